This design comes from an exercise in tuning for small area on the open sky130 flow, not from production work. Function was checked by simulation only, so behaviour that the tests miss may differ from the original. The runs stand in the order in which they began. Some may have run side by side, so a run need not build on the results above it, and the first need not be the original design. The series may have gaps, and a smaller design here may also do less where the tests do not look. No activity file was given, so power comes from the tool's default toggle rates.

===== flow/run.sh =====
#!/bin/bash
# synth_recipe.tcl (not shown) runs the flow's synth.tcl, then flattens the netlist and writes it again
# the make line also repeats each setting of config.mk as NAME=value (left out here)
make -C /OpenROAD-flow-scripts/flow DESIGN_CONFIG=/design/flow/config.mk WORK_HOME=/design/flow/orfs CLKGATE_MAP_FILE= SYNTH_SCRIPT=/design/flow/synth_recipe.tcl finish

===== flow/config.mk =====
export PLATFORM = sky130hd
export DESIGN_NAME = VendingMachine
export DESIGN_NICKNAME = VendingMachine
export VERILOG_FILES = /design/flow/design.v
export SDC_FILE = /design/flow/constraint.sdc
export NUM_CORES = 4
export LEC_CHECK = 0
export CAP_MARGIN = 20
export CORE_MARGIN = 2
export CORE_UTILIZATION = 40
export PLACE_DENSITY = 0.6
export SLEW_MARGIN = 20

===== flow/constraint.sdc =====
create_clock -name core_clock -period 10.0 [get_ports {clock}]
set_input_delay 2.0000 -clock core_clock [delete_from_list [all_inputs] [get_ports {clock}]]
set_output_delay 2.0000 -clock core_clock [all_outputs]
set_load 0.01 [all_outputs]

===== flow/design.v =====
module IoSync(
  input   clock,
  input   io_buy,
  input   io_coin2,
  input   io_coin5,
  input   io_p1,
  input   io_p2,
  output  io_s_buy,
  output  io_s_coin2,
  output  io_s_coin5,
  output  io_s_p1,
  output  io_s_p2
);
  reg  io_s_buy_REG;  
  reg  io_s_buy_REG_1;  
  reg  io_s_coin2_REG;  
  reg  io_s_coin2_REG_1;  
  reg  io_s_coin5_REG;  
  reg  io_s_coin5_REG_1;  
  reg  io_s_p1_REG;  
  reg  io_s_p1_REG_1;  
  reg  io_s_p2_REG;  
  reg  io_s_p2_REG_1;  
  assign io_s_buy = io_s_buy_REG_1;  
  assign io_s_coin2 = io_s_coin2_REG_1;  
  assign io_s_coin5 = io_s_coin5_REG_1;  
  assign io_s_p1 = io_s_p1_REG_1;  
  assign io_s_p2 = io_s_p2_REG_1;  
  always @(posedge clock) begin
    io_s_buy_REG <= io_buy;  
    io_s_buy_REG_1 <= io_s_buy_REG;  
    io_s_coin2_REG <= io_coin2;  
    io_s_coin2_REG_1 <= io_s_coin2_REG;  
    io_s_coin5_REG <= io_coin5;  
    io_s_coin5_REG_1 <= io_s_coin5_REG;  
    io_s_p1_REG <= io_p1;  
    io_s_p1_REG_1 <= io_s_p1_REG;  
    io_s_p2_REG <= io_p2;  
    io_s_p2_REG_1 <= io_s_p2_REG;  
  end
endmodule
module FSM(
  input   clock,
  input   reset,
  input   io_buyCheck,
  input   io_buy,
  input   io_coin2,
  input   io_coin5,
  output  io_add2,
  output  io_add5,
  output  io_subPrice,
  output  io_releaseCan,
  output  io_alarm
);
  reg [2:0] state;  
  wire  _T = 3'h0 == state;  
  wire [2:0] _GEN_0 = io_buy ? 3'h3 : 3'h0;  
  wire  _T_1 = 3'h2 == state;  
  wire  _T_2 = 3'h1 == state;  
  wire [2:0] _GEN_3 = io_buyCheck ? 3'h6 : 3'h4;  
  wire  _T_4 = 3'h4 == state;  
  wire [2:0] _GEN_4 = io_buy ? 3'h4 : 3'h7;  
  wire  _T_5 = 3'h6 == state;  
  wire  _T_6 = 3'h5 == state;  
  wire [2:0] _GEN_5 = io_buy ? 3'h5 : 3'h7;  
  wire [2:0] _GEN_6 = ~(io_buy | io_coin2 | io_coin5) ? 3'h0 : 3'h7;  
  wire [2:0] _GEN_7 = 3'h7 == state ? _GEN_6 : state;  
  wire [2:0] _GEN_8 = 3'h5 == state ? _GEN_5 : _GEN_7;  
  wire [2:0] _GEN_9 = 3'h6 == state ? 3'h5 : _GEN_8;  
  wire [2:0] _GEN_10 = 3'h4 == state ? _GEN_4 : _GEN_9;  
  wire [2:0] _GEN_11 = 3'h3 == state ? _GEN_3 : _GEN_10;  
  wire  _GEN_17 = _T_5 ? 1'h0 : _T_6;  
  wire  _GEN_19 = _T_4 ? 1'h0 : _T_5;  
  wire  _GEN_20 = _T_4 ? 1'h0 : _GEN_17;  
  wire  _GEN_22 = _T_2 ? 1'h0 : _T_4;  
  wire  _GEN_23 = _T_2 ? 1'h0 : _GEN_19;  
  wire  _GEN_24 = _T_2 ? 1'h0 : _GEN_20;  
  wire  _GEN_26 = _T_1 ? 1'h0 : _T_2;  
  wire  _GEN_27 = _T_1 ? 1'h0 : _GEN_22;  
  wire  _GEN_28 = _T_1 ? 1'h0 : _GEN_23;  
  wire  _GEN_29 = _T_1 ? 1'h0 : _GEN_24;  
  assign io_add2 = _T ? 1'h0 : _T_1;  
  assign io_add5 = _T ? 1'h0 : _GEN_26;  
  assign io_subPrice = _T ? 1'h0 : _GEN_28;  
  assign io_releaseCan = _T ? 1'h0 : _GEN_29;  
  assign io_alarm = _T ? 1'h0 : _GEN_27;  
  always @(posedge clock) begin
    if (reset) begin  
      state <= 3'h0;  
    end else if (3'h0 == state) begin  
      if (io_coin2) begin  
        state <= 3'h2;  
      end else if (io_coin5) begin  
        state <= 3'h1;  
      end else begin
        state <= _GEN_0;
      end
    end else if (3'h2 == state) begin  
      state <= 3'h7;  
    end else if (3'h1 == state) begin  
      state <= 3'h7;  
    end else begin
      state <= _GEN_11;
    end
  end
endmodule
module Datapath(
  input        clock,
  input        reset,
  input  [7:0] io_price,
  input        io_add2,
  input        io_add5,
  input        io_subPrice,
  output       io_buyCheck,
  output [7:0] io_sum
);
  reg [7:0] sumReg;  
  wire [7:0] _sumReg_T_1 = sumReg + 8'h2;  
  wire [7:0] _sumReg_T_3 = sumReg + 8'h5;  
  wire [7:0] _sumReg_T_5 = sumReg - io_price;  
  assign io_buyCheck = sumReg >= io_price;  
  assign io_sum = sumReg;  
  always @(posedge clock) begin
    if (reset) begin  
      sumReg <= 8'h0;  
    end else if (io_subPrice) begin  
      sumReg <= _sumReg_T_5;  
    end else if (io_add5) begin  
      sumReg <= _sumReg_T_3;  
    end else if (io_add2) begin  
      sumReg <= _sumReg_T_1;  
    end
  end
endmodule
module SevenSegDec(
  input  [4:0] io_in,
  output [6:0] io_out
);
  wire [6:0] _GEN_0 = 5'h1f == io_in ? 7'h5c : 7'h0;  
  wire [6:0] _GEN_1 = 5'h1e == io_in ? 7'h1c : _GEN_0;  
  wire [6:0] _GEN_2 = 5'h1d == io_in ? 7'h3e : _GEN_1;  
  wire [6:0] _GEN_3 = 5'h1c == io_in ? 7'h78 : _GEN_2;  
  wire [6:0] _GEN_4 = 5'h1b == io_in ? 7'h33 : _GEN_3;  
  wire [6:0] _GEN_5 = 5'h1a == io_in ? 7'h67 : _GEN_4;  
  wire [6:0] _GEN_6 = 5'h19 == io_in ? 7'h73 : _GEN_5;  
  wire [6:0] _GEN_7 = 5'h18 == io_in ? 7'h37 : _GEN_6;  
  wire [6:0] _GEN_8 = 5'h17 == io_in ? 7'h15 : _GEN_7;  
  wire [6:0] _GEN_9 = 5'h16 == io_in ? 7'h38 : _GEN_8;  
  wire [6:0] _GEN_10 = 5'h15 == io_in ? 7'h75 : _GEN_9;  
  wire [6:0] _GEN_11 = 5'h14 == io_in ? 7'h1e : _GEN_10;  
  wire [6:0] _GEN_12 = 5'h13 == io_in ? 7'h3d : _GEN_11;  
  wire [6:0] _GEN_13 = 5'h12 == io_in ? 7'hf : _GEN_12;  
  wire [6:0] _GEN_14 = 5'h11 == io_in ? 7'h39 : _GEN_13;  
  wire [6:0] _GEN_15 = 5'h10 == io_in ? 7'h76 : _GEN_14;  
  wire [6:0] _GEN_16 = 5'hf == io_in ? 7'h71 : _GEN_15;  
  wire [6:0] _GEN_17 = 5'he == io_in ? 7'h79 : _GEN_16;  
  wire [6:0] _GEN_18 = 5'hd == io_in ? 7'h5e : _GEN_17;  
  wire [6:0] _GEN_19 = 5'hc == io_in ? 7'h58 : _GEN_18;  
  wire [6:0] _GEN_20 = 5'hb == io_in ? 7'h7c : _GEN_19;  
  wire [6:0] _GEN_21 = 5'ha == io_in ? 7'h77 : _GEN_20;  
  wire [6:0] _GEN_22 = 5'h9 == io_in ? 7'h6f : _GEN_21;  
  wire [6:0] _GEN_23 = 5'h8 == io_in ? 7'h7f : _GEN_22;  
  wire [6:0] _GEN_24 = 5'h7 == io_in ? 7'h7 : _GEN_23;  
  wire [6:0] _GEN_25 = 5'h6 == io_in ? 7'h7d : _GEN_24;  
  wire [6:0] _GEN_26 = 5'h5 == io_in ? 7'h6d : _GEN_25;  
  wire [6:0] _GEN_27 = 5'h4 == io_in ? 7'h66 : _GEN_26;  
  wire [6:0] _GEN_28 = 5'h3 == io_in ? 7'h4f : _GEN_27;  
  wire [6:0] _GEN_29 = 5'h2 == io_in ? 7'h5b : _GEN_28;  
  wire [6:0] _GEN_30 = 5'h1 == io_in ? 7'h6 : _GEN_29;  
  assign io_out = 5'h0 == io_in ? 7'h3f : _GEN_30;  
endmodule
module DisplayMultiplexer5bit(
  input         clock,
  input         reset,
  input         io_rawEnable,
  input  [27:0] io_raw,
  input  [9:0]  io_sum,
  input  [9:0]  io_price,
  output [6:0]  io_seg,
  output [3:0]  io_an
);
  wire [4:0] decoder_io_in;  
  wire [6:0] decoder_io_out;  
  reg [31:0] tcReg;  
  reg [1:0] anReg;  
  wire [31:0] _tcReg_T_1 = tcReg + 32'h1;  
  wire [1:0] _anReg_T_1 = anReg + 2'h1;  
  wire  _T_1 = 2'h0 == anReg;  
  wire  _T_2 = 2'h1 == anReg;  
  wire  _T_3 = 2'h2 == anReg;  
  wire  _T_4 = 2'h3 == anReg;  
  wire [6:0] _GEN_3 = 2'h3 == anReg ? io_raw[6:0] : decoder_io_out;  
  wire [3:0] _GEN_4 = 2'h2 == anReg ? 4'h2 : 4'h1;  
  wire [6:0] _GEN_5 = 2'h2 == anReg ? io_raw[13:7] : _GEN_3;  
  wire [3:0] _GEN_6 = 2'h1 == anReg ? 4'h4 : _GEN_4;  
  wire [6:0] _GEN_7 = 2'h1 == anReg ? io_raw[20:14] : _GEN_5;  
  wire [3:0] _GEN_8 = 2'h0 == anReg ? 4'h8 : _GEN_6;  
  wire [6:0] _GEN_9 = 2'h0 == anReg ? io_raw[27:21] : _GEN_7;  
  wire [4:0] _GEN_11 = _T_4 ? io_price[4:0] : 5'h0;  
  wire [4:0] _GEN_13 = _T_3 ? io_price[9:5] : _GEN_11;  
  wire [4:0] _GEN_15 = _T_2 ? io_sum[4:0] : _GEN_13;  
  wire [4:0] _GEN_17 = _T_1 ? io_sum[9:5] : _GEN_15;  
  wire [3:0] select = io_rawEnable ? _GEN_8 : _GEN_8;  
  wire [6:0] sevSeg = io_rawEnable ? _GEN_9 : decoder_io_out;  
  SevenSegDec decoder (  
    .io_in(decoder_io_in),
    .io_out(decoder_io_out)
  );
  assign io_seg = ~sevSeg;  
  assign io_an = ~select;  
  assign decoder_io_in = io_rawEnable ? 5'h0 : _GEN_17;  
  always @(posedge clock) begin
    if (reset) begin  
      tcReg <= 32'h0;  
    end else if (tcReg < 32'h64) begin  
      tcReg <= _tcReg_T_1;  
    end else begin
      tcReg <= 32'h0;  
    end
    if (reset) begin  
      anReg <= 2'h0;  
    end else if (!(tcReg < 32'h64)) begin  
      anReg <= _anReg_T_1;  
    end
  end
endmodule
module DecimalSeperator(
  input  [7:0] io_in,
  output [7:0] io_out
);
  wire [7:0] _left_T = io_in / 10'ha;  
  wire [12:0] left = {_left_T, 5'h0};  
  wire [9:0] _GEN_1 = {{2'd0}, io_in};  
  wire [9:0] _GEN_2 = _GEN_1 % 10'ha;  
  wire [7:0] right = _GEN_2[7:0];  
  wire [12:0] _GEN_0 = {{5'd0}, right};  
  wire [12:0] _io_out_T = left | _GEN_0;  
  assign io_out = _io_out_T[7:0];  
endmodule
module RNG(
  input        clock,
  input        reset,
  output [3:0] io_random
);
  reg [3:0] cnt;  
  wire [3:0] _cnt_T_1 = cnt + 4'h1;  
  assign io_random = cnt;  
  always @(posedge clock) begin
    if (reset) begin  
      cnt <= 4'h0;  
    end else if (cnt == 4'hf) begin  
      cnt <= 4'h0;  
    end else begin
      cnt <= _cnt_T_1;  
    end
  end
endmodule
module Win(
  input         clock,
  input         reset,
  input         io_enable,
  output [3:0]  io_visualPoints,
  output [13:0] io_visualBuffer
);
  reg [3:0] cnt;  
  reg [31:0] clk;  
  wire [31:0] _clk_T_1 = clk + 32'h1;  
  wire [3:0] _cnt_T_1 = cnt + 4'h1;  
  wire  _T_2 = 4'h0 == cnt;  
  wire  _T_3 = 4'h1 == cnt;  
  wire  _T_4 = 4'h2 == cnt;  
  wire  _T_5 = 4'h3 == cnt;  
  wire  _T_6 = 4'h4 == cnt;  
  wire  _T_7 = 4'h5 == cnt;  
  wire  _T_8 = 4'h6 == cnt;  
  wire  _T_9 = 4'h7 == cnt;  
  wire  _T_10 = 4'h8 == cnt;  
  wire  _T_11 = 4'h9 == cnt;  
  wire  _T_12 = 4'ha == cnt;  
  wire  _T_13 = 4'hb == cnt;  
  wire  _T_14 = 4'hc == cnt;  
  wire  _T_15 = 4'hd == cnt;  
  wire  _T_16 = 4'he == cnt;  
  wire [2:0] _GEN_5 = 4'he == cnt ? 3'h7 : 3'h0;  
  wire [2:0] _GEN_6 = 4'hd == cnt ? 3'h0 : _GEN_5;  
  wire [2:0] _GEN_7 = 4'hc == cnt ? 3'h7 : _GEN_6;  
  wire [2:0] _GEN_8 = 4'hb == cnt ? 3'h0 : _GEN_7;  
  wire [2:0] _GEN_9 = 4'ha == cnt ? 3'h7 : _GEN_8;  
  wire [2:0] _GEN_10 = 4'h9 == cnt ? 3'h0 : _GEN_9;  
  wire [2:0] _GEN_11 = 4'h8 == cnt ? 3'h7 : _GEN_10;  
  wire [2:0] _GEN_12 = 4'h7 == cnt ? 3'h7 : _GEN_11;  
  wire [2:0] _GEN_13 = 4'h6 == cnt ? 3'h6 : _GEN_12;  
  wire [2:0] _GEN_14 = 4'h5 == cnt ? 3'h5 : _GEN_13;  
  wire [2:0] _GEN_15 = 4'h4 == cnt ? 3'h4 : _GEN_14;  
  wire [2:0] _GEN_16 = 4'h3 == cnt ? 3'h3 : _GEN_15;  
  wire [2:0] _GEN_17 = 4'h2 == cnt ? 3'h2 : _GEN_16;  
  wire [2:0] _GEN_18 = 4'h1 == cnt ? 3'h1 : _GEN_17;  
  wire [2:0] _GEN_19 = 4'h0 == cnt ? 3'h0 : _GEN_18;  
  wire [7:0] _GEN_20 = _T_16 ? 8'h81 : 8'h0;  
  wire [13:0] _GEN_21 = _T_15 ? 14'h2040 : {{6'd0}, _GEN_20};  
  wire [13:0] _GEN_22 = _T_14 ? 14'h408 : _GEN_21;  
  wire [13:0] _GEN_23 = _T_13 ? 14'h81 : _GEN_22;  
  wire [13:0] _GEN_24 = _T_12 ? 14'h2040 : _GEN_23;  
  wire [13:0] _GEN_25 = _T_11 ? 14'h408 : _GEN_24;  
  wire [13:0] _GEN_26 = _T_10 ? 14'h0 : _GEN_25;  
  wire [13:0] _GEN_27 = _T_9 ? 14'h2040 : _GEN_26;  
  wire [13:0] _GEN_28 = _T_8 ? 14'h2040 : _GEN_27;  
  wire [13:0] _GEN_29 = _T_7 ? 14'h81 : _GEN_28;  
  wire [13:0] _GEN_30 = _T_6 ? 14'h81 : _GEN_29;  
  wire [13:0] _GEN_31 = _T_5 ? 14'h2040 : _GEN_30;  
  wire [13:0] _GEN_32 = _T_4 ? 14'h2040 : _GEN_31;  
  wire [13:0] _GEN_33 = _T_3 ? 14'h408 : _GEN_32;  
  assign io_visualPoints = {{1'd0}, _GEN_19};
  assign io_visualBuffer = _T_2 ? 14'h408 : _GEN_33;  
  always @(posedge clock) begin
    if (reset) begin  
      cnt <= 4'h0;  
    end else if (io_enable) begin  
      if (cnt == 4'hf) begin  
        cnt <= 4'h0;  
      end else if (clk == 32'h341) begin  
        cnt <= _cnt_T_1;  
      end
    end
    if (reset) begin  
      clk <= 32'h0;  
    end else if (io_enable) begin  
      if (clk == 32'h341) begin  
        clk <= 32'h0;  
      end else begin
        clk <= _clk_T_1;  
      end
    end
  end
endmodule
module SpeedupTable(
  input  [3:0] io_idx,
  output [4:0] io_out
);
  wire [3:0] _GEN_0 = 4'hf == io_idx ? 4'hc : 4'h0;  
  wire [3:0] _GEN_1 = 4'he == io_idx ? 4'ha : _GEN_0;  
  wire [3:0] _GEN_2 = 4'hd == io_idx ? 4'h8 : _GEN_1;  
  wire [3:0] _GEN_3 = 4'hc == io_idx ? 4'h7 : _GEN_2;  
  wire [3:0] _GEN_4 = 4'hb == io_idx ? 4'h6 : _GEN_3;  
  wire [3:0] _GEN_5 = 4'ha == io_idx ? 4'h5 : _GEN_4;  
  wire [3:0] _GEN_6 = 4'h9 == io_idx ? 4'h4 : _GEN_5;  
  wire [3:0] _GEN_7 = 4'h8 == io_idx ? 4'h3 : _GEN_6;  
  wire [3:0] _GEN_8 = 4'h7 == io_idx ? 4'h2 : _GEN_7;  
  wire [3:0] _GEN_9 = 4'h6 == io_idx ? 4'h2 : _GEN_8;  
  wire [3:0] _GEN_10 = 4'h5 == io_idx ? 4'h2 : _GEN_9;  
  wire [3:0] _GEN_11 = 4'h4 == io_idx ? 4'h1 : _GEN_10;  
  wire [3:0] _GEN_12 = 4'h3 == io_idx ? 4'h1 : _GEN_11;  
  wire [3:0] _GEN_13 = 4'h2 == io_idx ? 4'h1 : _GEN_12;  
  wire [3:0] _GEN_14 = 4'h1 == io_idx ? 4'h1 : _GEN_13;  
  wire [3:0] _GEN_15 = 4'h0 == io_idx ? 4'h0 : _GEN_14;  
  assign io_out = {{1'd0}, _GEN_15};
endmodule
module Pong(
  input         clock,
  input         reset,
  input         io_p1,
  input         io_p2,
  input         io_restart,
  output [6:0]  io_p1points,
  output [6:0]  io_p2points,
  output        io_renderMode,
  output [27:0] io_renderOut
);
  wire  RNG_clock;  
  wire  RNG_reset;  
  wire [3:0] RNG_io_random;  
  wire  win_clock;  
  wire  win_reset;  
  wire  win_io_enable;  
  wire [3:0] win_io_visualPoints;  
  wire [13:0] win_io_visualBuffer;  
  wire [3:0] speedupTable_io_idx;  
  wire [4:0] speedupTable_io_out;  
  reg [3:0] p1pointsPersist;  
  reg [3:0] p2pointsPersist;  
  reg [3:0] p1pointsTable;  
  reg [3:0] p2pointsTable;  
  wire [6:0] _GEN_0 = 4'h8 == p1pointsTable ? 7'h7f : 7'h0;  
  wire [6:0] _GEN_1 = 4'h7 == p1pointsTable ? 7'h7f : _GEN_0;  
  wire [6:0] _GEN_2 = 4'h6 == p1pointsTable ? 7'h7e : _GEN_1;  
  wire [6:0] _GEN_3 = 4'h5 == p1pointsTable ? 7'h7c : _GEN_2;  
  wire [6:0] _GEN_4 = 4'h4 == p1pointsTable ? 7'h78 : _GEN_3;  
  wire [6:0] _GEN_5 = 4'h3 == p1pointsTable ? 7'h70 : _GEN_4;  
  wire [6:0] _GEN_6 = 4'h2 == p1pointsTable ? 7'h60 : _GEN_5;  
  wire [6:0] _GEN_7 = 4'h1 == p1pointsTable ? 7'h40 : _GEN_6;  
  wire [6:0] _GEN_9 = 4'h8 == p2pointsTable ? 7'h7f : 7'h0;  
  wire [6:0] _GEN_10 = 4'h7 == p2pointsTable ? 7'h7f : _GEN_9;  
  wire [6:0] _GEN_11 = 4'h6 == p2pointsTable ? 7'h7e : _GEN_10;  
  wire [6:0] _GEN_12 = 4'h5 == p2pointsTable ? 7'h7c : _GEN_11;  
  wire [6:0] _GEN_13 = 4'h4 == p2pointsTable ? 7'h78 : _GEN_12;  
  wire [6:0] _GEN_14 = 4'h3 == p2pointsTable ? 7'h70 : _GEN_13;  
  wire [6:0] _GEN_15 = 4'h2 == p2pointsTable ? 7'h60 : _GEN_14;  
  wire [6:0] _GEN_16 = 4'h1 == p2pointsTable ? 7'h40 : _GEN_15;  
  reg  blk;  
  reg [31:0] blkCnt;  
  wire [31:0] _blkCnt_T_1 = blkCnt + 32'h1;  
  wire  _GEN_19 = blkCnt == 32'h1388 ? 1'h0 : blk;  
  wire  _GEN_20 = blkCnt == 32'h9c4 | _GEN_19;  
  reg [27:0] buffer;  
  reg [31:0] bufCnt;  
  wire [31:0] _bufCnt_T_1 = bufCnt + 32'h1;  
  reg [3:0] hitCnt;  
  reg [31:0] bulletCnt;  
  wire [31:0] _bulletCnt_T_1 = bulletCnt + 32'h1;  
  wire [23:0] _T_21 = 19'h68 * speedupTable_io_out;  
  wire [23:0] _T_23 = 24'h9c4 - _T_21;  
  wire [31:0] _GEN_168 = {{8'd0}, _T_23};  
  reg  bulletY;  
  reg [2:0] bullet;  
  reg  p1pos;  
  reg  p2pos;  
  reg  p1Trigger_REG;  
  wire  p1Trigger = io_p1 & ~p1Trigger_REG;  
  reg  p2Trigger_REG;  
  wire  p2Trigger = io_p2 & ~p2Trigger_REG;  
  reg [3:0] state;  
  wire  _GEN_24 = io_p2 ? 1'h0 : bulletY;  
  wire [3:0] _GEN_25 = io_p2 ? 4'h4 : state;  
  wire  _GEN_27 = io_p1 | _GEN_24;  
  wire [3:0] _GEN_28 = io_p1 ? 4'h3 : _GEN_25;  
  wire [3:0] _hitCnt_T_1 = hitCnt + 4'h1;  
  wire [3:0] _GEN_29 = hitCnt < 4'hf ? _hitCnt_T_1 : hitCnt;  
  wire  rnd = RNG_io_random < 4'h8;  
  wire [2:0] _bullet_T_1 = bullet + 3'h1;  
  wire [2:0] _GEN_30 = rnd == bulletY ? _bullet_T_1 : bullet;  
  wire [3:0] _GEN_34 = p1pos == bulletY ? 4'h3 : 4'h6;  
  wire  rnd_1 = RNG_io_random > 4'h7;  
  wire [2:0] _bullet_T_3 = bullet - 3'h1;  
  wire [2:0] _GEN_36 = rnd_1 == bulletY ? _bullet_T_3 : bullet;  
  wire [3:0] _GEN_37 = p2pos == bulletY ? _GEN_29 : hitCnt;  
  wire [2:0] _GEN_38 = p2pos == bulletY ? _GEN_36 : bullet;  
  wire  _GEN_39 = p2pos == bulletY ? rnd_1 : bulletY;  
  wire [3:0] _GEN_40 = p2pos == bulletY ? 4'h4 : 4'h5;  
  wire [3:0] _p1pointsPersist_T_1 = p1pointsPersist + 4'h1;  
  wire [3:0] _p1pointsTable_T_1 = p1pointsTable + 4'h1;  
  wire [3:0] _GEN_41 = p1pointsPersist == 4'h6 ? 4'h9 : 4'h8;  
  wire [3:0] _p2pointsPersist_T_1 = p2pointsPersist + 4'h1;  
  wire [3:0] _p2pointsTable_T_1 = p2pointsTable + 4'h1;  
  wire [3:0] _GEN_42 = p2pointsPersist == 4'h6 ? 4'ha : 4'h7;  
  wire [3:0] _GEN_43 = p1Trigger ? 4'h3 : state;  
  wire [3:0] _GEN_44 = p2Trigger ? 4'h4 : state;  
  wire  _T_42 = bulletCnt == 32'h0;  
  wire [2:0] _GEN_45 = bulletCnt == 32'h0 ? _bullet_T_1 : bullet;  
  wire [2:0] _GEN_46 = bullet < 3'h7 ? _GEN_45 : bullet;  
  wire [3:0] _GEN_47 = bullet < 3'h7 ? state : 4'h2;  
  wire [2:0] _GEN_48 = _T_42 ? _bullet_T_3 : bullet;  
  wire [2:0] _GEN_49 = bullet > 3'h0 ? _GEN_48 : bullet;  
  wire [3:0] _GEN_50 = bullet > 3'h0 ? state : 4'h1;  
  wire [3:0] _GEN_51 = p1Trigger ? 4'h0 : state;  
  wire [27:0] _buffer_T = {win_io_visualBuffer, 14'h0};  
  wire [3:0] _GEN_52 = p2Trigger ? 4'h0 : state;  
  wire [3:0] _GEN_53 = 4'ha == state ? _GEN_52 : state;  
  wire [3:0] _GEN_55 = 4'ha == state ? win_io_visualPoints : p2pointsTable;  
  wire [27:0] _GEN_56 = 4'ha == state ? {{14'd0}, win_io_visualBuffer} : buffer;  
  wire [3:0] _GEN_57 = 4'h9 == state ? _GEN_51 : _GEN_53;  
  wire  _GEN_58 = 4'h9 == state | 4'ha == state;  
  wire [3:0] _GEN_59 = 4'h9 == state ? win_io_visualPoints : p1pointsTable;  
  wire [27:0] _GEN_60 = 4'h9 == state ? _buffer_T : _GEN_56;  
  wire [3:0] _GEN_61 = 4'h9 == state ? p2pointsTable : _GEN_55;  
  wire [2:0] _GEN_62 = 4'h4 == state ? _GEN_49 : bullet;  
  wire [3:0] _GEN_63 = 4'h4 == state ? _GEN_50 : _GEN_57;  
  wire  _GEN_64 = 4'h4 == state ? 1'h0 : _GEN_58;  
  wire [3:0] _GEN_65 = 4'h4 == state ? p1pointsTable : _GEN_59;  
  wire [27:0] _GEN_66 = 4'h4 == state ? buffer : _GEN_60;  
  wire [3:0] _GEN_67 = 4'h4 == state ? p2pointsTable : _GEN_61;  
  wire [2:0] _GEN_68 = 4'h3 == state ? _GEN_46 : _GEN_62;  
  wire [3:0] _GEN_69 = 4'h3 == state ? _GEN_47 : _GEN_63;  
  wire  _GEN_70 = 4'h3 == state ? 1'h0 : _GEN_64;  
  wire [3:0] _GEN_71 = 4'h3 == state ? p1pointsTable : _GEN_65;  
  wire [27:0] _GEN_72 = 4'h3 == state ? buffer : _GEN_66;  
  wire [3:0] _GEN_73 = 4'h3 == state ? p2pointsTable : _GEN_67;  
  wire [3:0] _GEN_74 = 4'h8 == state ? _GEN_44 : _GEN_69;  
  wire [2:0] _GEN_75 = 4'h8 == state ? bullet : _GEN_68;  
  wire  _GEN_76 = 4'h8 == state ? 1'h0 : _GEN_70;  
  wire [3:0] _GEN_77 = 4'h8 == state ? p1pointsTable : _GEN_71;  
  wire [27:0] _GEN_78 = 4'h8 == state ? buffer : _GEN_72;  
  wire [3:0] _GEN_79 = 4'h8 == state ? p2pointsTable : _GEN_73;  
  wire [3:0] _GEN_80 = 4'h7 == state ? _GEN_43 : _GEN_74;  
  wire [2:0] _GEN_81 = 4'h7 == state ? bullet : _GEN_75;  
  wire  _GEN_82 = 4'h7 == state ? 1'h0 : _GEN_76;  
  wire [3:0] _GEN_83 = 4'h7 == state ? p1pointsTable : _GEN_77;  
  wire [27:0] _GEN_84 = 4'h7 == state ? buffer : _GEN_78;  
  wire [3:0] _GEN_85 = 4'h7 == state ? p2pointsTable : _GEN_79;  
  wire [3:0] _GEN_86 = 4'h6 == state ? 4'h0 : hitCnt;  
  wire [3:0] _GEN_87 = 4'h6 == state ? _p2pointsPersist_T_1 : p2pointsPersist;  
  wire [3:0] _GEN_88 = 4'h6 == state ? _p2pointsTable_T_1 : _GEN_85;  
  wire [3:0] _GEN_89 = 4'h6 == state ? _GEN_42 : _GEN_80;  
  wire [2:0] _GEN_90 = 4'h6 == state ? bullet : _GEN_81;  
  wire  _GEN_91 = 4'h6 == state ? 1'h0 : _GEN_82;  
  wire [3:0] _GEN_92 = 4'h6 == state ? p1pointsTable : _GEN_83;  
  wire [27:0] _GEN_93 = 4'h6 == state ? buffer : _GEN_84;  
  wire [3:0] _GEN_94 = 4'h5 == state ? 4'h0 : _GEN_86;  
  wire [3:0] _GEN_95 = 4'h5 == state ? _p1pointsPersist_T_1 : p1pointsPersist;  
  wire [3:0] _GEN_96 = 4'h5 == state ? _p1pointsTable_T_1 : _GEN_92;  
  wire [3:0] _GEN_97 = 4'h5 == state ? _GEN_41 : _GEN_89;  
  wire [3:0] _GEN_98 = 4'h5 == state ? p2pointsPersist : _GEN_87;  
  wire [3:0] _GEN_99 = 4'h5 == state ? p2pointsTable : _GEN_88;  
  wire [2:0] _GEN_100 = 4'h5 == state ? bullet : _GEN_90;  
  wire  _GEN_101 = 4'h5 == state ? 1'h0 : _GEN_91;  
  wire [27:0] _GEN_102 = 4'h5 == state ? buffer : _GEN_93;  
  wire [3:0] _GEN_106 = 4'h2 == state ? _GEN_40 : _GEN_97;  
  wire  _GEN_111 = 4'h2 == state ? 1'h0 : _GEN_101;  
  wire [27:0] _GEN_112 = 4'h2 == state ? buffer : _GEN_102;  
  wire [3:0] _GEN_116 = 4'h1 == state ? _GEN_34 : _GEN_106;  
  wire  _GEN_121 = 4'h1 == state ? 1'h0 : _GEN_111;  
  wire [27:0] _GEN_122 = 4'h1 == state ? buffer : _GEN_112;  
  wire [27:0] _GEN_123 = 4'h0 == state ? 28'h0 : _GEN_122;  
  wire  _GEN_125 = 4'h0 == state ? 1'h0 : p1pos;  
  wire  _GEN_126 = 4'h0 == state | p2pos;  
  wire [3:0] _GEN_135 = 4'h0 == state ? _GEN_28 : _GEN_116;  
  wire  _p1pos_T = ~p1pos;  
  wire  _p2pos_T = ~p2pos;  
  wire [16:0] _T_49 = 17'h64 / 3'h4;  
  wire [31:0] _GEN_169 = {{15'd0}, _T_49};  
  wire  _T_52 = 3'h0 == bullet;  
  wire  _T_53 = 3'h1 == bullet;  
  wire  _T_54 = 3'h2 == bullet;  
  wire  _T_55 = 3'h3 == bullet;  
  wire  _T_56 = 3'h4 == bullet;  
  wire  _T_57 = 3'h5 == bullet;  
  wire  _T_58 = 3'h6 == bullet;  
  wire  _T_59 = 3'h7 == bullet;  
  wire [27:0] _GEN_139 = 3'h7 == bullet ? 28'h8 : _GEN_123;  
  wire [27:0] _GEN_140 = 3'h6 == bullet ? 28'h8 : _GEN_139;  
  wire [34:0] _GEN_141 = 3'h5 == bullet ? 35'h400 : {{7'd0}, _GEN_140};  
  wire [34:0] _GEN_142 = 3'h4 == bullet ? 35'h400 : _GEN_141;  
  wire [41:0] _GEN_143 = 3'h3 == bullet ? 42'h20000 : {{7'd0}, _GEN_142};  
  wire [41:0] _GEN_144 = 3'h2 == bullet ? 42'h20000 : _GEN_143;  
  wire [48:0] _GEN_145 = 3'h1 == bullet ? 49'h1000000 : {{7'd0}, _GEN_144};  
  wire [48:0] _GEN_146 = 3'h0 == bullet ? 49'h1000000 : _GEN_145;  
  wire [48:0] _GEN_147 = ~bulletY ? _GEN_146 : {{21'd0}, _GEN_123};  
  wire [48:0] _GEN_148 = _T_59 ? 49'h1 : _GEN_147;  
  wire [48:0] _GEN_149 = _T_58 ? 49'h1 : _GEN_148;  
  wire [48:0] _GEN_150 = _T_57 ? 49'h80 : _GEN_149;  
  wire [48:0] _GEN_151 = _T_56 ? 49'h80 : _GEN_150;  
  wire [48:0] _GEN_152 = _T_55 ? 49'h4000 : _GEN_151;  
  wire [48:0] _GEN_153 = _T_54 ? 49'h4000 : _GEN_152;  
  wire [48:0] _GEN_154 = _T_53 ? 49'h200000 : _GEN_153;  
  wire [48:0] _GEN_155 = _T_52 ? 49'h200000 : _GEN_154;  
  wire [48:0] _GEN_156 = bulletY ? _GEN_155 : _GEN_147;  
  wire [48:0] _GEN_157 = bufCnt == _GEN_169 ? _GEN_156 : {{21'd0}, _GEN_123};  
  wire [18:0] _T_70 = _T_49 * 2'h2;  
  wire [31:0] _GEN_170 = {{13'd0}, _T_70};  
  wire [27:0] _buffer_T_26 = buffer | 28'h2000000;  
  wire [27:0] _buffer_T_29 = buffer | 28'h4000000;  
  wire [48:0] _GEN_158 = p1pos ? {{21'd0}, _buffer_T_29} : _GEN_157;  
  wire [48:0] _GEN_159 = _p1pos_T ? {{21'd0}, _buffer_T_26} : _GEN_158;  
  wire [48:0] _GEN_160 = bufCnt == _GEN_170 ? _GEN_159 : _GEN_157;  
  wire [18:0] _T_75 = _T_49 * 2'h3;  
  wire [31:0] _GEN_171 = {{13'd0}, _T_75};  
  wire [27:0] _buffer_T_31 = buffer | 28'h4;  
  wire [27:0] _buffer_T_33 = buffer | 28'h2;  
  wire [48:0] _GEN_161 = p2pos ? {{21'd0}, _buffer_T_33} : _GEN_160;  
  wire [48:0] _GEN_162 = _p2pos_T ? {{21'd0}, _buffer_T_31} : _GEN_161;  
  wire [48:0] _GEN_163 = bufCnt == _GEN_171 ? _GEN_162 : _GEN_160;  
  wire [48:0] _GEN_167 = state != 4'h0 ? _GEN_163 : {{21'd0}, _GEN_123};  
  wire [48:0] _GEN_172 = reset ? 49'h0 : _GEN_167;  
  RNG RNG (  
    .clock(RNG_clock),
    .reset(RNG_reset),
    .io_random(RNG_io_random)
  );
  Win win (  
    .clock(win_clock),
    .reset(win_reset),
    .io_enable(win_io_enable),
    .io_visualPoints(win_io_visualPoints),
    .io_visualBuffer(win_io_visualBuffer)
  );
  SpeedupTable speedupTable (  
    .io_idx(speedupTable_io_idx),
    .io_out(speedupTable_io_out)
  );
  assign io_p1points = 4'h0 == p1pointsTable ? 7'h0 : _GEN_7;  
  assign io_p2points = 4'h0 == p2pointsTable ? 7'h0 : _GEN_16;  
  assign io_renderMode = 4'h0 == state ? blk : 1'h1;  
  assign io_renderOut = buffer;  
  assign RNG_clock = clock;
  assign RNG_reset = reset;
  assign win_clock = clock;
  assign win_reset = reset;
  assign win_io_enable = 4'h0 == state ? 1'h0 : _GEN_121;  
  assign speedupTable_io_idx = hitCnt;  
  always @(posedge clock) begin
    if (reset) begin  
      p1pointsPersist <= 4'h0;  
    end else if (4'h0 == state) begin  
      p1pointsPersist <= 4'h0;  
    end else if (!(4'h1 == state)) begin  
      if (!(4'h2 == state)) begin  
        p1pointsPersist <= _GEN_95;
      end
    end
    if (reset) begin  
      p2pointsPersist <= 4'h0;  
    end else if (4'h0 == state) begin  
      p2pointsPersist <= 4'h0;  
    end else if (!(4'h1 == state)) begin  
      if (!(4'h2 == state)) begin  
        p2pointsPersist <= _GEN_98;
      end
    end
    if (reset) begin  
      p1pointsTable <= 4'h0;  
    end else if (4'h0 == state) begin  
      p1pointsTable <= 4'h0;  
    end else if (!(4'h1 == state)) begin  
      if (!(4'h2 == state)) begin  
        p1pointsTable <= _GEN_96;
      end
    end
    if (reset) begin  
      p2pointsTable <= 4'h0;  
    end else if (4'h0 == state) begin  
      p2pointsTable <= 4'h0;  
    end else if (!(4'h1 == state)) begin  
      if (!(4'h2 == state)) begin  
        p2pointsTable <= _GEN_99;
      end
    end
    if (reset) begin  
      blk <= 1'h0;  
    end else begin
      blk <= _GEN_20;
    end
    if (reset) begin  
      blkCnt <= 32'h0;  
    end else if (blkCnt == 32'h1388) begin  
      blkCnt <= 32'h0;  
    end else begin
      blkCnt <= _blkCnt_T_1;  
    end
    buffer <= _GEN_172[27:0];  
    if (reset) begin  
      bufCnt <= 32'h0;  
    end else if (bufCnt == 32'h64) begin  
      bufCnt <= 32'h0;  
    end else begin
      bufCnt <= _bufCnt_T_1;  
    end
    if (reset) begin  
      hitCnt <= 4'h0;  
    end else if (4'h0 == state) begin  
      hitCnt <= 4'h0;  
    end else if (4'h1 == state) begin  
      if (p1pos == bulletY) begin  
        hitCnt <= _GEN_29;
      end
    end else if (4'h2 == state) begin  
      hitCnt <= _GEN_37;
    end else begin
      hitCnt <= _GEN_94;
    end
    if (reset) begin  
      bulletCnt <= 32'h0;  
    end else if (bulletCnt >= _GEN_168) begin  
      bulletCnt <= 32'h0;  
    end else begin
      bulletCnt <= _bulletCnt_T_1;  
    end
    if (reset) begin  
      bulletY <= 1'h0;  
    end else if (4'h0 == state) begin  
      bulletY <= _GEN_27;
    end else if (4'h1 == state) begin  
      if (p1pos == bulletY) begin  
        bulletY <= rnd;  
      end
    end else if (4'h2 == state) begin  
      bulletY <= _GEN_39;
    end
    if (reset) begin  
      bullet <= 3'h0;  
    end else if (4'h0 == state) begin  
      if (io_p1) begin  
        bullet <= 3'h0;  
      end else if (io_p2) begin  
        bullet <= 3'h7;  
      end
    end else if (4'h1 == state) begin  
      if (p1pos == bulletY) begin  
        bullet <= _GEN_30;
      end
    end else if (4'h2 == state) begin  
      bullet <= _GEN_38;
    end else begin
      bullet <= _GEN_100;
    end
    if (reset) begin  
      p1pos <= 1'h0;  
    end else if (state != 4'h0) begin  
      if (p1Trigger) begin  
        p1pos <= ~p1pos;  
      end else begin
        p1pos <= _GEN_125;
      end
    end else begin
      p1pos <= _GEN_125;
    end
    if (reset) begin  
      p2pos <= 1'h0;  
    end else if (state != 4'h0) begin  
      if (p2Trigger) begin  
        p2pos <= ~p2pos;  
      end else begin
        p2pos <= _GEN_126;
      end
    end else begin
      p2pos <= _GEN_126;
    end
    p1Trigger_REG <= io_p1;  
    p2Trigger_REG <= io_p2;  
    if (reset) begin  
      state <= 4'h0;  
    end else if (state != 4'h0) begin  
      if (io_restart) begin  
        state <= 4'h0;  
      end else begin
        state <= _GEN_135;
      end
    end else begin
      state <= _GEN_135;
    end
  end
endmodule
module VendingMachine(
  input        clock,
  input        reset,
  input        io_pongMode,
  input  [4:0] io_price,
  input        io_coin2,
  input        io_coin5,
  input        io_buy,
  input        io_p1,
  input        io_p2,
  output       io_releaseCan,
  output       io_alarm,
  output [6:0] io_seg,
  output [3:0] io_an,
  output       io_p2LED1,
  output       io_p2LED2,
  output       io_p2LED3,
  output       io_p2LED4,
  output       io_p2LED5,
  output       io_p2LED6,
  output       io_p2LED7,
  output       io_p1LED1,
  output       io_p1LED2,
  output       io_p1LED3,
  output       io_p1LED4,
  output       io_p1LED5,
  output       io_p1LED6,
  output       io_p1LED7
);
  wire  IoSync_clock;  
  wire  IoSync_io_buy;  
  wire  IoSync_io_coin2;  
  wire  IoSync_io_coin5;  
  wire  IoSync_io_p1;  
  wire  IoSync_io_p2;  
  wire  IoSync_io_s_buy;  
  wire  IoSync_io_s_coin2;  
  wire  IoSync_io_s_coin5;  
  wire  IoSync_io_s_p1;  
  wire  IoSync_io_s_p2;  
  wire  FSM_clock;  
  wire  FSM_reset;  
  wire  FSM_io_buyCheck;  
  wire  FSM_io_buy;  
  wire  FSM_io_coin2;  
  wire  FSM_io_coin5;  
  wire  FSM_io_add2;  
  wire  FSM_io_add5;  
  wire  FSM_io_subPrice;  
  wire  FSM_io_releaseCan;  
  wire  FSM_io_alarm;  
  wire  DP_clock;  
  wire  DP_reset;  
  wire [7:0] DP_io_price;  
  wire  DP_io_add2;  
  wire  DP_io_add5;  
  wire  DP_io_subPrice;  
  wire  DP_io_buyCheck;  
  wire [7:0] DP_io_sum;  
  wire  display_clock;  
  wire  display_reset;  
  wire  display_io_rawEnable;  
  wire [27:0] display_io_raw;  
  wire [9:0] display_io_sum;  
  wire [9:0] display_io_price;  
  wire [6:0] display_io_seg;  
  wire [3:0] display_io_an;  
  wire [7:0] seperator1_io_in;  
  wire [7:0] seperator1_io_out;  
  wire [7:0] seperator2_io_in;  
  wire [7:0] seperator2_io_out;  
  wire  pong_clock;  
  wire  pong_reset;  
  wire  pong_io_p1;  
  wire  pong_io_p2;  
  wire  pong_io_restart;  
  wire [6:0] pong_io_p1points;  
  wire [6:0] pong_io_p2points;  
  wire  pong_io_renderMode;  
  wire [27:0] pong_io_renderOut;  
  IoSync IoSync (  
    .clock(IoSync_clock),
    .io_buy(IoSync_io_buy),
    .io_coin2(IoSync_io_coin2),
    .io_coin5(IoSync_io_coin5),
    .io_p1(IoSync_io_p1),
    .io_p2(IoSync_io_p2),
    .io_s_buy(IoSync_io_s_buy),
    .io_s_coin2(IoSync_io_s_coin2),
    .io_s_coin5(IoSync_io_s_coin5),
    .io_s_p1(IoSync_io_s_p1),
    .io_s_p2(IoSync_io_s_p2)
  );
  FSM FSM (  
    .clock(FSM_clock),
    .reset(FSM_reset),
    .io_buyCheck(FSM_io_buyCheck),
    .io_buy(FSM_io_buy),
    .io_coin2(FSM_io_coin2),
    .io_coin5(FSM_io_coin5),
    .io_add2(FSM_io_add2),
    .io_add5(FSM_io_add5),
    .io_subPrice(FSM_io_subPrice),
    .io_releaseCan(FSM_io_releaseCan),
    .io_alarm(FSM_io_alarm)
  );
  Datapath DP (  
    .clock(DP_clock),
    .reset(DP_reset),
    .io_price(DP_io_price),
    .io_add2(DP_io_add2),
    .io_add5(DP_io_add5),
    .io_subPrice(DP_io_subPrice),
    .io_buyCheck(DP_io_buyCheck),
    .io_sum(DP_io_sum)
  );
  DisplayMultiplexer5bit display (  
    .clock(display_clock),
    .reset(display_reset),
    .io_rawEnable(display_io_rawEnable),
    .io_raw(display_io_raw),
    .io_sum(display_io_sum),
    .io_price(display_io_price),
    .io_seg(display_io_seg),
    .io_an(display_io_an)
  );
  DecimalSeperator seperator1 (  
    .io_in(seperator1_io_in),
    .io_out(seperator1_io_out)
  );
  DecimalSeperator seperator2 (  
    .io_in(seperator2_io_in),
    .io_out(seperator2_io_out)
  );
  Pong pong (  
    .clock(pong_clock),
    .reset(pong_reset),
    .io_p1(pong_io_p1),
    .io_p2(pong_io_p2),
    .io_restart(pong_io_restart),
    .io_p1points(pong_io_p1points),
    .io_p2points(pong_io_p2points),
    .io_renderMode(pong_io_renderMode),
    .io_renderOut(pong_io_renderOut)
  );
  assign io_releaseCan = FSM_io_releaseCan;  
  assign io_alarm = FSM_io_alarm;  
  assign io_seg = display_io_seg;  
  assign io_an = display_io_an;  
  assign io_p2LED1 = pong_io_p2points[6];  
  assign io_p2LED2 = pong_io_p2points[5];  
  assign io_p2LED3 = pong_io_p2points[4];  
  assign io_p2LED4 = pong_io_p2points[3];  
  assign io_p2LED5 = pong_io_p2points[2];  
  assign io_p2LED6 = pong_io_p2points[1];  
  assign io_p2LED7 = pong_io_p2points[0];  
  assign io_p1LED1 = pong_io_p1points[6];  
  assign io_p1LED2 = pong_io_p1points[5];  
  assign io_p1LED3 = pong_io_p1points[4];  
  assign io_p1LED4 = pong_io_p1points[3];  
  assign io_p1LED5 = pong_io_p1points[2];  
  assign io_p1LED6 = pong_io_p1points[1];  
  assign io_p1LED7 = pong_io_p1points[0];  
  assign IoSync_clock = clock;
  assign IoSync_io_buy = io_buy;  
  assign IoSync_io_coin2 = io_coin2;  
  assign IoSync_io_coin5 = io_coin5;  
  assign IoSync_io_p1 = io_p1;  
  assign IoSync_io_p2 = io_p2;  
  assign FSM_clock = clock;
  assign FSM_reset = reset;
  assign FSM_io_buyCheck = DP_io_buyCheck;  
  assign FSM_io_buy = IoSync_io_s_buy;  
  assign FSM_io_coin2 = IoSync_io_s_coin2;  
  assign FSM_io_coin5 = IoSync_io_s_coin5;  
  assign DP_clock = clock;
  assign DP_reset = reset;
  assign DP_io_price = {{3'd0}, io_price};  
  assign DP_io_add2 = FSM_io_add2;  
  assign DP_io_add5 = FSM_io_add5;  
  assign DP_io_subPrice = FSM_io_subPrice;  
  assign display_clock = clock;
  assign display_reset = reset;
  assign display_io_rawEnable = io_pongMode & pong_io_renderMode;  
  assign display_io_raw = pong_io_renderOut;  
  assign display_io_sum = io_pongMode ? 10'h320 : {{2'd0}, seperator1_io_out};  
  assign display_io_price = io_pongMode ? 10'h313 : {{2'd0}, seperator2_io_out};  
  assign seperator1_io_in = DP_io_sum;  
  assign seperator2_io_in = {{3'd0}, io_price};  
  assign pong_clock = clock;
  assign pong_reset = reset;
  assign pong_io_p1 = IoSync_io_s_p1;  
  assign pong_io_p2 = IoSync_io_s_p2;  
  assign pong_io_restart = ~io_pongMode;  
endmodule

==> impl_metrics.env, run 1 <==
export IMPL_first_iter_violations=716
export IMPL_routed_wl_mm=32.95
export IMPL_maxSlewHeadroom=0.3275
export IMPL_grt_ovfl_total=0
export IMPL_routabilityCongestion=0.8633
export IMPL_antenna_found_initial=0
export IMPL_start_util=0.4056
export IMPL_die_w_um=193.9
export IMPL_io_buffers=39
export IMPL_grt_util_all_layers=0.1716
export IMPL_peakVddDrop_mv=0.1695
export IMPL_worstHoldPathType="reg -> reg"
export IMPL_dp_slack_ns=1.467
export IMPL_critPathRequiredTime_ns=8.00
export IMPL_grt_pass1_wl_mm=56.26
export IMPL_yosysSeqAreaShare=0.3497
export IMPL_fp_dieArea_mm2=0.03760
export IMPL_yosysUniqueCellTypes=92
export IMPL_ys_ff_latch=252
export IMPL_wl_per_cell_um=14.13
export IMPL_worst_slack_ns=1.168
export IMPL_path_class="reg -> out"
export IMPL_area_growth_pct=13.69
export IMPL_ioPinCount=40
export IMPL_cts_hold_buf=0
export IMPL_cts_resized=0
export IMPL_yosys_warnings=7
export IMPL_fin_nets=1947
export IMPL_status="timing/DRC/antenna clean"
export IMPL_syn_area_per_cell_um2=7.997
export IMPL_vias=12620
export IMPL_clock_root_buffer="clkbuf_16"
export IMPL_setup_viol=0
export IMPL_h_tree_depth=1
export IMPL_async_flop_share=0
export IMPL_firstDrtPassIters=5
export IMPL_die_y_um=193.9
export IMPL_hold_violations=0
export IMPL_synth_edf_count=0
export IMPL_ctsLongestPathBuffers=3
export IMPL_seq_area_mm2=0.005045
export IMPL_setup_tns_ns=0
export IMPL_std_cell_rows=69
export IMPL_post_dp_cell_area_mm2=0.01530
export IMPL_fmax_ghz=0.1132
export IMPL_finClkSkew_ns=0.009127
export IMPL_cts_sinks=252
export IMPL_syn_area_mm2=0.01443
export IMPL_period_minus_slack_ns=8.832
export IMPL_avgViaCountPerCell=5.413
export IMPL_utilization=0.4611
export IMPL_power_density_mw_per_mm2=183.6
export IMPL_rsz0062_at_grt="false"
export IMPL_drv_slew=0
export IMPL_critPathLaunchType="flip-flop"
export IMPL_drive_gt1_frac=0.05184
export IMPL_detailed_place_hpwl_mm=23.14
export IMPL_worstMarginPinSlew_ns=1.009
export IMPL_end_kind="output pin"
export IMPL_diodes=0
export IMPL_fin_area_mm2=0.01640
export IMPL_multiInputGateArea_mm2=0.008931
export IMPL_insertion_delay_ns=0.56
export IMPL_min_period_over_period=0.8832
export IMPL_synthFlopType="dfxtp_1"
export IMPL_fill_cells=3547
export IMPL_critPathMaxFanout=19
export IMPL_synthCells=1804
export IMPL_cts_tree="yes"
export IMPL_core_mm2=0.03557
export IMPL_path_clk_slew_ns=0.06
export IMPL_maxCapViolCount=0
export IMPL_ant_nets=0
export IMPL_post_cts_setup_buffer_count=0
export IMPL_leakage_nw=6.199
export IMPL_arrival_ns=6.83
export IMPL_cts_made_buffers=29
export IMPL_drc=0
export IMPL_grt_max_degree=45
export IMPL_grt_pass1_vias=11640
worst max-delay path, cell delays in order, from the launching register on:
cell and delay, ns:
dfxtp_1 0.69, inv_1 0.25, ha_1 0.28, nor2b_1 0.53, a21oi_1 0.14, o21ai_0 0.26
and3_1 0.27, a21oi_1 0.17, o21ai_1 0.52, o21ai_0 0.30, a22oi_1 0.48, o41ai_1 0.18
a31oi_1 0.72, nand3_1 0.33, a21oi_1 0.29, a21oi_1 0.07, o221ai_1 0.20, clkdlybuf4s50_1 0.57
where the power goes:
part           switching (mW)  internal, mW
clock network           0.443         0.753
logic                   0.451         0.276
registers              0.0512          1.04
total                   0.945          2.07
cell usage after synthesis (14+ instances only):
cell	count	area (µm²)
dfxtp_1	252	5045
inv_1	81	304.0
nand3_1	63	315.3
xnor2_1	49	429.2
and2_1	19	118.9
ha_1	84	1051
nor2b_1	29	181.4
nand2_1	139	521.8
a31oi_1	18	112.6
and3_1	40	250.2
nor2_1	255	957.2
nand4_1	25	156.4
a21oi_1	116	580.6
nor3_1	48	240.2
xor2_1	89	779.5
clkbuf_1	64	240.2
o211ai_1	14	105.1
nand2b_1	26	162.7
a211oi_1	22	165.2
nor4_1	41	256.5
o21ai_0	105	525.5
per-stage QoR:
| stage | instances | hold slack (ns) | total power [mW] |
|---|---|---|---|
| floorplan | 1847 | 0.3096 | 1.634 |
| CTS | 2332 | 0.3317 | 3.036 |
| detailed placement | 2278 | 0.3150 | 1.826 |
| finish | 2332 | 0.3276 | 3.012 |
| global route | 2332 | 0.3345 | 3.171 |
| global placement | 2278 | 0.3157 | 1.825 |
placed cells by master, fill, tap and decap left out, types with 17 or more instances in the layout:
cell	instances
a31oi_1	17
clkdlybuf4s50_1	38
nand2_1	139
a211oi_1	22
inv_1	81
nor2b_1	29
and2_1	19
nor2_1	255
dfxtp_1	252
nand3_1	63
nor3_1	48
a21oi_1	116
nand2b_1	26
clkbuf_16	29
and3_1	40
conb_1	44
xnor2_1	49
xor2_1	89
ha_1	84
nand4_1	25
o21ai_0	105
nor4_1	41
sequential cells by signal (all words and copies together), names as in the netlist, 2 cells and up:
register	flops
DP.sumReg	8
FSM.state	3
display.anReg	2
display.tcReg	32
pong.RNG.cnt	4
pong.blkCnt	32
pong.bufCnt	32
pong.buffer	28
pong.bullet	3
pong.bulletCnt	32
pong.hitCnt	4
pong.p1pointsPersist	4
pong.p1pointsTable	4
pong.p2pointsPersist	4
pong.p2pointsTable	4
pong.state	4
pong.win.clk	32
pong.win.cnt	4
cells by family after synthesis:
group / share of synthesized area
adders and majority gates: 0.07563
and+or+nand+nor: 0.2517
muxes: 0.01032
DFF: 0.3497
buffers and inverters: 0.04284
AOI/OAI and AO/OA: 0.1858
xor gates and xnor gates: 0.08378
other: 0.0002599
routing by layer:
metal,vias up,GRT usage,part of all wire,routed length (µm)
li1,6428,-,-,-
met1,5879,0.2374,0.49,16030
met2,259,0.2778,0.45,14700
met3,58,0.02209,0.040,1315
met4,0,0.05499,0.027,898
met5,-,0,0,0
final timing paths:
path	start	endpoint	slack (ns)	depth (start not counted)
setup / recovery	DP.sumReg[2]	io_seg[5]	1.17	17
hold / removal	IoSync.io_s_coin2_REG	IoSync.io_s_coin2_REG_1	0.33	0
setup reg to reg	pong.hitCnt[0]	pong.bulletCnt[10]	5.11	19
hold reg to reg	IoSync.io_s_coin2_REG	IoSync.io_s_coin2_REG_1	0.33	0
layout make-up:
| type | count | share of cell area |
|---|---|---|
| clock inverter | 20 | 0.01884 |
| clock buffer | 34 | 0.04844 |
| tap | 461 | 0.03517 |
| multi-input combinational | 1437 | 0.5445 |
| timing repair buffer | 46 | 0.02670 |
| inverter | 82 | 0.01877 |
| sequential | 252 | 0.3076 |
==> inputs of run 2 (changes only) <==
==> flow/design.v (replaced) <==
module VendingMachine(
  input        clock,
  input        reset,
  input        io_pongMode,
  input  [4:0] io_price,
  input        io_coin2,
  input        io_coin5,
  input        io_buy,
  input        io_p1,
  input        io_p2,
  output       io_releaseCan,
  output       io_alarm,
  output [6:0] io_seg,
  output [3:0] io_an,
  output       io_p2LED1,
  output       io_p2LED2,
  output       io_p2LED3,
  output       io_p2LED4,
  output       io_p2LED5,
  output       io_p2LED6,
  output       io_p2LED7,
  output       io_p1LED1,
  output       io_p1LED2,
  output       io_p1LED3,
  output       io_p1LED4,
  output       io_p1LED5,
  output       io_p1LED6,
  output       io_p1LED7
);
  reg buy_a, buy_s, c2_a, c2_s, c5_a, c5_s, p1_a, p1_s, p2_a, p2_s;
  reg p1_d, p2_d;
  always @(posedge clock) begin
    buy_a <= io_buy;   buy_s <= buy_a;
    c2_a  <= io_coin2; c2_s  <= c2_a;
    c5_a  <= io_coin5; c5_s  <= c5_a;
    p1_a  <= io_p1;    p1_s  <= p1_a;
    p2_a  <= io_p2;    p2_s  <= p2_a;
    p1_d  <= p1_s;
    p2_d  <= p2_s;
  end
  wire p1Trig = p1_s & ~p1_d;
  wire p2Trig = p2_s & ~p2_d;
  reg [2:0] vst;
  reg [7:0] sum;
  wire buyCheck = sum >= {3'b000, io_price};
  always @(posedge clock) begin
    if (reset) vst <= 3'd0;
    else case (vst)
      3'd0: vst <= c2_s ? 3'd2 : c5_s ? 3'd1 : buy_s ? 3'd3 : 3'd0;
      3'd1, 3'd2: vst <= 3'd7;
      3'd3: vst <= buyCheck ? 3'd6 : 3'd4;
      3'd4: vst <= buy_s ? 3'd4 : 3'd7;
      3'd5: vst <= buy_s ? 3'd5 : 3'd7;
      3'd6: vst <= 3'd5;
      default: vst <= (buy_s | c2_s | c5_s) ? 3'd7 : 3'd0;
    endcase
  end
  assign io_releaseCan = vst == 3'd5;
  assign io_alarm = vst == 3'd4;
  always @(posedge clock) begin
    if (reset) sum <= 8'd0;
    else if (vst == 3'd6) sum <= sum - {3'b000, io_price};
    else if (vst == 3'd1) sum <= sum + 8'd5;
    else if (vst == 3'd2) sum <= sum + 8'd2;
  end
  reg [6:0] tc;
  reg [1:0] an;
  wire tcEnd = tc[6] & tc[5] & tc[2];    
  always @(posedge clock) begin
    if (reset) begin
      tc <= 7'd0;
      an <= 2'd0;
    end else begin
      tc <= tcEnd ? 7'd0 : tc + 7'd1;
      if (tcEnd) an <= an + 2'd1;
    end
  end
  reg [3:0] st;
  reg [2:0] pt1, pt2;         
  reg [3:0] hitCnt;
  reg [11:0] bulletCnt;
  reg       bulletY;
  reg [2:0] bullet;
  reg       p1pos, p2pos;
  reg [3:0] rng;
  reg [3:0] wcnt;
  reg [9:0] wclk;
  reg [11:0] bc;
  reg        blk;
  wire bcEnd = bc[11] & bc[8] & bc[7] & bc[6] & bc[2];   
  always @(posedge clock) begin
    if (reset) begin
      bc <= 12'd0;
      blk <= 1'b0;
    end else if (bcEnd) begin
      bc <= {11'd0, ~blk};
      blk <= ~blk;
    end else
      bc <= bc + 12'd1;
  end
  always @(posedge clock) begin
    if (reset) rng <= 4'd0;
    else rng <= rng + 4'd1;
  end
  wire s0 = st == 4'd0;
  wire s1 = st == 4'd1;
  wire s2 = st == 4'd2;
  wire s3 = st == 4'd3;
  wire s4 = st == 4'd4;
  wire s5 = st == 4'd5;
  wire s6 = st == 4'd6;
  wire s9 = st == 4'd9;
  wire s10 = st == 4'd10;
  wire winEn = s9 | s10;
  wire wclkEnd = wclk[9] & wclk[8] & wclk[6] & wclk[0];   
  always @(posedge clock) begin
    if (reset) begin
      wcnt <= 4'd0;
      wclk <= 10'd0;
    end else if (winEn) begin
      if (wcnt == 4'hf) wcnt <= 4'd0;
      else if (wclkEnd) wcnt <= wcnt + 4'd1;
      wclk <= wclkEnd ? 10'd0 : wclk + 10'd1;
    end
  end
  reg [2:0] vPts;
  reg [1:0] vPat;    
  always @(*) begin
    case (wcnt)
      4'd0, 4'd1, 4'd2, 4'd3, 4'd4, 4'd5, 4'd6: vPts = wcnt[2:0];
      4'd7, 4'd8, 4'd10, 4'd12, 4'd14: vPts = 3'd7;
      default: vPts = 3'd0;
    endcase
    case (wcnt)
      4'd0, 4'd1, 4'd9, 4'd12: vPat = 2'd2;
      4'd2, 4'd3, 4'd6, 4'd7, 4'd10, 4'd13: vPat = 2'd3;
      4'd4, 4'd5, 4'd11, 4'd14: vPat = 2'd1;
      default: vPat = 2'd0;
    endcase
  end
  reg [3:0] spd;
  always @(*) begin
    case (hitCnt)
      4'd0: spd = 4'd0;
      4'd1, 4'd2, 4'd3, 4'd4: spd = 4'd1;
      4'd5, 4'd6, 4'd7: spd = 4'd2;
      4'd8: spd = 4'd3;
      4'd9: spd = 4'd4;
      4'd10: spd = 4'd5;
      4'd11: spd = 4'd6;
      4'd12: spd = 4'd7;
      4'd13: spd = 4'd8;
      4'd14: spd = 4'd10;
      default: spd = 4'd12;
    endcase
  end
  wire [11:0] limit = 12'd2500 - 12'd104 * {8'd0, spd};
  always @(posedge clock) begin
    if (reset) bulletCnt <= 12'd0;
    else if (bulletCnt >= limit) bulletCnt <= 12'd0;
    else bulletCnt <= bulletCnt + 12'd1;
  end
  wire bulletTick = bulletCnt == 12'd0;
  wire hit1 = p1pos == bulletY;
  wire hit2 = p2pos == bulletY;
  wire [3:0] hitInc = (hitCnt == 4'hf) ? hitCnt : hitCnt + 4'd1;
  always @(posedge clock) begin
    if (reset) st <= 4'd0;
    else if (!s0 && !io_pongMode) st <= 4'd0;
    else case (st)
      4'd0: st <= p1_s ? 4'd3 : p2_s ? 4'd4 : 4'd0;
      4'd1: st <= hit1 ? 4'd3 : 4'd6;
      4'd2: st <= hit2 ? 4'd4 : 4'd5;
      4'd3: st <= (bullet == 3'd7) ? 4'd2 : 4'd3;
      4'd4: st <= (bullet == 3'd0) ? 4'd1 : 4'd4;
      4'd5: st <= (pt1 == 3'd6) ? 4'd9 : 4'd8;
      4'd6: st <= (pt2 == 3'd6) ? 4'd10 : 4'd7;
      4'd7: st <= p1Trig ? 4'd3 : 4'd7;
      4'd8: st <= p2Trig ? 4'd4 : 4'd8;
      4'd9: st <= p1Trig ? 4'd0 : 4'd9;
      4'd10: st <= p2Trig ? 4'd0 : 4'd10;
      default: st <= st;
    endcase
  end
  always @(posedge clock) begin
    if (reset) begin
      pt1 <= 3'd0;
      pt2 <= 3'd0;
      hitCnt <= 4'd0;
      bulletY <= 1'b0;
      bullet <= 3'd0;
      p1pos <= 1'b0;
      p2pos <= 1'b0;
    end else begin
      if (s0) pt1 <= 3'd0;
      else if (s5) pt1 <= pt1 + 3'd1;
      else if (s9) pt1 <= vPts;
      if (s0) pt2 <= 3'd0;
      else if (s6) pt2 <= pt2 + 3'd1;
      else if (s10) pt2 <= vPts;
      if (s0 | s5 | s6) hitCnt <= 4'd0;
      else if ((s1 & hit1) | (s2 & hit2)) hitCnt <= hitInc;
      if (s0) begin
        if (p1_s) bulletY <= 1'b1;
        else if (p2_s) bulletY <= 1'b0;
      end else if (s1 & hit1) bulletY <= ~rng[3];
      else if (s2 & hit2) bulletY <= rng[3];
      if (s0) begin
        if (p1_s) bullet <= 3'd0;
        else if (p2_s) bullet <= 3'd7;
      end else if (s1 & hit1) begin
        if (rng[3] != bulletY) bullet <= bullet + 3'd1;
      end else if (s2 & hit2) begin
        if (rng[3] == bulletY) bullet <= bullet - 3'd1;
      end else if (s3 & bullet != 3'd7 & bulletTick) bullet <= bullet + 3'd1;
      else if (s4 & bullet != 3'd0 & bulletTick) bullet <= bullet - 3'd1;
      if (s0) p1pos <= 1'b0;
      else if (p1Trig) p1pos <= ~p1pos;
      if (s0) p2pos <= 1'b1;
      else if (p2Trig) p2pos <= ~p2pos;
    end
  end
  reg [3:0] bA, bD, bG;
  reg bE, bF, bB, bC;
  wire tc25 = tc == 7'd25;
  wire tc50 = tc == 7'd50;
  wire tc75 = tc == 7'd75;
  wire [3:0] ballDig = 4'b1000 >> bullet[2:1];
  wire [3:0] visDig = s9 ? 4'b1100 : 4'b0011;    
  always @(posedge clock) begin
    if (reset | s0) begin
      bA <= 4'd0; bD <= 4'd0; bG <= 4'd0;
      bE <= 1'b0; bF <= 1'b0; bB <= 1'b0; bC <= 1'b0;
    end else if (tc25) begin
      bA <= bulletY ? ballDig : 4'd0;
      bD <= bulletY ? 4'd0 : ballDig;
      bG <= 4'd0;
      bE <= 1'b0; bF <= 1'b0; bB <= 1'b0; bC <= 1'b0;
    end else if (tc50) begin
      if (p1pos) bF <= 1'b1; else bE <= 1'b1;
    end else if (tc75) begin
      if (p2pos) bB <= 1'b1; else bC <= 1'b1;
    end else if (winEn) begin
      bA <= (vPat == 2'd1) ? visDig : 4'd0;
      bD <= (vPat == 2'd2) ? visDig : 4'd0;
      bG <= (vPat == 2'd3) ? visDig : 4'd0;
      bE <= 1'b0; bF <= 1'b0; bB <= 1'b0; bC <= 1'b0;
    end
  end
  wire rawEn = io_pongMode & (s0 ? blk : 1'b1);
  wire [7:0] sq = sum / 8'd10;
  wire [7:0] sr = sum % 8'd10;
  wire [4:0] pq = io_price / 5'd10;
  wire [4:0] pr = io_price % 5'd10;
  reg [3:0] dig;
  always @(*) begin
    case (an)
      2'd0: dig = {1'b0, sq[2:0]};
      2'd1: dig = sr[3:0];
      2'd2: dig = {2'b00, pq[1:0]};
      default: dig = pr[3:0];
    endcase
  end
  reg [6:0] decSeg;
  always @(*) begin
    case (dig)
      4'd0: decSeg = 7'h3f;
      4'd1: decSeg = 7'h06;
      4'd2: decSeg = 7'h5b;
      4'd3: decSeg = 7'h4f;
      4'd4: decSeg = 7'h66;
      4'd5: decSeg = 7'h6d;
      4'd6: decSeg = 7'h7d;
      4'd7: decSeg = 7'h07;
      4'd8: decSeg = 7'h7f;
      default: decSeg = 7'h6f;
    endcase
  end
  reg [6:0] pongSeg;    
  always @(*) begin
    case (an)
      2'd0: pongSeg = 7'h73;
      2'd1: pongSeg = 7'h3f;
      2'd2: pongSeg = 7'h37;
      default: pongSeg = 7'h3d;
    endcase
  end
  reg [6:0] rawSeg;
  always @(*) begin
    case (an)
      2'd0: rawSeg = {bG[3], bF, bE, bD[3], 2'b00, bA[3]};
      2'd1: rawSeg = {bG[2], 2'b00, bD[2], 2'b00, bA[2]};
      2'd2: rawSeg = {bG[1], 2'b00, bD[1], 2'b00, bA[1]};
      default: rawSeg = {bG[0], 2'b00, bD[0], bC, bB, bA[0]};
    endcase
  end
  wire [6:0] seg = rawEn ? rawSeg : io_pongMode ? pongSeg : decSeg;
  assign io_seg = ~seg;
  assign io_an = ~(4'b1000 >> an);
  assign io_p1LED1 = pt1 >= 3'd1;
  assign io_p1LED2 = pt1 >= 3'd2;
  assign io_p1LED3 = pt1 >= 3'd3;
  assign io_p1LED4 = pt1 >= 3'd4;
  assign io_p1LED5 = pt1 >= 3'd5;
  assign io_p1LED6 = pt1 >= 3'd6;
  assign io_p1LED7 = pt1 == 3'd7;
  assign io_p2LED1 = pt2 >= 3'd1;
  assign io_p2LED2 = pt2 >= 3'd2;
  assign io_p2LED3 = pt2 >= 3'd3;
  assign io_p2LED4 = pt2 >= 3'd4;
  assign io_p2LED5 = pt2 >= 3'd5;
  assign io_p2LED6 = pt2 >= 3'd6;
  assign io_p2LED7 = pt2 == 3'd7;
endmodule
==> impl_metrics.env, run 2 <==
export IMPL_status="timing/DRC/antenna clean"
export IMPL_fmax_ghz=0.1173
export IMPL_antenna_found_initial=0
export IMPL_cts_hold_buf=0
export IMPL_period_minus_slack_ns=8.524
export IMPL_grt_max_degree=32
export IMPL_cts_made_buffers=17
export IMPL_grt_util_all_layers=0.1771
export IMPL_fill_cells=1972
export IMPL_critPathLaunchType="input pin"
export IMPL_ant_nets=0
export IMPL_worst_r2r_setup_slack_ns=6.34
export IMPL_h_tree_depth=4
export IMPL_setup_viol=0
export IMPL_ioPinCount=40
export IMPL_die_w_um=146.1
export IMPL_synth_edf_count=0
export IMPL_cts_sinks=115
export IMPL_rsz0062_at_grt="false"
export IMPL_drv_slew=0
export IMPL_hold_worst_slack_ns=0.3243
export IMPL_wl_per_cell_um=14.25
export IMPL_grt_ovfl_total=0
export IMPL_detailed_place_hpwl_mm=13.76
export IMPL_yosysTopAreaCellShare=0.2850
export IMPL_leakage_nw=3.720
export IMPL_worstMarginPinSlew_ns=0.9272
export IMPL_synth_top_cell_by_area="dfxtp_1"
export IMPL_critPathMaxFanout=5
export IMPL_critPathMaxStageDelay_ns=0.48
export IMPL_crit_path_start="io_price[3]"
export IMPL_power_mw=1.752
export IMPL_yosys_warnings=1
export IMPL_fp_dieArea_mm2=0.02135
export IMPL_r2r_cells=14
export IMPL_min_period_over_period=0.8524
export IMPL_path_class="in -> out"
export IMPL_peakVddDrop_mv=0.1241
export IMPL_grt_use_met2=0.2958
export IMPL_fin_area_mm2=0.009269
export IMPL_use_met1=0.2329
export IMPL_cts_resized=0
export IMPL_critPathRequiredTime_ns=8.00
export IMPL_finClkSkew_ns=0.01145
export IMPL_drive_gt1_frac=0.05577
export IMPL_io_buffers=39
export IMPL_maxCapViolCount=0
export IMPL_multiInputGateArea_mm2=0.005303
export IMPL_area_growth_pct=14.73
export IMPL_avgViaCountPerCell=5.447
export IMPL_post_dp_cell_area_mm2=0.008623
export IMPL_grt_pass1_vias=6616
export IMPL_ys_ff_latch=115
export IMPL_clock_root_buffer="clkbuf_16"
export IMPL_path_common_cell="a21oi_1"
export IMPL_largestRegisters="bc: 12 flops, bulletCnt: 12 flops, wclk: 10 flops"
export IMPL_crit_chain="clkdlybuf4s50_1, mux2_2, a32oi_1, o22ai_1, a21oi_1, ha_1, nor4b_1, a311o_1, a31oi_1, o211ai_1, o2111a_1, a21boi_1, o211ai_1, inv_1, ha_1, inv_1, a21oi_1, a21oi_1, o31a_1, clkdlybuf4s50_1"
export IMPL_yosysSeqAreaShare=0.2850
export IMPL_insertion_delay_ns=0.43
export IMPL_synthFlopType="dfxtp_1"
export IMPL_syn_area_per_cell_um2=7.867
export IMPL_worst_slack_ns=1.476
export IMPL_rr_endpoint="bulletCnt[11]"
export IMPL_vias=7206
export IMPL_synth_commonest_cells="nor2_1 (136), dfxtp_1 (115), ha_1 (78), a21oi_1 (73), inv_1 (69)"
export IMPL_final_cell_mix="nor2_1 (136), dfxtp_1 (115), ha_1 (78), a21oi_1 (73), inv_1 (69)"
export IMPL_synth_area_leaders="dfxtp_1 (28%), ha_1 (12%), nor2_1 (6.3%)"
export IMPL_worstHoldPathType="reg -> reg"
export IMPL_grt_met3_usage=0.03063
export IMPL_async_flop_share=0
export IMPL_drc=0
export IMPL_hold_violations=0
export IMPL_firstDrtPassIters=7
export IMPL_path_clk_slew_ns=0.05
export IMPL_diodes=0
export IMPL_end_kind="output pin"
export IMPL_routabilityCongestion=0.8510
export IMPL_routed_wl_mm=18.86
export IMPL_layout_commonest_cell="nor2_1"
export IMPL_fin_nets=1138
export IMPL_synthCells=1027
export IMPL_cts_tree="yes"
export IMPL_start_util=0.4111
export IMPL_std_cell_rows=51
export IMPL_syn_area_mm2=0.008079
export IMPL_setup_tns_ns=0
export IMPL_critPathSlowestCell="clkdlybuf4s50_1"
export IMPL_post_cts_setup_buffer_count=0
export IMPL_r2r_start="spd[1]"
export IMPL_maxSlewHeadroom=0.3791
export IMPL_crit_path_end="io_seg[4]"
export IMPL_dp_slack_ns=1.513
export IMPL_yosysUniqueCellTypes=82
export IMPL_die_y_um=146.1
export IMPL_first_iter_violations=478
export IMPL_seq_area_mm2=0.002302
export IMPL_grt_pass1_wl_mm=31.55
export IMPL_yosysMostFrequentCell="nor2_1"
export IMPL_ctsLongestPathBuffers=2
export IMPL_arrival_ns=6.52
export IMPL_grt_busiest_layer="met2"
export IMPL_power_density_mw_per_mm2=189.0
export IMPL_core_mm2=0.01965
-- run 2: how the worst min path moves through the flow --
stage	endpoint	from	slack (ns)	cells past startpoint
2_1_floorplan	buy_s	buy_a	0.31	0
3_3_place_gp	c5_s	c5_a	0.31	0
3_5_place_dp	p1_s	p1_a	0.31	0
4_1_cts	p1_s	p1_a	0.33	0
5_1_grt	p2_s	p2_a	0.33	0
6_report	c2_s	c2_a	0.32	0
-- run 2: kinds of logic (layout without fill, tap and decap cells) --
| family | Yosys count | in the layout | synth area share |
|---|---|---|---|
| flops | 115 | 115 | 0.2850 |
| fa+ha+maj | 82 | 82 | 0.1282 |
| buf+inv | 116 | 147 | 0.05870 |
| xor+xnor | 68 | 68 | 0.07372 |
| compound gates | 258 | 258 | 0.2080 |
| simple gates | 374 | 374 | 0.2275 |
| mux | 14 | 14 | 0.01889 |
-- run 2: power breakdown --
part           internal [mW]  total, mW  switching, mW
logic                  0.229      0.528          0.299
registers              0.490      0.566         0.0759
clock network          0.436      0.658          0.222
-- run 2: area by class of cell --
cell class                      instances  area share
Clock buffer                           20     0.05035
Clock inverter                         12     0.01930
Inverter                               73     0.02956
Multi-Input combinational cell        796      0.5721
Sequential cell                       115      0.2484
Tap cell                              265     0.03577
Timing Repair Buffer                   42     0.04455
-- run 2: metal layers --
metal,part of all wire,routed length [µm]
met3,0.032,607
met1,0.49,9156
met5,0,0
met4,0.015,275
met2,0.47,8818
-- run 2: per-stage QoR --
step | utilization | instances
floorplan | - | 1027
global placement | 0.4388 | 1291
detailed placement | 0.4388 | 1291
CTS | 0.4716 | 1323
global route | 0.4716 | 1323
finish | 0.4716 | 1323
-- run 2: worst max-delay path, delay by kind of cell --
kind / cells / cell delay [ns]
AOI/OAI and AO/OA: 12 / 2.21
buffers and inverters: 4 / 1.19
adders and majority gates: 2 / 0.44
and+or+nand+nor: 1 / 0.37
muxes: 1 / 0.33
==> inputs of run 3 (changes only) <==
--- a/flow/config.mk
+++ b/flow/config.mk
@@ -5,6 +5,7 @@
 export SDC_FILE = /design/flow/constraint.sdc
 export NUM_CORES = 4
 export LEC_CHECK = 0
+export ABC_AREA = 1
 export CAP_MARGIN = 20
 export CORE_MARGIN = 2
 export CORE_UTILIZATION = 40
==> impl_metrics.env, run 3 <==
export IMPL_vias=7081
export IMPL_p_int_mw=1.224
export IMPL_cts_tree="yes"
export IMPL_antenna_found_initial=0
export IMPL_syn_area_per_cell_um2=6.915
export IMPL_yosysMostFrequentCell="nand2_1"
export IMPL_seq_area_mm2=0.002302
export IMPL_largestRegisters="bc: 12 flops, bulletCnt: 12 flops, wclk: 10 flops"
export IMPL_yosysSeqAreaShare=0.2926
export IMPL_async_flop_share=0
export IMPL_drc=0
export IMPL_grt_pass1_vias=6807
export IMPL_critPathSlowestCell="clkdlybuf4s50_1"
export IMPL_layout_commonest_cell="nand2_1"
export IMPL_path_clk_slew_ns=0.05
export IMPL_routabilityCongestion=0.8544
export IMPL_leakage_nw=4.008
export IMPL_die_y_um=144.3
export IMPL_wl_per_cell_um=11.71
export IMPL_arrival_ns=6.06
export IMPL_power_density_mw_per_mm2=227.4
export IMPL_ioPinCount=40
export IMPL_peakVddDrop_mv=0.1231
export IMPL_area_growth_pct=15.66
export IMPL_synth_top_cell_by_area="dfxtp_1"
export IMPL_ctsLongestPathBuffers=2
export IMPL_h_tree_depth=4
export IMPL_yosysTopAreaCellShare=0.2926
export IMPL_grt_max_degree=21
export IMPL_grt_pass1_wl_mm=29.66
export IMPL_synth_commonest_cells="nand2_1 (188), inv_1 (187), nor2_1 (146), dfxtp_1 (115), ha_1 (78)"
export IMPL_fill_cells=2020
export IMPL_start_util=0.4056
export IMPL_synthCells=1138
export IMPL_rsz0062_at_grt="false"
export IMPL_fin_nets=1274
export IMPL_seqPwrFrac=0.274
export IMPL_ys_ff_latch=115
export IMPL_worstHoldPathType="reg -> reg"
export IMPL_critPathRequiredTime_ns=8.00
export IMPL_grt_ovfl_total=0
export IMPL_setup_viol=0
export IMPL_final_cell_mix="nand2_1 (188), inv_1 (187), nor2_1 (146), dfxtp_1 (115), ha_1 (78)"
export IMPL_status="timing/DRC/antenna clean"
export IMPL_critPathMaxStageDelay_ns=0.59
export IMPL_period_minus_slack_ns=8.055
export IMPL_cts_resized=0
export IMPL_path_class="in -> out"
export IMPL_switching_share=0.4085
export IMPL_maxCapViolCount=0
export IMPL_synthFlopType="dfxtp_1"
export IMPL_avgViaCountPerCell=4.853
export IMPL_clkPwrFrac=0.282
export IMPL_io_buffers=39
export IMPL_p_switching_mw=0.8455
export IMPL_post_cts_setup_buffer_count=0
export IMPL_syn_area_mm2=0.007869
export IMPL_insertion_delay_ns=0.41
export IMPL_hold_violations=0
export IMPL_cts_made_buffers=17
export IMPL_clock_root_buffer="clkbuf_16"
export IMPL_multiInputGateArea_mm2=0.004743
export IMPL_std_cell_rows=51
export IMPL_end_kind="output pin"
export IMPL_yosys_warnings=1
export IMPL_routed_wl_mm=17.09
export IMPL_diodes=0
export IMPL_comb_power_share=0.445
export IMPL_critPathMaxFanout=5
export IMPL_path_common_cell="nand2_2"
export IMPL_detailed_place_hpwl_mm=13.09
export IMPL_first_iter_violations=325
export IMPL_ant_nets=0
export IMPL_min_period_over_period=0.8055
export IMPL_cts_hold_buf=0
export IMPL_yosysUniqueCellTypes=58
export IMPL_core_mm2=0.01940
export IMPL_critPathLaunchType="input pin"
export IMPL_fp_dieArea_mm2=0.02081
export IMPL_drv_slew=0
export IMPL_maxSlewHeadroom=0.4828
export IMPL_synth_area_leaders="dfxtp_1 (29%), ha_1 (12%), nand2_1 (9.0%)"
export IMPL_finClkSkew_ns=0.007559
export IMPL_hold_worst_slack_ns=0.3235
export IMPL_synth_edf_count=0
export IMPL_setup_tns_ns=0
export IMPL_die_w_um=144.3
export IMPL_worstMarginPinSlew_ns=0.7758
export IMPL_cts_sinks=115
export IMPL_firstDrtPassIters=4
export IMPL_grt_util_all_layers=0.1733
export IMPL_fmax_ghz=0.1241
export IMPL_drive_gt1_frac=0.07705
## run 3: changes by cell type after synthesis, moves of 18 or more
| cell | delta |
|---|---|
| xnor2_1 | -24 |
| xor2_1 | -19 |
| inv_1 | +118 |
| nand2_1 | +123 |
| nand3_1 | +21 |
| nor2b_1 | -18 |
## run 3: path summary, 6_finish.rpt
check	from	slack, ns	end	cells after the start
hold / removal	c2_a	0.32	c2_s	0
setup reg to reg	spd[1]	6.62	bulletCnt[3]	15
setup / recovery	io_price[4]	1.94	io_seg[3]	29
hold reg to reg	c2_a	0.32	c2_s	0
## run 3: kinds of logic (layout without fill, tap and decap cells)
| logic type | after synthesis | after routing | synth area share |
|---|---|---|---|
| and+or+nand+nor | 499 | 499 | 0.2910 |
| AOI/OAI and AO/OA | 204 | 204 | 0.1549 |
| DFF | 115 | 115 | 0.2926 |
| xor gates and xnor gates | 25 | 25 | 0.02783 |
| buffers and inverters | 215 | 271 | 0.1046 |
| adders and majority gates | 80 | 80 | 0.1291 |
## run 3: routing by layer
metal  vias to the layer above  wire [µm]  GRT usage
met1                      3135       8379     0.2195
li1                       3801          -          -
met3                        25        546    0.03377
met5                         -          0          0
met4                         0        295    0.06081
met2                       120       7871     0.2947
## run 3: power groups by stage
stage               combinational [mW]  sequential (mW)  clock [mW]
global placement                 0.918            0.575           0
detailed placement               0.918            0.575           0
floorplan                        0.700            0.544           0
finish                           0.920            0.567       0.583
CTS                              0.925            0.565       0.597
global route                      1.06            0.575       0.619
## run 3: critical path, delay by kind of cell
family	cells	cell delay [ns]
simple gates	17	1.76
fa+ha+maj	2	0.29
compound gates	4	0.50
buf+inv	6	1.51
## run 3: per-stage QoR
stage                     setup slack, ns  instances    util  cell area, µm²  power [mW]
final                               1.945       1459  0.4692            9101       2.070
after global routing                1.467       1459  0.4692            9101       2.255
after CTS                           1.911       1459  0.4692            9101       2.087
after detailed placement            1.934       1427  0.4398            8531       1.493
after global placement              2.002       1427  0.4398            8531       1.493
after floorplan                     3.335       1138       -            7869       1.245
## run 3: area by class of cell
| type | count | share of cell area |
|---|---|---|
| Multi-Input combinational cell | 808 | 0.5212 |
| Inverter | 198 | 0.08221 |
| Tap cell | 265 | 0.03643 |
| Sequential cell | 115 | 0.2530 |
| Clock inverter | 13 | 0.01512 |
| Clock buffer | 19 | 0.04757 |
| Timing Repair Buffer | 41 | 0.04454 |
==> inputs of run 4 (changes only) <==
--- a/flow/design.v
+++ b/flow/design.v
@@ -65,20 +65,19 @@
   end
   reg [6:0] tc;
   reg [1:0] an;
-  wire tcEnd = tc[6] & tc[5] & tc[2];    
-  always @(posedge clock) begin
-    if (reset) begin
-      tc <= 7'd0;
-      an <= 2'd0;
-    end else begin
-      tc <= tcEnd ? 7'd0 : tc + 7'd1;
-      if (tcEnd) an <= an + 2'd1;
-    end
+  wire tc25  = (tc & 7'h6e) == 7'h64;
+  wire tc50  = (tc & 7'h5b) == 7'h51;
+  wire tc75  = tc == 7'h7b;
+  wire tcEnd = (tc & 7'h2f) == 7'h05;
+  wire tcClr = reset | tcEnd;
+  always @(posedge clock) begin
+    tc <= tcClr ? 7'd0 : {~tc[5:0], ~(tc[0] ^ tc[6])};
+    if (reset) an <= 2'd0;
+    else if (tcEnd) an <= an + 2'd1;
   end
   reg [3:0] st;
   reg [2:0] pt1, pt2;         
   reg [3:0] hitCnt;
-  reg [11:0] bulletCnt;
   reg       bulletY;
   reg [2:0] bullet;
   reg       p1pos, p2pos;
@@ -87,16 +86,11 @@
   reg [9:0] wclk;
   reg [11:0] bc;
   reg        blk;
-  wire bcEnd = bc[11] & bc[8] & bc[7] & bc[6] & bc[2];   
-  always @(posedge clock) begin
-    if (reset) begin
-      bc <= 12'd0;
-      blk <= 1'b0;
-    end else if (bcEnd) begin
-      bc <= {11'd0, ~blk};
-      blk <= ~blk;
-    end else
-      bc <= bc + 12'd1;
+  wire bcEnd = blk ? ((bc & 12'hd7f) == 12'hc6c) : ((bc & 12'haff) == 12'h227);
+  always @(posedge clock) begin
+    bc <= (reset | bcEnd) ? 12'd0 : {~bc[10:0], bc[0] ^ bc[11]};
+    if (reset) blk <= 1'b0;
+    else if (bcEnd) blk <= ~blk;
   end
   always @(posedge clock) begin
     if (reset) rng <= 4'd0;
@@ -112,7 +106,7 @@
   wire s9 = st == 4'd9;
   wire s10 = st == 4'd10;
   wire winEn = s9 | s10;
-  wire wclkEnd = wclk[9] & wclk[8] & wclk[6] & wclk[0];   
+  wire wclkEnd = (wclk & 10'h27f) == 10'h20e;
   always @(posedge clock) begin
     if (reset) begin
       wcnt <= 4'd0;
@@ -120,47 +114,37 @@
     end else if (winEn) begin
       if (wcnt == 4'hf) wcnt <= 4'd0;
       else if (wclkEnd) wcnt <= wcnt + 4'd1;
-      wclk <= wclkEnd ? 10'd0 : wclk + 10'd1;
+      wclk <= wclkEnd ? 10'd0 : {~wclk[8:0], wclk[8] ^ wclk[9]};
     end
   end
-  reg [2:0] vPts;
-  reg [1:0] vPat;    
-  always @(*) begin
-    case (wcnt)
-      4'd0, 4'd1, 4'd2, 4'd3, 4'd4, 4'd5, 4'd6: vPts = wcnt[2:0];
-      4'd7, 4'd8, 4'd10, 4'd12, 4'd14: vPts = 3'd7;
-      default: vPts = 3'd0;
-    endcase
-    case (wcnt)
-      4'd0, 4'd1, 4'd9, 4'd12: vPat = 2'd2;
-      4'd2, 4'd3, 4'd6, 4'd7, 4'd10, 4'd13: vPat = 2'd3;
-      4'd4, 4'd5, 4'd11, 4'd14: vPat = 2'd1;
-      default: vPat = 2'd0;
-    endcase
-  end
-  reg [3:0] spd;
-  always @(*) begin
-    case (hitCnt)
-      4'd0: spd = 4'd0;
-      4'd1, 4'd2, 4'd3, 4'd4: spd = 4'd1;
-      4'd5, 4'd6, 4'd7: spd = 4'd2;
-      4'd8: spd = 4'd3;
-      4'd9: spd = 4'd4;
-      4'd10: spd = 4'd5;
-      4'd11: spd = 4'd6;
-      4'd12: spd = 4'd7;
-      4'd13: spd = 4'd8;
-      4'd14: spd = 4'd10;
-      default: spd = 4'd12;
-    endcase
-  end
-  wire [11:0] limit = 12'd2500 - 12'd104 * {8'd0, spd};
-  always @(posedge clock) begin
-    if (reset) bulletCnt <= 12'd0;
-    else if (bulletCnt >= limit) bulletCnt <= 12'd0;
-    else bulletCnt <= bulletCnt + 12'd1;
-  end
-  wire bulletTick = bulletCnt == 12'd0;
+  wire [2:0] vPts = wcnt[3] ? (wcnt[0] ? 3'd0 : 3'd7) : (wcnt == 4'd7 ? 3'd7 : wcnt[2:0]);
+  wire vA = (wcnt == 4'd4) | (wcnt == 4'd5) | (wcnt == 4'd11) | (wcnt == 4'd14);
+  wire vD = (wcnt == 4'd0) | (wcnt == 4'd1) | (wcnt == 4'd9) | (wcnt == 4'd12);
+  wire vG = (wcnt == 4'd2) | (wcnt == 4'd3) | (wcnt == 4'd6) | (wcnt == 4'd7) |
+            (wcnt == 4'd10) | (wcnt == 4'd13);
+  wire [1:0] vPat = {vD | vG, vA | vG};
+  reg [6:0] bk;
+  reg [4:0] bj;
+  wire [4:0] bjLim =
+    (hitCnt == 4'd0)  ? 5'd25 :
+    (hitCnt <= 4'd4)  ? 5'd24 :
+    (hitCnt <= 4'd7)  ? 5'd23 :
+    (hitCnt == 4'd8)  ? 5'd22 :
+    (hitCnt == 4'd9)  ? 5'd21 :
+    (hitCnt == 4'd10) ? 5'd20 :
+    (hitCnt == 4'd11) ? 5'd19 :
+    (hitCnt == 4'd12) ? 5'd18 :
+    (hitCnt == 4'd13) ? 5'd17 :
+    (hitCnt == 4'd14) ? 5'd15 : 5'd13;
+  wire bRestart = bj >= bjLim;
+  wire bkEnd = (bk & 7'h7b) == 7'h20;
+  wire bk3   = (bk & 7'h77) == 7'h72;
+  always @(posedge clock) begin
+    bk <= (reset | bRestart | bkEnd) ? 7'd0 : {~bk[5:0], bk[2] ^ bk[6]};
+    if (reset | bRestart) bj <= 5'd0;
+    else if (bk3) bj <= bj + 5'd1;
+  end
+  wire bulletTick = (bj == 5'd0) & ~bk[1];
   wire hit1 = p1pos == bulletY;
   wire hit2 = p2pos == bulletY;
   wire [3:0] hitInc = (hitCnt == 4'hf) ? hitCnt : hitCnt + 4'd1;
@@ -220,31 +204,33 @@
       else if (p2Trig) p2pos <= ~p2pos;
     end
   end
-  reg [3:0] bA, bD, bG;
-  reg bE, bF, bB, bC;
-  wire tc25 = tc == 7'd25;
-  wire tc50 = tc == 7'd50;
-  wire tc75 = tc == 7'd75;
-  wire [3:0] ballDig = 4'b1000 >> bullet[2:1];
-  wire [3:0] visDig = s9 ? 4'b1100 : 4'b0011;    
+  reg [1:0] rSeg;
+  reg       rVis;
+  reg [1:0] rDig;
+  reg       rP1, rP1f, rP2, rP2b;
   always @(posedge clock) begin
     if (reset | s0) begin
-      bA <= 4'd0; bD <= 4'd0; bG <= 4'd0;
-      bE <= 1'b0; bF <= 1'b0; bB <= 1'b0; bC <= 1'b0;
+      rSeg <= 2'd0;
+      rP1 <= 1'b0;
+      rP2 <= 1'b0;
     end else if (tc25) begin
-      bA <= bulletY ? ballDig : 4'd0;
-      bD <= bulletY ? 4'd0 : ballDig;
-      bG <= 4'd0;
-      bE <= 1'b0; bF <= 1'b0; bB <= 1'b0; bC <= 1'b0;
+      rSeg <= bulletY ? 2'd1 : 2'd2;
+      rVis <= 1'b0;
+      rDig <= bullet[2:1];
+      rP1 <= 1'b0;
+      rP2 <= 1'b0;
     end else if (tc50) begin
-      if (p1pos) bF <= 1'b1; else bE <= 1'b1;
+      rP1 <= 1'b1;
+      rP1f <= p1pos;
     end else if (tc75) begin
-      if (p2pos) bB <= 1'b1; else bC <= 1'b1;
+      rP2 <= 1'b1;
+      rP2b <= p2pos;
     end else if (winEn) begin
-      bA <= (vPat == 2'd1) ? visDig : 4'd0;
-      bD <= (vPat == 2'd2) ? visDig : 4'd0;
-      bG <= (vPat == 2'd3) ? visDig : 4'd0;
-      bE <= 1'b0; bF <= 1'b0; bB <= 1'b0; bC <= 1'b0;
+      rSeg <= vPat;
+      rVis <= 1'b1;
+      rDig[1] <= s10;
+      rP1 <= 1'b0;
+      rP2 <= 1'b0;
     end
   end
   wire rawEn = io_pongMode & (s0 ? blk : 1'b1);
@@ -252,48 +238,23 @@
   wire [7:0] sr = sum % 8'd10;
   wire [4:0] pq = io_price / 5'd10;
   wire [4:0] pr = io_price % 5'd10;
-  reg [3:0] dig;
-  always @(*) begin
-    case (an)
-      2'd0: dig = {1'b0, sq[2:0]};
-      2'd1: dig = sr[3:0];
-      2'd2: dig = {2'b00, pq[1:0]};
-      default: dig = pr[3:0];
-    endcase
-  end
-  reg [6:0] decSeg;
-  always @(*) begin
-    case (dig)
-      4'd0: decSeg = 7'h3f;
-      4'd1: decSeg = 7'h06;
-      4'd2: decSeg = 7'h5b;
-      4'd3: decSeg = 7'h4f;
-      4'd4: decSeg = 7'h66;
-      4'd5: decSeg = 7'h6d;
-      4'd6: decSeg = 7'h7d;
-      4'd7: decSeg = 7'h07;
-      4'd8: decSeg = 7'h7f;
-      default: decSeg = 7'h6f;
-    endcase
-  end
-  reg [6:0] pongSeg;    
-  always @(*) begin
-    case (an)
-      2'd0: pongSeg = 7'h73;
-      2'd1: pongSeg = 7'h3f;
-      2'd2: pongSeg = 7'h37;
-      default: pongSeg = 7'h3d;
-    endcase
-  end
-  reg [6:0] rawSeg;
-  always @(*) begin
-    case (an)
-      2'd0: rawSeg = {bG[3], bF, bE, bD[3], 2'b00, bA[3]};
-      2'd1: rawSeg = {bG[2], 2'b00, bD[2], 2'b00, bA[2]};
-      2'd2: rawSeg = {bG[1], 2'b00, bD[1], 2'b00, bA[1]};
-      default: rawSeg = {bG[0], 2'b00, bD[0], bC, bB, bA[0]};
-    endcase
-  end
+  wire [3:0] dig = an[1] ? (an[0] ? pr[3:0] : {2'b00, pq[1:0]})
+                         : (an[0] ? sr[3:0] : {1'b0, sq[2:0]});
+  wire [6:0] decSeg =
+    (dig == 4'd0) ? 7'h3f : (dig == 4'd1) ? 7'h06 : (dig == 4'd2) ? 7'h5b :
+    (dig == 4'd3) ? 7'h4f : (dig == 4'd4) ? 7'h66 : (dig == 4'd5) ? 7'h6d :
+    (dig == 4'd6) ? 7'h7d : (dig == 4'd7) ? 7'h07 : (dig == 4'd8) ? 7'h7f : 7'h6f;
+  wire [6:0] pongSeg = an[1] ? (an[0] ? 7'h3d : 7'h37) : (an[0] ? 7'h3f : 7'h73);
+  wire rHere = (rDig[1] == an[1]) & (rVis | (rDig[0] == an[0]));
+  wire an0 = an == 2'd0;
+  wire an3 = an == 2'd3;
+  wire [6:0] rawSeg = {rHere & (rSeg == 2'd3),
+                       an0 & rP1 & rP1f,
+                       an0 & rP1 & ~rP1f,
+                       rHere & (rSeg == 2'd2),
+                       an3 & rP2 & ~rP2b,
+                       an3 & rP2 & rP2b,
+                       rHere & (rSeg == 2'd1)};
   wire [6:0] seg = rawEn ? rawSeg : io_pongMode ? pongSeg : decSeg;
   assign io_seg = ~seg;
   assign io_an = ~(4'b1000 >> an);
==> flow/flow/run.sh (new file) <==
#!/bin/bash
# Own layout flow: the standard ORFS flow (standard.sh) with three changes:
#  - synthesis maps adders with ABC like the rest of the logic (no extract_fa pre-mapping to
#    half/full-adder cells) and uses an area-oriented ABC script (flow/abc_area.script);
#    registers are mapped exactly as in the standard synthesis;
#  - the ports are buffered with the smallest buffer;
#  - clock tree synthesis uses small clock buffers and no dummy loads.
# Each make run's full output goes to a log file in this folder.
set -euo pipefail
W=$PWD
cat > "$W/own_synth.tcl" <<EOT
proc abc {args} {
  set i [lsearch \$args -script]
  set a [lreplace \$args [expr {\$i + 1}] [expr {\$i + 1}] $W/flow/abc_area.script]
  yosys abc {*}\$a
}
source $W/synth_recipe.tcl
EOT
VARS=(
  "SYNTH_SCRIPT=$W/own_synth.tcl"
  "ADDER_MAP_FILE="
  "BUFFER_PORTS_ARGS=-buffer_cell sky130_fd_sc_hd__buf_1"
  "CTS_ARGS=-sink_clustering_enable -repair_clock_nets -dont_use_dummy_load -sink_clustering_size 12 -buf_list {sky130_fd_sc_hd__clkbuf_4 sky130_fd_sc_hd__clkbuf_8}"
)
bash standard.sh "${VARS[@]}" synth > "$W/flow_synth.log" 2>&1
bash standard.sh "${VARS[@]}" finish > "$W/flow_finish.log" 2>&1
==> flow/flow/abc_area.script (new file) <==
strash
ifraig
scorr
dc2
strash
dch -f
map -a
strash
dch -f
map -a
topo
==> flow/standard.sh (new file) <==
#!/bin/bash
# synth_recipe.tcl (not shown) runs the flow's synth.tcl, then flattens the netlist and writes it again
# the make line also repeats each setting of config.mk as NAME=value (left out here)
make -C /OpenROAD-flow-scripts/flow DESIGN_CONFIG=/design/flow/config.mk WORK_HOME=/design/flow/orfs CLKGATE_MAP_FILE= SYNTH_SCRIPT=/design/flow/synth_recipe.tcl "${@:-finish}"
--- a/flow/config.mk
+++ b/flow/config.mk
@@ -5,7 +5,6 @@
 export SDC_FILE = /design/flow/constraint.sdc
 export NUM_CORES = 4
 export LEC_CHECK = 0
-export ABC_AREA = 1
 export CAP_MARGIN = 20
 export CORE_MARGIN = 2
 export CORE_UTILIZATION = 40
removed: flow/run.sh
==> impl_metrics.env, run 4 <==
export IMPL_status="timing/DRC/antenna clean"
export IMPL_rsz0062_at_grt="false"
export IMPL_cts_resized=0
export IMPL_hold_violations=0
export IMPL_async_flop_share=0
export IMPL_final_cell_mix="nor2_1 (159), clkinv_1 (141), dfxtp_1 (99), o21ai_0 (79), nand2_1 (63)"
export IMPL_yosysMostFrequentCell="nor2_1"
export IMPL_synth_top_cell_by_area="dfxtp_1"
export IMPL_drv_slew=0
export IMPL_p_switching_mw=0.4645
export IMPL_fill_cells=1305
export IMPL_h_tree_depth=3
export IMPL_routabilityCongestion=0.8385
export IMPL_fp_dieArea_mm2=0.01373
export IMPL_synthFlopType="dfxtp_1"
export IMPL_peakVddDrop_mv=0.1150
export IMPL_final_cells=970
export IMPL_period_minus_slack_ns=6.714
export IMPL_leakage_nw=2.004
export IMPL_critPathMaxFanout=5
export IMPL_path_class="reg -> out"
export IMPL_start_util=0.4078
export IMPL_clkPwrFrac=0.179
export IMPL_syn_area_per_cell_um2=6.842
export IMPL_synth_edf_count=5
export IMPL_post_cts_setup_buffer_count=0
export IMPL_arrival_ns=4.71
export IMPL_synth_commonest_cells="nor2_1 (159), clkinv_1 (141), dfxtp_1 (99), o21ai_0 (79), nand2_1 (63)"
export IMPL_dp_slack_ns=3.603
export IMPL_min_period_over_period=0.6714
export IMPL_worstHoldPathType="reg -> reg"
export IMPL_detailed_place_hpwl_mm=8.955
export IMPL_dp_cells=961
export IMPL_routed_wl_mm=11.65
export IMPL_io_buffers=39
export IMPL_yosys_warnings=1
export IMPL_critPathMaxStageDelay_ns=0.41
export IMPL_path_clk_slew_ns=0.10
export IMPL_yosysSeqAreaShare=0.4160
export IMPL_vias=4880
export IMPL_critPathLaunchType="flip-flop"
export IMPL_grt_pass1_vias=4438
export IMPL_setup_tns_ns=0
export IMPL_critPathSlowestCell="dfxtp_1"
export IMPL_yosysUniqueCellTypes=31
export IMPL_insertion_delay_ns=0.37
export IMPL_drive_gt1_frac=0.02381
export IMPL_firstDrtPassIters=5
export IMPL_cts_tree="yes"
export IMPL_fin_nets=813
export IMPL_area_growth_pct=9.766
export IMPL_largest_reg_flops=12
export IMPL_clock_root_buffer="clkbuf_8"
export IMPL_worst_slack_ns=3.286
export IMPL_seqPwrFrac=0.438
export IMPL_synth_area_leaders="dfxtp_1 (39%), nor2_1 (12%), clkinv_1 (10%)"
export IMPL_layout_commonest_cell="nor2_1"
export IMPL_die_y_um=117.2
export IMPL_finClkSkew_ns=0.02710
export IMPL_grt_pass1_wl_mm=19.76
export IMPL_grt_util_all_layers=0.1795
export IMPL_switching_share=0.4033
export IMPL_ant_nets=0
export IMPL_cts_sinks=104
export IMPL_end_kind="output pin"
export IMPL_power_density_mw_per_mm2=204.7
export IMPL_utilization=0.4476
export IMPL_drc=0
export IMPL_cts_hold_buf=0
export IMPL_syn_area_mm2=0.005125
export IMPL_die_w_um=117.2
export IMPL_largestRegisters="bc: 12 flops, wclk: 10 flops, sum: 8 flops"
export IMPL_diodes=0
export IMPL_cts_made_buffers=9
export IMPL_regMostFlops="bc"
export IMPL_grt_ovfl_total=0
export IMPL_comb_power_share=0.383
export IMPL_std_cell_rows=41
export IMPL_synthCells=749
export IMPL_antenna_found_initial=0
export IMPL_fmax_ghz=0.1489
export IMPL_yosysTopAreaCellShare=0.3867
export IMPL_critPathRequiredTime_ns=8.00
export IMPL_ioPinCount=40
export IMPL_ys_ff_latch=104
export IMPL_setup_viol=0
export IMPL_avgViaCountPerCell=5.031
export IMPL_ctsLongestPathBuffers=2
export IMPL_maxSlewHeadroom=0.3863
export IMPL_core_mm2=0.01257
export IMPL_wl_per_cell_um=12.01
export IMPL_first_iter_violations=309
export IMPL_p_int_mw=0.6872
export IMPL_worstMarginPinSlew_ns=0.9121
export IMPL_maxCapViolCount=0
export IMPL_grt_max_degree=30
-- run 4: changes by cell type after synthesis, sizes merged, moves of 40 or more --
cell    before  now
clkinv       1  141
nand2      209   63
ha          78    0
nand3       64   24
inv        197    0
-- run 4: cells by family (layout without fill, tap and decap cells) --
| logic type | count (synthesis) | after routing | share of synthesized area |
|---|---|---|---|
| simple gates | 291 | 291 | 0.2351 |
| compound gates | 196 | 196 | 0.2185 |
| buf+inv | 143 | 192 | 0.1047 |
| flops | 104 | 104 | 0.4160 |
| xor+xnor | 15 | 15 | 0.02563 |
-- run 4: through the flow --
step           instance area [µm²]  total power [mW]  hold slack (ns)
4_1_cts                       5625             1.159           0.3411
5_1_grt                       5625             1.249           0.3452
3_5_place_dp                  5502            0.9490           0.3183
3_3_place_gp                  5502            0.9400           0.3101
2_1_floorplan                 5125            0.8400           0.3096
6_report                      5625             1.152           0.3410
-- run 4: path summary, 6_finish.rpt --
check | endpoint | slack, ns | from | cells past startpoint
max | io_seg[1] | 3.29 | sum[6] | 30
min | p2_s | 0.34 | p2_a | 0
max reg2reg | sum[6] | 7.49 | vst[2] | 9
min reg2reg | p2_s | 0.34 | p2_a | 0
-- run 4: area by class of cell --
cell class	count	area (µm²)	share of cell area
multi-input cells	502	2456	0.4366
clock buffers	9	123.9	0.02202
well taps	172	215.2	0.03826
inverters	141	529.3	0.09408
flip-flops and latches	104	2132	0.3790
repair buffers	42	168.9	0.03003
-- run 4: worst max-delay path, delay by kind of cell, from the launching register on --
kind	cells	cell delay [ns]
simple gates	10	1.23
flops	1	0.41
compound gates	11	1.68
xor+xnor	1	0.15
buf+inv	8	0.89
-- run 4: per-layer routing --
metal | vias up | share of wire | global-route usage
li1 | 2602 | - | -
met1 | 2194 | 0.50 | 0.2407
met2 | 72 | 0.45 | 0.2889
met3 | 12 | 0.038 | 0.04274
met4 | 0 | 0.013 | 0.05255
met5 | - | 0 | 0
-- run 4: power by group through the flow --
stage / sequential, mW / combinational (mW) / clock [mW]
6_report: 0.504 / 0.441 / 0.206
5_1_grt: 0.510 / 0.506 / 0.232
4_1_cts: 0.503 / 0.438 / 0.217
3_5_place_dp: 0.513 / 0.436 / 0
3_3_place_gp: 0.512 / 0.428 / 0
2_1_floorplan: 0.502 / 0.338 / 0
==> inputs of run 5 (changes only) <==
--- a/flow/design.v
+++ b/flow/design.v
@@ -75,7 +75,8 @@
     if (reset) an <= 2'd0;
     else if (tcEnd) an <= an + 2'd1;
   end
-  reg [3:0] st;
+  reg [2:0] ph;
+  reg       side;
   reg [2:0] pt1, pt2;         
   reg [3:0] hitCnt;
   reg       bulletY;
@@ -96,16 +97,14 @@
     if (reset) rng <= 4'd0;
     else rng <= rng + 4'd1;
   end
-  wire s0 = st == 4'd0;
-  wire s1 = st == 4'd1;
-  wire s2 = st == 4'd2;
-  wire s3 = st == 4'd3;
-  wire s4 = st == 4'd4;
-  wire s5 = st == 4'd5;
-  wire s6 = st == 4'd6;
-  wire s9 = st == 4'd9;
-  wire s10 = st == 4'd10;
-  wire winEn = s9 | s10;
+  localparam [2:0] IDLE = 3'd0, MOVE = 3'd1, ATEND = 3'd2, POINT = 3'd3, WAIT = 3'd4, WON = 3'd5;
+  wire s0 = ph == IDLE;
+  wire sMove = ph == MOVE;
+  wire sEnd = ph == ATEND;
+  wire sPoint = ph == POINT;
+  wire winEn = ph == WON;
+  wire s9 = winEn & ~side;
+  wire s10 = winEn & side;
   wire wclkEnd = (wclk & 10'h27f) == 10'h20e;
   always @(posedge clock) begin
     if (reset) begin
@@ -145,26 +144,28 @@
     else if (bk3) bj <= bj + 5'd1;
   end
   wire bulletTick = (bj == 5'd0) & ~bk[1];
-  wire hit1 = p1pos == bulletY;
-  wire hit2 = p2pos == bulletY;
+  wire defPos = side ? p1pos : p2pos;         
+  wire hit = defPos == bulletY;
+  wire atEnd = side ? (bullet == 3'd0) : (bullet == 3'd7);
+  wire attTrig = side ? p2Trig : p1Trig;       
+  wire defTrig = side ? p1Trig : p2Trig;
+  wire [2:0] attPts = side ? pt2 : pt1;
   wire [3:0] hitInc = (hitCnt == 4'hf) ? hitCnt : hitCnt + 4'd1;
-  always @(posedge clock) begin
-    if (reset) st <= 4'd0;
-    else if (!s0 && !io_pongMode) st <= 4'd0;
-    else case (st)
-      4'd0: st <= p1_s ? 4'd3 : p2_s ? 4'd4 : 4'd0;
-      4'd1: st <= hit1 ? 4'd3 : 4'd6;
-      4'd2: st <= hit2 ? 4'd4 : 4'd5;
-      4'd3: st <= (bullet == 3'd7) ? 4'd2 : 4'd3;
-      4'd4: st <= (bullet == 3'd0) ? 4'd1 : 4'd4;
-      4'd5: st <= (pt1 == 3'd6) ? 4'd9 : 4'd8;
-      4'd6: st <= (pt2 == 3'd6) ? 4'd10 : 4'd7;
-      4'd7: st <= p1Trig ? 4'd3 : 4'd7;
-      4'd8: st <= p2Trig ? 4'd4 : 4'd8;
-      4'd9: st <= p1Trig ? 4'd0 : 4'd9;
-      4'd10: st <= p2Trig ? 4'd0 : 4'd10;
-      default: st <= st;
+  wire newY = rng[3] ^ side;                    
+  always @(posedge clock) begin
+    if (reset) ph <= IDLE;
+    else if (!s0 && !io_pongMode) ph <= IDLE;
+    else case (ph)
+      IDLE:  if (p1_s | p2_s) ph <= MOVE;
+      MOVE:  if (atEnd) ph <= ATEND;
+      ATEND: ph <= hit ? MOVE : POINT;
+      POINT: ph <= (attPts == 3'd6) ? WON : WAIT;
+      WAIT:  if (defTrig) ph <= MOVE;
+      WON:   if (attTrig) ph <= IDLE;
+      default: ph <= ph;
     endcase
+    if (s0) side <= ~p1_s;
+    else if ((sEnd & hit) | ((ph == WAIT) & defTrig)) side <= ~side;
   end
   always @(posedge clock) begin
     if (reset) begin
@@ -177,27 +178,23 @@
       p2pos <= 1'b0;
     end else begin
       if (s0) pt1 <= 3'd0;
-      else if (s5) pt1 <= pt1 + 3'd1;
+      else if (sPoint & ~side) pt1 <= pt1 + 3'd1;
       else if (s9) pt1 <= vPts;
       if (s0) pt2 <= 3'd0;
-      else if (s6) pt2 <= pt2 + 3'd1;
+      else if (sPoint & side) pt2 <= pt2 + 3'd1;
       else if (s10) pt2 <= vPts;
-      if (s0 | s5 | s6) hitCnt <= 4'd0;
-      else if ((s1 & hit1) | (s2 & hit2)) hitCnt <= hitInc;
+      if (s0 | sPoint) hitCnt <= 4'd0;
+      else if (sEnd & hit) hitCnt <= hitInc;
       if (s0) begin
         if (p1_s) bulletY <= 1'b1;
         else if (p2_s) bulletY <= 1'b0;
-      end else if (s1 & hit1) bulletY <= ~rng[3];
-      else if (s2 & hit2) bulletY <= rng[3];
+      end else if (sEnd & hit) bulletY <= newY;
       if (s0) begin
         if (p1_s) bullet <= 3'd0;
         else if (p2_s) bullet <= 3'd7;
-      end else if (s1 & hit1) begin
-        if (rng[3] != bulletY) bullet <= bullet + 3'd1;
-      end else if (s2 & hit2) begin
-        if (rng[3] == bulletY) bullet <= bullet - 3'd1;
-      end else if (s3 & bullet != 3'd7 & bulletTick) bullet <= bullet + 3'd1;
-      else if (s4 & bullet != 3'd0 & bulletTick) bullet <= bullet - 3'd1;
+      end else if (sEnd & hit) begin
+        if (newY == bulletY) bullet <= side ? bullet + 3'd1 : bullet - 3'd1;
+      end else if (sMove & ~atEnd & bulletTick) bullet <= side ? bullet - 3'd1 : bullet + 3'd1;
       if (s0) p1pos <= 1'b0;
       else if (p1Trig) p1pos <= ~p1pos;
       if (s0) p2pos <= 1'b1;
==> flow/flow/run.sh (replaced) <==
#!/bin/bash
# Own layout flow: the standard ORFS flow (standard.sh) with these changes:
#  - synthesis maps adders with ABC like the rest of the logic (no extract_fa pre-mapping to
#    half/full-adder cells) and uses area-oriented ABC scripts: it is run with each script in
#    flow/abc_*.script and the smallest netlist is kept; registers are mapped exactly as in the
#    standard synthesis;
#  - the ports are buffered with the smallest buffer;
#  - clock tree synthesis uses clkbuf_4/clkbuf_8 and no dummy loads.
# Each make run's full output goes to a log file of its own in this folder.
set -euo pipefail
W=$PWD
common=(
  "ADDER_MAP_FILE="
  "BUFFER_PORTS_ARGS=-buffer_cell sky130_fd_sc_hd__buf_1"
  "CTS_ARGS=-sink_clustering_enable -repair_clock_nets -dont_use_dummy_load -sink_clustering_size 12 -buf_list {sky130_fd_sc_hd__clkbuf_4 sky130_fd_sc_hd__clkbuf_8}"
)
synth_tcl() {
  cat > "$W/own_synth_$1.tcl" <<EOT
proc abc {args} {
  set i [lsearch \$args -script]
  set a [lreplace \$args [expr {\$i + 1}] [expr {\$i + 1}] $W/flow/abc_$1.script]
  yosys abc {*}\$a
}
source $W/synth_recipe.tcl
EOT
}
best=""; best_area=""
for f in flow/abc_*.script; do
  s=$(basename "$f" .script); s=${s#abc_}
  synth_tcl "$s"
  rm -rf "$W/orfs"
  if bash standard.sh "${common[@]}" "SYNTH_SCRIPT=$W/own_synth_$s.tcl" synth > "$W/flow_synth_$s.log" 2>&1; then
    a=$(awk '/Chip area for module/ {print $NF}' "$W"/orfs/reports/*/VendingMachine/base/synth_stat.txt)
    echo "synthesis with abc_$s: area $a" | tee -a "$W/flow_choice.log"
    if [[ -z "$best_area" ]] || awk -v a="$a" -v b="$best_area" 'BEGIN {exit !(a < b)}'; then
      best=$s; best_area=$a
    fi
  fi
done
echo "chosen: abc_$best ($best_area)" | tee -a "$W/flow_choice.log"
rm -rf "$W/orfs"
bash standard.sh "${common[@]}" "SYNTH_SCRIPT=$W/own_synth_$best.tcl" synth > "$W/flow_synth.log" 2>&1
bash standard.sh "${common[@]}" "SYNTH_SCRIPT=$W/own_synth_$best.tcl" finish > "$W/flow_finish.log" 2>&1
==> flow/flow/abc_a10.script (new file) <==
strash
ifraig
scorr
dc2
strash
dch -f
map -a
strash
dch -f
map -a
strash
dch -f
map -a -F 1
topo
==> flow/flow/abc_a5.script (new file) <==
strash
dch -f
map -a
strash
dch -f
map -a
strash
dch -f
map -a
topo
==> flow/flow/abc_a7.script (new file) <==
strash
ifraig
scorr
dc2
strash
dch -f
map -a
strash
dch -f
map -a
topo
==> flow/flow/abc_a8.script (new file) <==
strash
ifraig
scorr
dc2
strash
dch -f
amap
topo
==> flow/flow/abc_a9.script (new file) <==
strash
ifraig
scorr
dc2
strash
&get -n
&dch -f
&nf -R 1000
&put
topo
--- a/flow/config.mk
+++ b/flow/config.mk
@@ -7,6 +7,6 @@
 export LEC_CHECK = 0
 export CAP_MARGIN = 20
 export CORE_MARGIN = 2
-export CORE_UTILIZATION = 40
-export PLACE_DENSITY = 0.6
+export CORE_UTILIZATION = 60
+export PLACE_DENSITY = 0.75
 export SLEW_MARGIN = 20
removed: flow/flow/abc_area.script
==> impl_metrics.env, run 5 <==
export IMPL_path_clk_slew_ns=0.10
export IMPL_fin_area_mm2=0.005351
export IMPL_regMostFlops="bc"
export IMPL_syn_area_mm2=0.004942
export IMPL_die_w_um=94.76
export IMPL_vias=4874
export IMPL_setup_viol=0
export IMPL_yosysTopAreaCellShare=0.3970
export IMPL_syn_area_per_cell_um2=7.365
export IMPL_insertion_delay_ns=0.37
export IMPL_yosysSeqAreaShare=0.4334
export IMPL_diodes=0
export IMPL_cts_tree="yes"
export IMPL_hold_worst_slack_ns=0.3378
export IMPL_cts_hold_buf=0
export IMPL_wl_per_cell_um=13.68
export IMPL_fmax_ghz=0.1337
export IMPL_worstMarginPinSlew_ns=0.9529
export IMPL_fin_nets=734
export IMPL_end_kind="output pin"
export IMPL_utilization=0.6613
export IMPL_path_common_cell="nor2_1"
export IMPL_routed_wl_mm=11.27
export IMPL_synthSimpleGateAreaFrac=0.2519
export IMPL_yosysUniqueCellTypes=45
export IMPL_drv_slew=0
export IMPL_multiInputGateArea_mm2=0.002459
export IMPL_synthFlopType="dfxtp_1"
export IMPL_ioPinCount=40
export IMPL_critPathLaunchType="flip-flop"
export IMPL_grt_max_degree=35
export IMPL_final_cells=824
export IMPL_synth_top_cell_by_area="dfxtp_1"
export IMPL_die_y_um=94.76
export IMPL_synth_adder_area_share=0
export IMPL_grt_pass1_wl_mm=18.80
export IMPL_std_cell_rows=33
export IMPL_drive_gt1_frac=0.01530
export IMPL_io_buffers=39
export IMPL_rsz0062_at_grt="false"
export IMPL_async_flop_share=0
export IMPL_synth_compound_area_frac=0.2456
export IMPL_critPathRequiredTime_ns=8.00
export IMPL_drc=0
export IMPL_finClkSkew_ns=0.03682
export IMPL_post_dp_cell_area_mm2=0.005228
export IMPL_synthCells=671
export IMPL_clock_root_buffer="clkbuf_8"
export IMPL_setup_tns_ns=0
export IMPL_ant_nets=0
export IMPL_hold_violations=0
export IMPL_largestRegisters="bc: 12 flops, wclk: 10 flops, sum: 8 flops"
export IMPL_post_cts_setup_buffer_count=0
export IMPL_grt_util_all_layers=0.2599
export IMPL_holdPathStages=0
export IMPL_fill_cells=741
export IMPL_yosysMostFrequentCell="nor2_1"
export IMPL_yosys_warnings=1
export IMPL_status="timing/DRC/antenna clean"
export IMPL_min_period_over_period=0.7480
export IMPL_start_util=0.6107
export IMPL_critPathSlowestCell="a31oi_1"
export IMPL_worstHoldPathType="reg -> reg"
export IMPL_synth_xor_area_frac=0
export IMPL_largest_reg_flops=12
export IMPL_maxCapViolCount=0
export IMPL_routabilityCongestion=0.9313
export IMPL_antenna_found_initial=0
export IMPL_final_cell_mix="nor2_1 (162), dfxtp_1 (98), clkinv_1 (89), nand2_1 (54), o21ai_0 (45)"
export IMPL_area_growth_pct=8.278
export IMPL_path_class="reg -> out"
export IMPL_seq_area_mm2=0.002142
export IMPL_firstDrtPassIters=5
export IMPL_avgViaCountPerCell=5.915
export IMPL_critPathMaxStageDelay_ns=0.40
export IMPL_maxSlewHeadroom=0.3599
export IMPL_first_iter_violations=274
export IMPL_cts_made_buffers=9
export IMPL_r2r_cells=10
export IMPL_leakage_nw=1.790
export IMPL_dp_cells=815
export IMPL_synth_edf_count=6
export IMPL_core_mm2=0.008093
export IMPL_ys_ff_latch=104
export IMPL_power_density_mw_per_mm2=225.7
export IMPL_h_tree_depth=3
export IMPL_synth_commonest_cells="nor2_1 (162), dfxtp_1 (98), clkinv_1 (89), nand2_1 (54), o21ai_0 (45)"
export IMPL_fp_dieArea_mm2=0.008979
export IMPL_peakVddDrop_mv=0.1149
export IMPL_synth_area_leaders="dfxtp_1 (40%), nor2_1 (12%), clkinv_1 (6.8%)"
export IMPL_period_minus_slack_ns=7.480
export IMPL_cts_sinks=104
export IMPL_critPathMaxFanout=4
export IMPL_synth_top_family_by_area="simple AND/OR/NAND/NOR gates"
export IMPL_cts_resized=0
export IMPL_grt_ovfl_total=0
export IMPL_ctsLongestPathBuffers=2
export IMPL_detailed_place_hpwl_mm=8.492
export IMPL_grt_pass1_vias=4437
export IMPL_layout_commonest_cell="nor2_1"
export IMPL_synth_mux_area_frac=0
export IMPL_arrival_ns=5.48
==> run 5: cell count changes in the layout (fill, tap and decap cells not counted), moves of 10 or more <==
cell	previous run	this run
a21oi_1	61	36
clkinv_1	141	89
o21ai_0	79	45
xor2_1	10	0
==> run 5: power breakdown <==
part	leakage, nW	internal (mW)	total [mW]	switching, mW
clock	0.0647	0.0810	0.201	0.120
sequential	0.862	0.464	0.511	0.0470
combinational	0.863	0.168	0.496	0.329
==> run 5: cells by family after synthesis <==
| kind of cell | Yosys count |
|---|---|
| buffers and inverters | 91 |
| flip-flops | 104 |
| AND/OR/NAND/NOR | 293 |
| AO/OA/AOI/OAI | 183 |
==> run 5: final timing paths <==
kind         startpoint   endpoint  slack, ns
max reg2reg        side  bullet[1]       6.58
max              sum[7]  io_seg[3]       2.52
min                p1_a       p1_s       0.34
min reg2reg        p1_a       p1_s       0.34
==> run 5: stage by stage <==
step                      setup slack, ns  total power [mW]
after floorplan                     3.838            0.8828
after global placement              3.331            0.9845
after detailed placement            3.001             1.002
after CTS                           2.609             1.205
after global routing                1.671             1.304
final                               2.520             1.208
==> run 5: layout make-up <==
cell class,count,area share
sequential,104,0.4003
inverter,89,0.06243
timing repair buffer,41,0.03016
clock buffer,9,0.02315
multi-input combinational,476,0.4594
tap,105,0.02455
==> run 5: routing by layer <==
| metal | part of all wire | track usage |
|---|---|---|
| met1 | 0.45 | 0.3114 |
| met2 | 0.50 | 0.4669 |
| met3 | 0.046 | 0.05188 |
| met4 | 0.011 | 0.08092 |
| met5 | 0 | 0 |
==> run 5: worst max-delay path, delay by kind of cell (launching register included) <==
kind	cells	cell delay, ns
compound gates	11	2.19
buf+inv	5	0.67
flops	1	0.37
simple gates	13	1.91
==> inputs of run 6 (changes only) <==
--- a/flow/flow/run.sh
+++ b/flow/flow/run.sh
@@ -1,7 +1,8 @@
 #!/bin/bash
 # Own layout flow: the standard ORFS flow (standard.sh) with these changes:
 #  - synthesis maps adders with ABC like the rest of the logic (no extract_fa pre-mapping to
-#    half/full-adder cells) and uses area-oriented ABC scripts: it is run with each script in
+#    half/full-adder cells) and uses area-oriented ABC scripts (AIG optimisation with &deepsyn
+#    under several seeds, then area mapping): it is run with each script in
 #    flow/abc_*.script and the smallest netlist is kept; registers are mapped exactly as in the
 #    standard synthesis;
 #  - the ports are buffered with the smallest buffer;
==> flow/flow/abc_ds0.script (new file) <==
strash
&get -n
&deepsyn -T 20 -S 0
&put
dch -f
amap
topo
==> flow/flow/abc_ds1.script (new file) <==
strash
&get -n
&deepsyn -T 20 -S 1
&put
dch -f
amap
topo
==> flow/flow/abc_ds2.script (new file) <==
strash
&get -n
&deepsyn -T 20 -S 2
&put
dch -f
amap
topo
==> flow/flow/abc_ds3.script (new file) <==
strash
&get -n
&deepsyn -T 20 -S 3
&put
dch -f
amap
topo
==> flow/flow/abc_ds4.script (new file) <==
strash
&get -n
&deepsyn -T 20 -S 4
&put
dch -f
amap
topo
==> flow/flow/abc_ds5.script (new file) <==
strash
&get -n
&deepsyn -T 20 -S 5
&put
dch -f
amap
topo
removed: flow/flow/abc_a10.script
removed: flow/flow/abc_a5.script
removed: flow/flow/abc_a7.script
==> impl_metrics.env, run 6 <==
export IMPL_status="timing/DRC/antenna clean"
export IMPL_wl_per_cell_um=13.54
export IMPL_p_switching_mw=0.2841
export IMPL_hold_start="p2_a"
export IMPL_synth_area_leaders="dfxtp_1 (42%), nor2_1 (12%), clkinv_1 (7.0%)"
export IMPL_yosysUniqueCellTypes=44
export IMPL_grt_ovfl_total=0
export IMPL_die_y_um=92.54
export IMPL_largestRegisters="bc: 12 flops, wclk: 10 flops, sum: 8 flops"
export IMPL_io_buffers=39
export IMPL_avgViaCountPerCell=5.775
export IMPL_regMostFlops="bc"
export IMPL_leakage_nw=1.788
export IMPL_critPathRequiredTime_ns=8.00
export IMPL_core_mm2=0.007647
export IMPL_synth_top_cell_by_area="dfxtp_1"
export IMPL_grt_pass1_vias=4089
export IMPL_drc=0
export IMPL_cts_resized=0
export IMPL_fp_dieArea_mm2=0.008563
export IMPL_rsz0062_at_grt="false"
export IMPL_synthFlopType="dfxtp_1"
export IMPL_largest_reg_flops=12
export IMPL_switching_share=0.3220
export IMPL_setup_viol=0
export IMPL_die_w_um=92.54
export IMPL_first_iter_violations=265
export IMPL_synth_commonest_cells="nor2_1 (152), dfxtp_1 (98), clkinv_1 (88), nand2_1 (56), o21ai_0 (39)"
export IMPL_grt_util_all_layers=0.2561
export IMPL_min_to="p2_s"
export IMPL_grt_pass1_wl_mm=17.93
export IMPL_critPathMaxStageDelay_ns=0.83
export IMPL_comb_power_share=0.230
export IMPL_cts_sinks=104
export IMPL_holdPathStages=0
export IMPL_synthCells=632
export IMPL_yosysTopAreaCellShare=0.4171
export IMPL_seqPwrFrac=0.542
export IMPL_std_cell_rows=32
export IMPL_async_flop_share=0
export IMPL_fin_nets=694
export IMPL_r2r_cells=13
export IMPL_p_int_mw=0.5982
export IMPL_worst_r2r_setup_slack_ns=7.01
export IMPL_syn_area_per_cell_um2=7.442
export IMPL_detailed_place_hpwl_mm=7.978
export IMPL_firstDrtPassIters=5
export IMPL_fill_cells=704
export IMPL_routed_wl_mm=10.58
export IMPL_path_clk_slew_ns=0.07
export IMPL_fin_area_mm2=0.005102
export IMPL_post_dp_cell_area_mm2=0.004977
export IMPL_critPathSlowestCell="a2111oi_1"
export IMPL_syn_area_mm2=0.004703
export IMPL_start_util=0.6150
export IMPL_diodes=0
export IMPL_drv_slew=0
export IMPL_min_period_over_period=0.6742
export IMPL_end_kind="output pin"
export IMPL_layout_commonest_cell="nor2_1"
export IMPL_clkPwrFrac=0.228
export IMPL_cts_made_buffers=9
export IMPL_period_minus_slack_ns=6.742
export IMPL_ctsLongestPathBuffers=2
export IMPL_crit_family="compound AO/OA/AOI/OAI gates"
export IMPL_ioPinCount=40
export IMPL_routabilityCongestion=0.9104
export IMPL_hold_violations=0
export IMPL_r2r_start="ph[1]"
export IMPL_cts_tree="yes"
export IMPL_ys_ff_latch=104
export IMPL_hold_worst_slack_ns=0.3297
export IMPL_ant_nets=0
export IMPL_critPathMaxFanout=6
export IMPL_grt_max_degree=29
export IMPL_peakVddDrop_mv=0.1314
export IMPL_path_common_cell="nor2_1"
export IMPL_yosys_warnings=1
export IMPL_h_tree_depth=3
export IMPL_insertion_delay_ns=0.37
export IMPL_setup_tns_ns=0
export IMPL_yosysSeqAreaShare=0.4554
export IMPL_arrival_ns=4.74
export IMPL_maxSlewHeadroom=0.3870
export IMPL_drive_gt1_frac=0.01473
export IMPL_critPathLaunchType="input pin"
export IMPL_cts_hold_buf=0
export IMPL_crit_chain="buf_1, clkinv_1, nor2_1, a21oi_1, nor2_1, or3_1, nor2_1, a2111oi_1, o21ai_0, nor2_1, nor3_1, o32a_1, buf_1"
export IMPL_power_density_mw_per_mm2=172.9
export IMPL_yosysMostFrequentCell="nor2_1"
export IMPL_final_cell_mix="nor2_1 (152), dfxtp_1 (98), clkinv_1 (88), nand2_1 (56)"
export IMPL_clock_root_buffer="clkbuf_8"
export IMPL_maxCapViolCount=0
export IMPL_worstHoldPathType="reg -> reg"
export IMPL_antenna_found_initial=0
export IMPL_timing_critical_path_buf_inv=3
export IMPL_area_growth_pct=8.486
export IMPL_post_cts_setup_buffer_count=0
export IMPL_worstMarginPinSlew_ns=0.9171
export IMPL_fmax_ghz=0.1483
export IMPL_path_class="in -> out"
export IMPL_finClkSkew_ns=0.03937
export IMPL_vias=4510
export IMPL_rr_endpoint="bullet[2]"
export IMPL_dp_cells=772
export IMPL_synth_edf_count=6
export IMPL_final_cells=781
==> run 6: cell types whose count changed after synthesis, moves of 5 or more <==
cell,previous run,this run
a221oi_1,7,2
nor2_1,162,152
o21a_1,8,2
o21ai_0,45,39
o22ai_1,14,19
a21oi_1,36,31
or3_1,1,9
nand3_1,15,6
==> run 6: cell families (layout without fill, tap and decap cells) <==
| kind of cell | Yosys count | in the layout | synth area share |
|---|---|---|---|
| buf+inv | 90 | 137 | 0.07183 |
| simple gates | 279 | 279 | 0.2554 |
| flops | 104 | 104 | 0.4554 |
| compound gates | 159 | 159 | 0.2173 |
==> run 6: worst max-delay path by stage <==
stage                      startpoint   endpoint  slack, ns  cells after the start
after floorplan           io_price[4]  io_seg[3]       3.92                     11
after CTS                 io_price[4]  io_seg[3]       3.12                     13
final                     io_price[4]  io_seg[3]       3.26                     13
after global routing      io_price[4]  io_seg[3]       2.86                     13
after detailed placement  io_price[4]  io_seg[3]       3.12                     13
after global placement    io_price[4]  io_seg[3]       3.30                     13
==> run 6: power groups by stage <==
| stage | clock (mW) | sequential (mW) | combinational (mW) |
|---|---|---|---|
| 3_3_place_gp | 0 | 0.486 | 0.192 |
| 4_1_cts | 0.208 | 0.477 | 0.199 |
| 6_report | 0.201 | 0.478 | 0.203 |
| 2_1_floorplan | 0 | 0.479 | 0.149 |
| 3_5_place_dp | 0 | 0.487 | 0.198 |
| 5_1_grt | 0.221 | 0.482 | 0.229 |
==> run 6: metrics by stage <==
step	utilization	setup WS [ns]	total power, mW
2_1_floorplan	-	3.918	0.6274
3_3_place_gp	0.6509	3.298	0.6771
3_5_place_dp	0.6509	3.119	0.6848
4_1_cts	0.6670	3.118	0.8842
5_1_grt	0.6672	2.864	0.9319
6_report	0.6672	3.258	0.8823
==> run 6: metal layers <==
layer,GRT usage,up-vias,wire length [µm]
li1,-,2295,-
met1,0.3528,2060,5075
met2,0.4130,143,4757
met3,0.05126,12,651
met4,0.06716,0,94
met5,0,-,0
==> run 6: cell type report <==
| cell class | count | area (µm²) | share of cell area |
|---|---|---|---|
| well taps | 102 | 127.6 | 0.02501 |
| multi-input cells | 438 | 2225 | 0.4360 |
| inverters | 88 | 330.3 | 0.06474 |
| repair buffers | 40 | 153.9 | 0.03016 |
| flip-flops and latches | 104 | 2142 | 0.4198 |
| clock buffers | 9 | 123.9 | 0.02428 |
==> inputs of run 7 (changes only) <==
==> flow/flow/run.sh (replaced) <==
#!/bin/bash
# Own layout flow: the standard ORFS flow (standard.sh) with these changes:
#  - synthesis maps adders with ABC like the rest of the logic (no extract_fa pre-mapping to
#    half/full-adder cells) and uses area-oriented ABC scripts (AIG optimisation with &deepsyn
#    under several seeds, then area mapping). Synthesis runs once per script in
#    flow/abc_*.script and the smallest netlist is kept. Registers are mapped exactly as in
#    the standard synthesis;
#  - the ports are buffered with the smallest buffer;
#  - clock tree synthesis uses clkbuf_4/clkbuf_8 and no dummy loads.
# Each make run's full output goes to a log file of its own in this folder.
set -euo pipefail
W=$PWD
common=(
  "ADDER_MAP_FILE="
  "BUFFER_PORTS_ARGS=-buffer_cell sky130_fd_sc_hd__buf_1"
  "CTS_ARGS=-sink_clustering_enable -repair_clock_nets -dont_use_dummy_load -sink_clustering_size 12 -buf_list {sky130_fd_sc_hd__clkbuf_4 sky130_fd_sc_hd__clkbuf_8}"
)
best=""; best_area=""
for f in flow/abc_*.script; do
  s=$(basename "$f" .script); s=${s#abc_}
  cat > "$W/own_synth_$s.tcl" <<EOT
proc abc {args} {
  set i [lsearch \$args -script]
  set a [lreplace \$args [expr {\$i + 1}] [expr {\$i + 1}] $W/flow/abc_$s.script]
  yosys abc {*}\$a
}
source $W/synth_recipe.tcl
EOT
  rm -rf "$W/orfs"
  if bash standard.sh "${common[@]}" "SYNTH_SCRIPT=$W/own_synth_$s.tcl" synth > "$W/flow_synth_$s.log" 2>&1; then
    a=$(awk '/Chip area for module/ {print $NF}' "$W"/orfs/reports/*/VendingMachine/base/synth_stat.txt)
    echo "synthesis with abc_$s: area $a" | tee -a "$W/flow_choice.log"
    if [[ -z "$best_area" ]] || awk -v a="$a" -v b="$best_area" 'BEGIN {exit !(a < b)}'; then
      [[ -n "$best" ]] && rm -rf "$W/orfs_$best"
      best=$s; best_area=$a
      mv "$W/orfs" "$W/orfs_$s"
    fi
  fi
done
echo "chosen: abc_$best ($best_area)" | tee -a "$W/flow_choice.log"
rm -rf "$W/orfs"
mv "$W/orfs_$best" "$W/orfs"
bash standard.sh "${common[@]}" "SYNTH_SCRIPT=$W/own_synth_$best.tcl" finish > "$W/flow_finish.log" 2>&1
==> flow/flow/abc_ds6.script (new file) <==
strash
&get -n
&deepsyn -T 20 -S 6
&put
dch -f
amap
topo
==> flow/flow/abc_ds7.script (new file) <==
strash
&get -n
&deepsyn -T 20 -S 7
&put
dch -f
amap
topo
==> flow/flow/abc_ds8.script (new file) <==
strash
&get -n
&deepsyn -T 20 -S 8
&put
dch -f
amap
topo
==> flow/flow/abc_ds9.script (new file) <==
strash
&get -n
&deepsyn -T 20 -S 9
&put
dch -f
amap
topo
removed: flow/flow/abc_a9.script
==> impl_metrics.env, run 7 <==
export IMPL_grt_pass1_wl_mm=18.22
export IMPL_cts_tree="yes"
export IMPL_period_minus_slack_ns=6.462
export IMPL_end_kind="output pin"
export IMPL_routed_wl_mm=10.80
export IMPL_cts_hold_buf=0
export IMPL_largestRegisters="bc: 12 flops, wclk: 10 flops, sum: 8 flops"
export IMPL_firstDrtPassIters=6
export IMPL_drive_gt1_frac=0.01497
export IMPL_ant_nets=0
export IMPL_fp_dieArea_mm2=0.008517
export IMPL_synth_adder_area_share=0
export IMPL_fill_cells=686
export IMPL_antenna_found_initial=0
export IMPL_async_flop_share=0
export IMPL_critPathMaxFanout=7
export IMPL_dp_slack_ns=3.663
export IMPL_critPathLaunchType="input pin"
export IMPL_ctsLongestPathBuffers=2
export IMPL_arrival_ns=4.46
export IMPL_area_growth_pct=8.507
export IMPL_first_iter_violations=188
export IMPL_diodes=0
export IMPL_worst_slack_ns=3.538
export IMPL_power_mw=0.9381
export IMPL_post_cts_setup_buffer_count=0
export IMPL_drc=0
export IMPL_critPathRequiredTime_ns=8.00
export IMPL_syn_area_per_cell_um2=7.531
export IMPL_cts_sinks=104
export IMPL_setup_tns_ns=0
export IMPL_synthSimpleGateAreaFrac=0.2362
export IMPL_drv_slew=0
export IMPL_synth_commonest_cells="nor2_1 (123), dfxtp_1 (98), clkinv_1 (88), nand2_1 (59), o21ai_0 (51)"
export IMPL_power_density_mw_per_mm2=184.9
export IMPL_path_class="in -> out"
export IMPL_regMostFlops="bc"
export IMPL_clock_root_buffer="clkbuf_8"
export IMPL_min_period_over_period=0.6462
export IMPL_yosysSeqAreaShare=0.4580
export IMPL_die_y_um=92.29
export IMPL_cts_made_buffers=9
export IMPL_synthCells=621
export IMPL_synth_edf_count=6
export IMPL_synth_area_leaders="dfxtp_1 (42%), nor2_1 (9.9%), clkinv_1 (7.1%)"
export IMPL_syn_area_mm2=0.004677
export IMPL_grt_max_degree=29
export IMPL_synth_top_cell_by_area="dfxtp_1"
export IMPL_synth_compound_area_frac=0.2335
export IMPL_finClkSkew_ns=0.03907
export IMPL_core_mm2=0.007647
export IMPL_status="timing/DRC/antenna clean"
export IMPL_vias=4475
export IMPL_synth_top_family_by_area="simple AND/OR/NAND/NOR gates"
export IMPL_yosysUniqueCellTypes=43
export IMPL_rsz0062_at_grt="false"
export IMPL_ys_ff_latch=104
export IMPL_avgViaCountPerCell=5.812
export IMPL_path_clk_slew_ns=0.07
export IMPL_largest_reg_flops=12
export IMPL_die_w_um=92.29
export IMPL_grt_util_all_layers=0.2635
export IMPL_grt_pass1_vias=4171
export IMPL_yosysTopAreaCellShare=0.4195
export IMPL_fmax_ghz=0.1548
export IMPL_layout_commonest_cell="nor2_1"
export IMPL_io_buffers=39
export IMPL_yosys_warnings=1
export IMPL_leakage_nw=1.765
export IMPL_grt_ovfl_total=0
export IMPL_peakVddDrop_mv=0.09798
export IMPL_synth_xor_area_frac=0
export IMPL_fin_nets=683
export IMPL_worstHoldPathType="reg -> reg"
export IMPL_final_cell_mix="nor2_1 (123), dfxtp_1 (98), clkinv_1 (88), nand2_1 (59), o21ai_0 (51)"
export IMPL_wl_per_cell_um=14.03
export IMPL_yosysMostFrequentCell="nor2_1"
export IMPL_ioPinCount=40
export IMPL_hold_violations=0
export IMPL_fin_area_mm2=0.005075
export IMPL_h_tree_depth=3
export IMPL_cts_resized=0
export IMPL_start_util=0.6116
export IMPL_std_cell_rows=32
export IMPL_setup_viol=0
export IMPL_maxSlewHeadroom=0.4873
export IMPL_post_dp_cell_area_mm2=0.004951
export IMPL_insertion_delay_ns=0.37
export IMPL_routabilityCongestion=0.8578
export IMPL_synthFlopType="dfxtp_1"
export IMPL_maxCapViolCount=0
export IMPL_worstMarginPinSlew_ns=0.7595
export IMPL_synth_mux_area_frac=0
export IMPL_detailed_place_hpwl_mm=7.967
[run 7: final cells by class]
cell class,instances,area [µm²],share of cell area
multi-input combinational,427,2197,0.4329
sequential,104,2142,0.4221
timing repair buffer,40,153.9,0.03033
tap,102,127.6,0.02515
clock buffer,9,123.9,0.02441
inverter,88,330.3,0.06509
[run 7: worst max-delay path: stages]
cell	delay [ns]
buf_1	0.25
clkinv_1	0.19
o22ai_1	0.26
clkinv_1	0.13
o31ai_1	0.24
o221a_1	0.22
o21ai_0	0.13
clkinv_1	0.10
a21oi_1	0.08
or3_1	0.42
o21ai_0	0.26
buf_1	0.19
[run 7: cell families after synthesis]
| family | Yosys count |
|---|---|
| buffers and inverters | 90 |
| AO/OA/AOI/OAI | 172 |
| AND/OR/NAND/NOR | 255 |
| flip-flops | 104 |
[run 7: final timing paths]
kind / start / to / slack, ns / cells after the start
worst max-delay path: io_price[3] / io_seg[2] / 3.54 / 12
worst min-delay path: buy_a / buy_s / 0.31 / 0
worst max register to register: side / bullet[2] / 6.71 / 14
worst min register to register: buy_a / buy_s / 0.31 / 0
[run 7: through the flow]
stage,utilization,std cells,hold WS (ns)
after floorplan,-,621,0.3096
after global placement,0.6474,761,0.3137
after detailed placement,0.6474,761,0.3150
after CTS,0.6636,770,0.3152
after global routing,0.6636,770,0.3322
final,0.6636,770,0.3135
[run 7: report_power, final]
part / internal [mW] / total (mW) / switching (mW) / leakage (nW)
Clock: 0.0811 / 0.206 / 0.125 / 0.0647
Combinational: 0.0801 / 0.244 / 0.163 / 0.837
Sequential: 0.454 / 0.489 / 0.0346 / 0.863
Total: 0.616 / 0.938 / 0.323 / 1.77
[run 7: layer usage]
metal  global-route usage  vias to the layer above  wire [µm]
li1                     -                     2285          -
met1               0.3377                     2019       4888
met2               0.4485                      147       5115
met3              0.04231                       24        565
met4               0.1007                        0        233
met5                    0                        -          0

## afterwards: timing with drivers on the ports
The results above use ideal ports. As a check the final layouts listed here were re-extracted and re-timed, cells and wires unchanged. Step 1 assumes that a clkbuf_16 drives the clock port and a buf_2 every other input. Step 2 times the ports against the registers' clock, not the clock port: input delays grow and output delays shrink by t, the midpoint of the rising clock arrivals with the driver on. Three values: ideal, step 1, step 2; two values: the first two.
run | shift t [ns] | setup WS [ns] | hold slack, ns | worst data-port slew with drivers (ns)
run 1 | 0.609 | 1.168 / 1.112 / 1.285 | 0.328 / 0.328 / 0.328 | 0.06
run 2 | 0.461 | 1.476 / 1.453 / 1.453 | 0.324 / 0.324 / 0.324 | 0.03
run 3 | 0.452 | 1.945 / 1.917 / 1.917 | 0.324 / 0.324 / 0.324 | 0.03
run 4 | 0.395 | 3.286 / 3.249 / 3.558 | 0.341 / 0.341 / 0.341 | 0.03
run 5 | 0.381 | 2.520 / 2.487 / 2.867 | 0.338 / 0.338 / 0.338 | 0.03
run 6 | 0.380 | 3.258 / 3.237 / 3.237 | 0.330 / 0.330 / 0.330 | 0.03
run 7 | 0.385 | 3.538 / 3.509 / 3.509 | 0.314 / 0.314 / 0.314 | 0.04
After both steps every run listed still meets setup and hold. The setup slack of run 7, which loses most, moves by -0.029 ns with the drivers and by -0.029 ns with both steps.
